What follows belongs to an exercise in optimizing a design on an open flow for a short achievable clock period and few clock cycles; a production flow would make more cautious choices. RTL that was checked went through simulation tests only; none was proved equivalent to the original. The runs stand in the order in which they began. Some may have run side by side, so a run need not build on the results above it, and the first need not be the original design. Some runs may be left out. An edit can pass the tests and still lose a function that they never use. Function not checked in run 2: the RTL went through the layout flow alone. Power is estimated from default activity; no workload was simulated.

==> flow/design.v <==
`timescale 1ns / 1ps
module processor(
    input clock,
    input rst,
    input [31:0] instruction,
    output [31:0] current_PC, 
    output mem_read,
    output mem_write,
    output [31:0]  address,
    output [31:0] mem_write_data, 
    input [31:0] mem_read_data,
    output reg_write,
    output [4:0] rd,
    output reg [31:0] to_REG_WRITE_DATA
    );
    wire branch;
    wire [1:0] ALU_op;
    wire jump;
    wire jalr_select;
    wire [1:0] writeback_src;
    wire csr_read;
    wire alu_src1_is_pc;
    wire alu_src1_is_zero;
    wire [31:0] from_increment_adder;
    wire [31:0] from_branch_adder;
    wire [31:0] next_PC;
    wire PC_src_control;
    wire ALU_zero;
    wire ALU_src;
    wire [31:0] IMM_value;
    wire [31:0] rs1_value;
    wire [31:0] rs2_value;
    wire [31:0] csr_read_data;
    wire [31:0] PC_increment = 4;
    wire [31:0] from_ALU;
    assign address = from_ALU;
    wire branch_taken = ALU_zero ^ (instruction[12] ^ instruction[14]);
    assign PC_src_control = (branch && branch_taken) || jump;
    CPU_controller CPU_control (.opcode(instruction[6:0]),
                                 .branch(branch),
                                 .mem_read(mem_read),
                                 .ALU_op(ALU_op),
                                 .mem_write(mem_write),
                                 .ALU_src(ALU_src),
                                 .register_write(reg_write),
                                 .writeback_src(writeback_src),
                                 .jump(jump),
                                 .jalr_select(jalr_select),
                                 .csr_read(csr_read),
                                 .alu_src1_is_pc(alu_src1_is_pc),
                                 .alu_src1_is_zero(alu_src1_is_zero)
                                    ); 
    program_counter PC (.next_PC(next_PC), .current_PC(current_PC), .clk(clock), .rst(rst));
    wire [31:0] next_PC_branch_src;
    wire [31:0] branch_adder_inA;
    multiplexor JALR_PC_source_select(.control(jalr_select),
                                      .inA(current_PC),
                                      .inB(rs1_value),
                                      .out(branch_adder_inA));
    adder branch_adder(.inA(branch_adder_inA),
                        .inB(IMM_value),
                        .out(from_branch_adder)
                        );
    assign next_PC_branch_src = from_branch_adder & 32'hFFFFFFFC;
    multiplexor PC_value(.control(PC_src_control),
                         .inA(from_increment_adder), 
                         .inB(next_PC_branch_src),
                         .out(next_PC));
    adder increment_adder(.inA(PC_increment),
                          .inB(current_PC),
                          .out(from_increment_adder)
                          );
    wire [31:0] operand_2;
    multiplexor ALU_operand_2 (.control(ALU_src),
                           .inA(rs2_value), 
                           .inB(IMM_value),
                           .out(operand_2)
                           );
    reg [31:0] alu_op1;
    always @* begin
        if (alu_src1_is_pc) begin
            alu_op1 = current_PC;
        end else if (alu_src1_is_zero) begin
            alu_op1 = 32'b0;
        end else begin
            alu_op1 = rs1_value;
        end
    end
    always @* begin
        case (writeback_src)
            2'b00:  to_REG_WRITE_DATA = from_ALU;            
            2'b01:  to_REG_WRITE_DATA = mem_read_data;       
            2'b10:  to_REG_WRITE_DATA = from_increment_adder;  
            2'b11:  to_REG_WRITE_DATA = csr_read ? csr_read_data : IMM_value;  
            default: to_REG_WRITE_DATA = 32'hdeadbeef;      
        endcase
    end
   wire [4:0] rs1;
   assign rs1 =  instruction[19:15];
   wire [4:0] rs2;
   assign rs2 =  instruction[24:20];
   assign rd =  instruction[11:7];
   wire [6:0] opcode;
   assign opcode = instruction[6:0];
   wire get_counter_wire = 0;
   wire [11:0] csr_addr = instruction[31:20];
   register_file RF (.rs1(rs1),
                     .rs2(rs2),
                     .rd(rd),
                     .rd_value(to_REG_WRITE_DATA),
                     .register_write(reg_write),    
                     .rs1_value(rs1_value),
                     .rs2_value(rs2_value),
                     .clk(clock), 
                     .rst(rst),
                     .get_counter(get_counter_wire),
                     .current_PC(current_PC),
                     .csr_read(csr_read),
                     .csr_addr(csr_addr),
                     .csr_read_data(csr_read_data));
   assign mem_write_data = rs2_value;
    imm_gen IMM (.instruction(instruction), .IMM_value(IMM_value));
    wire [3:0] ALU_opcode;
    ALU ALU_instance (.opcode(ALU_opcode),
                      .operand_1(alu_op1),
                      .operand_2(operand_2),
                      .ALU_result(from_ALU),
                       .zero(ALU_zero),
                       .rst(rst));    
    wire [2:0] funct3 = instruction[14:12];
    wire [6:0] funct7 = instruction[31:25];
    ALU_controller ALU_control (.funct3(funct3),
                                .funct7(funct7),
                                .ALU_op(ALU_op),
                                .opcode(opcode),
                                .ALU_opcode(ALU_opcode)
                                   );
endmodule
`timescale 1ns / 1ps
module CPU_controller(input [6:0]opcode,
                       output wire branch,
                       output wire mem_read,
                       output wire [1:0] ALU_op,
                       output wire  mem_write,
                       output wire ALU_src,
                       output wire  register_write,
                       output reg [1:0] writeback_src,
                       output wire jump,
                       output wire jalr_select,
                       output wire csr_read,
                       output wire alu_src1_is_pc,
                       output wire alu_src1_is_zero
    );
assign alu_src1_is_zero = (opcode == 7'b0110111);  
assign alu_src1_is_pc = (opcode == 7'b0010111);  
assign csr_read = (opcode == 7'b1110011);  
assign jalr_select = (opcode == 7'b1100111) ? 1:0;
assign jump = (opcode == 7'b1101111 || opcode == 7'b1100111) ? 1:0;
assign branch = (opcode == 7'b1100011) ? 1:0;
assign mem_read = (opcode == 7'b0000011)? 1:0;
always @* begin
    case (opcode)
        7'b0000011: writeback_src = 2'b01;  
        7'b1101111: writeback_src = 2'b10;  
        7'b1100111: writeback_src = 2'b10;  
        7'b1110011: writeback_src = 2'b11;  
        default:    writeback_src = 2'b00;  
    endcase
end
assign ALU_op = (opcode == 7'b0110011 || opcode == 7'b0010011) ? 2'b10 :
                (opcode == 7'b1100011) ? 2'b01 :
                2'b00;  
assign mem_write = (opcode == 7'b0100011)? 1:0;
assign ALU_src = (opcode == 7'b0110011 || opcode == 7'b1100011) ? 0 : 1;
wire is_r_type = (opcode == 7'b0110011);
wire is_i_type = (opcode == 7'b0010011) || (opcode == 7'b0000011) || (opcode == 7'b1100111);
wire is_u_type = (opcode == 7'b0110111) || (opcode == 7'b0010111);
wire is_j_type = (opcode == 7'b1101111);
wire is_csr_type = (opcode == 7'b1110011);
assign register_write = is_r_type || is_i_type || is_u_type || is_j_type || is_csr_type;
endmodule
`timescale 1ns / 1ps
module ALU_controller(
    input wire [2:0] funct3,
    input wire [6:0] funct7,
    input wire [1:0] ALU_op,
    input wire [6:0] opcode,   
    output reg [3:0] ALU_opcode
    );
    parameter ALU_ADD = 4'b0001;
    parameter ALU_SUB = 4'b0010;
    parameter ALU_AND = 4'b0011;
    parameter ALU_OR  = 4'b0100;
    parameter ALU_SLL = 4'b0101;
    parameter ALU_SRL = 4'b0110;
    parameter ALU_XOR = 4'b0111;
    parameter ALU_SLT = 4'b0000;
    parameter ALU_SRA = 4'b1010;  
    parameter ALU_SLTU= 4'b1011;  
    parameter R_TYPE = 7'b0110011;
    parameter I_TYPE = 7'b0010011;
    always @* begin
        case (ALU_op)
            2'b10: begin
                case (funct3)
                    3'b000:  
                        if (opcode == R_TYPE && funct7 == 7'b0100000) 
                            ALU_opcode = ALU_SUB;
                        else 
                            ALU_opcode = ALU_ADD;
                    3'b001:  
                        ALU_opcode = ALU_SLL;
                    3'b010:  
                        ALU_opcode = ALU_SLT;
                    3'b011:  
                        ALU_opcode = ALU_SLTU;  
                    3'b100:  
                        ALU_opcode = ALU_XOR;
                    3'b101:  
                        if (funct7[5] == 1'b1) 
                            ALU_opcode = ALU_SRA;  
                        else 
                            ALU_opcode = ALU_SRL;  
                    3'b110:  
                        ALU_opcode = ALU_OR;
                    3'b111:  
                        ALU_opcode = ALU_AND;
                    default: ALU_opcode = 4'b0000;  
                endcase
            end
            2'b01: begin
                case (funct3[2:1])
                    2'b10:   ALU_opcode = ALU_SLT;
                    2'b11:   ALU_opcode = ALU_SLTU;
                    default: ALU_opcode = ALU_SUB;
                endcase
            end
            2'b00: begin
                ALU_opcode = ALU_ADD;
            end
            default: ALU_opcode = 4'b0000;  
        endcase
    end
endmodule
`timescale 1ns / 1ps
module ALU(
    input wire [3:0] opcode,
    input wire [31:0] operand_1,
    input wire [31:0] operand_2,
    output reg [31:0] ALU_result,
    output wire zero,
    input rst
    );
    parameter ADD=4'b0001, SUB=4'b0010, AND=4'b0011, OR=4'b0100, SLL=4'b0101, SRL=4'b0110, XOR=4'b0111, SLT=4'b0000, SRA=4'b1010, SLTU=4'b1011;
    wire [4:0] shift_amount = operand_2[4:0];
    always @* begin
        if (rst) begin
            ALU_result = 32'b0;
        end else begin
            case (opcode)
                ADD:  ALU_result = operand_1 + operand_2;
                SUB:  ALU_result = operand_1 - operand_2;
                AND:  ALU_result = operand_1 & operand_2;
                OR:   ALU_result = operand_1 | operand_2;
                SLL:  ALU_result = operand_1 << shift_amount;
                SRL:  ALU_result = operand_1 >> shift_amount;
                XOR:  ALU_result = operand_1 ^ operand_2;
                SRA:  ALU_result = $signed(operand_1) >>> shift_amount;
                SLT:  ALU_result = ($signed(operand_1) < $signed(operand_2)) ? 1 : 0;
                SLTU: ALU_result = (operand_1 < operand_2) ? 1 : 0;
                default: ALU_result = 32'b0;
            endcase
        end
    end
    assign zero = (ALU_result==0)? 1:0;                     
endmodule
`timescale 1ns / 1ps
module imm_gen(
    input wire [31:0] instruction, 
    output reg [31:0] IMM_value
    );
    wire [6:0] opcode;
    assign opcode = instruction[6:0];
    wire [31:0] stype_imm;
    wire [31:0] itype_imm;
    wire [31:0] btype_imm;
    wire [31:0] utype_imm;
    assign itype_imm = {{20{instruction[31]}},instruction[31:20]};
    assign stype_imm = {{20{instruction[31]}},instruction[31:25],instruction[11:7]};
    assign btype_imm = {{20{instruction[31]}}, instruction[7], instruction[30:25], instruction[11:8], 1'b0};
    assign utype_imm = {instruction[31:12], 12'h0};
    wire [20:0] j_imm_val = {instruction[31], instruction[19:12], instruction[20], instruction[30:21], 1'b0};
    parameter J=7'b1101111;
    parameter I_LOAD=7'b0000011;
    parameter I_ARITH=7'b0010011;
    parameter I_ARITH_SHIFT=7'b0010011; 
    parameter S=7'b0100011;
    parameter B=7'b1100011;
    parameter JALR=7'b1100111;
    parameter LUI=7'b0110111;
    parameter AUIPC=7'b0010111;
    always @* begin
        case (opcode)
            J:       IMM_value = {{11{j_imm_val[20]}}, j_imm_val};
            B:       IMM_value = btype_imm;
            S:       IMM_value = stype_imm;
            LUI:     IMM_value = utype_imm;
            AUIPC:   IMM_value = utype_imm;
            I_ARITH: begin
                if (instruction[14:12] == 3'b001 || instruction[14:12] == 3'b101) begin  
                    IMM_value = {{27{1'b0}}, instruction[24:20]};  
                end else begin
                    IMM_value = itype_imm;  
                end
            end
            I_LOAD:  IMM_value = itype_imm;  
            JALR:    IMM_value = itype_imm;  
            default: IMM_value = 32'b0;
        endcase
    end
endmodule
`timescale 1ns / 1ps
module program_counter(
    input [31:0] next_PC,
    output [31:0] current_PC,
    input clk,
    input rst
   );
    reg [31:0] inst_address;
    assign current_PC = inst_address;
    always @(posedge clk or posedge rst)
       if (rst) begin 
            inst_address <= 32'h80000000; 
       end
       else begin
            inst_address <= next_PC;
       end;
endmodule
`timescale 1ns / 1ps
module register_file(
    input wire [4:0] rs1,
    input wire [4:0] rs2,
    input wire [4:0] rd,
    input wire [31:0] rd_value,
    input register_write,    
    output [31:0] rs1_value,
    output [31:0] rs2_value,
    input  wire clk,
    input wire rst,
    input get_counter,
    input [31:0] current_PC,
    input csr_read,
    input [11:0] csr_addr,
    output reg [31:0] csr_read_data
    );
    reg [31:0] registers [31:0];
    integer i;
    parameter CSR_MHARTID = 12'hF14;
    wire [31:0] mhartid = 32'h0;  
    always @* begin
        if (csr_read && (csr_addr == CSR_MHARTID)) begin
            csr_read_data = mhartid;
        end else begin
            csr_read_data = 32'h0;  
        end
    end
    assign rs1_value = registers[rs1];
    assign rs2_value = registers[rs2];
    always @(posedge clk or posedge rst) 
        if (rst) begin
            for (i=0; i<32; i=i+1) begin
                registers[i] <= 0;
            end
        end
        else if (register_write && (rd != 0)) begin
            if (get_counter) begin 
                registers[rd] <= current_PC+1;
            end
            else begin  
                registers[rd] <= rd_value;
            end 
        end
endmodule
`timescale 1ns / 1ps
module adder(
    input [31:0] inA,
    input [31:0] inB,
    output wire [31:0] out
    );
    assign out = inA + inB;
endmodule
`timescale 1ns / 1ps
module multiplexor(
    input control,
    input [31:0] inA,
    input [31:0] inB,
    output wire [31:0] out
    );
   assign out = (control) ? inB: inA;
endmodule
==> flow/run.sh <==
#!/bin/bash
# synth_recipe.tcl (not shown) runs the flow's synth.tcl, then flattens the netlist and writes it again
# the make line also repeats each setting of config.mk as NAME=value (left out here)
make -C /OpenROAD-flow-scripts/flow DESIGN_CONFIG=/design/flow/config.mk WORK_HOME=/design/flow/orfs CLKGATE_MAP_FILE= SYNTH_SCRIPT=/design/flow/synth_recipe.tcl finish
==> flow/config.mk <==
export PLATFORM = sky130hd
export DESIGN_NAME = processor
export DESIGN_NICKNAME = processor
export VERILOG_FILES = /design/flow/design.v
export SDC_FILE = /design/flow/constraint.sdc
export NUM_CORES = 8
export LEC_CHECK = 0
export CAP_MARGIN = 20
export CORE_MARGIN = 2
export CORE_UTILIZATION = 30
export SETUP_SLACK_MARGIN = 5
export SLEW_MARGIN = 20
export TNS_END_PERCENT = 5
==> flow/constraint.sdc <==
create_clock -name core_clock -period 11.5 [get_ports {clock}]
set_input_delay 2.3000 -clock core_clock [delete_from_list [all_inputs] [get_ports {clock}]]
set_output_delay 2.3000 -clock core_clock [all_outputs]
set_load 0.01 [all_outputs]
==> run summary, run 1 <==
* Status: no timing/DRC/antenna violations
* Post-Route WL at 475800 µm
* DR vias at 78482
* HP Class: flop to flop
* Number of antenna-violating nets in the routed design at 0
* Slowest CP cell: nor2_1
* Register area share after synthesis at 39.76%
* Drt pass-1 iters at 9
* Layout Nets at just over 9000
* Synth warnings at 8
* Lkg Pwr at 40.55 nW
* H-tree depth at 3
* CP startpoint: instruction[15]
* Setup TNS Final at 0 ns
* Clk_skew at 0.08402 ns
* Top FF cell, synth: dfrtp_1
* Initial Util at 30.19%
* Top cells by area, synth: dfrtp_1, nand2_1, o21ai_0
* Most common cell in the netlist: nand2_1
* Mapped Area at about 66000 µm²
* Post-layout util at 40.51%
* Dpl cells at 11606
* Post-synth EDFFs at 0
* Crit path capture type: output port
* DP HPWL at 340400 µm
* FILL cells at 22027
* Post-DP Area at approximately 80000 µm²
* Crit-path max cell delay at 0.62 ns
* Seq. cell area at 26380 µm²
* CTS sink count at 1054
* CP max FO at 5
* Initial antenna violation count at 51
* All-Layer GR Usage at about two fifths
* Synth area leader: dfrtp_1
* CP Launch Type: input port
* DP Worst Slack at -1.095 ns
* Clk latency of the worst-skew pair at about 0.85 ns
* Die footprint at ~220000 µm²
* First-pass GRT wire length at 636400 µm
* Crit Path Class: input port to output port
* Total congestion overflow at 0
* Root Driver: clkbuf_16
* Synthesis-to-layout area growth at 34.17%
* Worst r2r path cells at 33
* Fin crit share at 95.69%
* Yosys top cell area share at 39.72%
* Non-filler instance count after layout at 12059
* Worst-margin pin slew at 1.235 ns
* Power Density at around 120 nW/µm²
* Top-level I/O count at 202
* Die width at around 470 µm
* Num CTS Buffers at 120
* Rows at 172
* Area of the multi-input gates at approximately 40000 µm²
* Cell variety after synth at around 120
* CTS Hold Bufs at 0
* Most frequent cells after synthesis: nand2_1, o21ai_0, dfrtp_1
* DR vias/cell at 6.508
* Max cap viols at 0
* Post-Syn Area per Cell at between 8 and 9 µm²
* Peak supply drop at 0.1421 mV
* Period minus WS final at approximately 11 ns
* Number of global-route vias before repair at 73179
* Gpl congestion at ~1.1
* Arr. time, crit path at between 8 and 9 ns
* Worst Slack Setup Final at 0.4960 ns
* Detailed Route Iter0 Violations at 12317
* RSZ-0062 raised after global routing: true
* Core area at 219700 µm²
* Yosys reg bits at 1054
* CTS tree: yes
* Rel. slew slack at between 15 and 20%
* Clock slew at the register clock pins of the worst setup and hold paths at 0.06 ns
* Total power at 10.32 mW
* Setup violators final at 0
* DR WL/cell at 39.46 µm
* Max-slew violations at 0
* Setup crit end: to_REG_WRITE_DATA[31]
* Hold WS at slightly below 0.4 ns
* Fin area at a little under 90000 µm²
* R2R Path Start: RF.registers[8][2]$_DFFE_PP0P_
* Post-Synthesis Cells at 8063
* Die height at 474.3 µm
* Async S/R FF share, synth at 100.0%
* Largest net degree at the start of global routing at 172
* Fraction of layout cells with a size suffix above 1 at 24.52%
* Port Buf Inserts at 199
* Worst r2r dst: PC.inst_address[2]$_DFF_PP0_
* Worst R2R Setup Slack at 3.33 ns
* Fmax at 0.09088 GHz
* CP Data Required Time at approximately 9.2 ns
* Drt drc at 0
* CTS Buffer Depth at 3
* Final Hold Fails at 0
* CP most frequent cell: buf_4
## layout make-up
type,count,area share (%)
multi-input combinational,6099,44.56
sequential,1054,29.63
timing repair buffer,1529,15.96
tap,2958,4.158
clock buffer,155,3.746
clock inverter,72,1.179
inverter,140,0.6171
antenna,52,0.1462
## flip-flops by register name (all words and copies together), names as in the netlist
signal and cells:
PC.inst_address 30, RF.registers 1024
## what timing repair did
item / in CTS / in global routing
setup buffers: 90 / 74
gates cloned: 6 / 4
resized for setup: 535 / 349
setup endpoints to repair: 1121 / 1262
pin swaps: 157 / 99
## kinds of logic (layout without fill, tap and decap cells)
group | count (synthesis) | count (layout) | share of synthesized area (%)
simple gates | 3027 | 3029 | 21.44
compound gates | 2605 | 2605 | 25.60
flops | 1054 | 1054 | 39.76
buf+inv | 913 | 1896 | 5.628
mux | 268 | 268 | 4.232
fa+ha+maj | 132 | 132 | 2.512
xor+xnor | 63 | 63 | 0.8317
other cells | 1 | 54 | 0.005652
## worst max-delay path, delay by kind of cell
| kind | cells | cell delay, ns |
|---|---|---|
| adders and majority gates | 1 | 0.23 |
| AOI/OAI and AO/OA | 13 | 2.38 |
| muxes | 1 | 0.15 |
| buffers and inverters | 11 | 2.00 |
| and+or+nand+nor | 6 | 1.61 |
## worst min path at each step
stage | startpoint | end | slack (ns) | cells past startpoint
after CTS | RF.registers[0][26]$_DFFE_PP0P_ | RF.registers[0][26]$_DFFE_PP0P_ | 0.40 | 0
after detailed placement | RF.registers[0][18]$_DFFE_PP0P_ | RF.registers[0][18]$_DFFE_PP0P_ | 0.39 | 0
final | RF.registers[0][29]$_DFFE_PP0P_ | RF.registers[0][29]$_DFFE_PP0P_ | 0.40 | 0
after global routing | RF.registers[0][26]$_DFFE_PP0P_ | RF.registers[0][26]$_DFFE_PP0P_ | 0.41 | 0
after global placement | RF.registers[0][26]$_DFFE_PP0P_ | RF.registers[0][26]$_DFFE_PP0P_ | 0.38 | 0
after floorplan | RF.registers[0][10]$_DFFE_PP0P_ | RF.registers[0][10]$_DFFE_PP0P_ | 0.44 | 1
## layout by cell type (no fill, tap or decap), types with 56 or more instances in the layout
cell	netlist	layout
a22oi_1	534	525
and3_1	289	273
clkbuf_16	0	121
nand3_1	285	282
a22o_1	57	56
ha_1	130	112
buf_4	26	1068
buf_6	12	131
nor2_1	350	278
dfrtp_1	1053	1053
nand4_1	107	107
clkdlybuf4s50_1	0	147
o21ai_0	1099	1049
mux2i_1	204	196
inv_1	135	117
a21oi_1	205	168
nor3_1	105	87
nand2_1	1491	1449
buf_12	0	123
## power by group
group | internal (mW) | total (mW) | switching, mW
Sequential | 3.80 | 4.00 | 0.202
Clock | 2.51 | 4.35 | 1.84
Combinational | 0.714 | 1.97 | 1.25
Total | 7.02 | 10.3 | 3.30
## layer usage
layer,GRT usage (%),wire length [µm],vias to the layer above
met5,0.9301,658,-
met4,35.22,51300,26
met3,15.91,61110,2303
met2,58.01,192000,6707
met1,48.30,170800,38235
li1,-,-,31211
Testbench counts, summed over its fixed seeds: cycles 26,159.
==> inputs of run 2 (changes only) <==
--- a/flow/design.v
+++ b/flow/design.v
@@ -3,138 +3,289 @@
     input clock,
     input rst,
     input [31:0] instruction,
-    output [31:0] current_PC, 
+    output [31:0] current_PC,
     output mem_read,
     output mem_write,
     output [31:0]  address,
-    output [31:0] mem_write_data, 
+    output [31:0] mem_write_data,
     input [31:0] mem_read_data,
     output reg_write,
     output [4:0] rd,
     output reg [31:0] to_REG_WRITE_DATA
     );
-    wire branch;
-    wire [1:0] ALU_op;
-    wire jump;
-    wire jalr_select;
-    wire [1:0] writeback_src;
-    wire csr_read;
-    wire alu_src1_is_pc;
-    wire alu_src1_is_zero;
-    wire [31:0] from_increment_adder;
-    wire [31:0] from_branch_adder;
-    wire [31:0] next_PC;
-    wire PC_src_control;
-    wire ALU_zero;
-    wire ALU_src;
-    wire [31:0] IMM_value;
-    wire [31:0] rs1_value;
-    wire [31:0] rs2_value;
-    wire [31:0] csr_read_data;
-    wire [31:0] PC_increment = 4;
-    wire [31:0] from_ALU;
-    assign address = from_ALU;
-    wire branch_taken = ALU_zero ^ (instruction[12] ^ instruction[14]);
-    assign PC_src_control = (branch && branch_taken) || jump;
-    CPU_controller CPU_control (.opcode(instruction[6:0]),
-                                 .branch(branch),
-                                 .mem_read(mem_read),
-                                 .ALU_op(ALU_op),
-                                 .mem_write(mem_write),
-                                 .ALU_src(ALU_src),
-                                 .register_write(reg_write),
-                                 .writeback_src(writeback_src),
-                                 .jump(jump),
-                                 .jalr_select(jalr_select),
-                                 .csr_read(csr_read),
-                                 .alu_src1_is_pc(alu_src1_is_pc),
-                                 .alu_src1_is_zero(alu_src1_is_zero)
-                                    ); 
-    program_counter PC (.next_PC(next_PC), .current_PC(current_PC), .clk(clock), .rst(rst));
-    wire [31:0] next_PC_branch_src;
-    wire [31:0] branch_adder_inA;
-    multiplexor JALR_PC_source_select(.control(jalr_select),
-                                      .inA(current_PC),
-                                      .inB(rs1_value),
-                                      .out(branch_adder_inA));
-    adder branch_adder(.inA(branch_adder_inA),
-                        .inB(IMM_value),
-                        .out(from_branch_adder)
-                        );
-    assign next_PC_branch_src = from_branch_adder & 32'hFFFFFFFC;
-    multiplexor PC_value(.control(PC_src_control),
-                         .inA(from_increment_adder), 
-                         .inB(next_PC_branch_src),
-                         .out(next_PC));
-    adder increment_adder(.inA(PC_increment),
-                          .inB(current_PC),
-                          .out(from_increment_adder)
-                          );
-    wire [31:0] operand_2;
-    multiplexor ALU_operand_2 (.control(ALU_src),
-                           .inA(rs2_value), 
-                           .inB(IMM_value),
-                           .out(operand_2)
-                           );
-    reg [31:0] alu_op1;
+    localparam NB = 16;                
+    reg  [31:2] pc_f;
+    reg         v_d;
+    reg  [31:0] ir_d;
+    reg  [31:2] pc_d;
+    reg  [31:2] pcp4_d;
+    reg         pt_d;                  
+    reg  [31:2] ptgt_d;                
+    reg         v_e;
+    reg  [31:2] pc_e;
+    reg  [31:2] pcp4_e;
+    reg  [31:0] a_e, b_e, sd_e;
+    reg  [31:0] imm_e;
+    reg         fa_e, fb_e, fs_e;      
+    reg  [4:0]  rd_e;
+    reg         wr_e, ld_e, st_e, br_e, jal_e, jalr_e;
+    reg  [2:0]  f3_e;
+    reg  [10:0] sel_e;                 
+    reg  [31:0] pv_e;                  
+    reg  [31:2] tgt_e;                 
+    reg         pt_e;                  
+    reg         bp_e;                  
+    reg  [31:2] ptgt_e;
+    reg         v_m;
+    reg  [31:0] res_m, sd_m;
+    reg  [4:0]  rd_m;
+    reg         wr_m, ld_m, st_m;
+    reg         v_w;
+    reg  [31:0] res_w;
+    reg  [4:0]  rd_w;
+    reg         wr_w;
+    reg  [31:0] rf [1:31];
+    reg  [NB-1:0] bv;
+    reg  [NB-1:0] bt;
+    reg  [31:2] btag [0:NB-1];
+    reg  [31:2] btgt [0:NB-1];
+    reg  [3:0]  bptr;
+    integer i;
+    assign current_PC = {pc_f, 2'b00};
+    wire [31:2] pcp4_f = pc_f + 30'd1;
+    reg [NB-1:0] hv;
+    reg [31:2]   hit_tgt;
+    reg          hit_t;
     always @* begin
-        if (alu_src1_is_pc) begin
-            alu_op1 = current_PC;
-        end else if (alu_src1_is_zero) begin
-            alu_op1 = 32'b0;
-        end else begin
-            alu_op1 = rs1_value;
+        hit_tgt = 30'd0;
+        hit_t = 1'b0;
+        for (i = 0; i < NB; i = i + 1) begin
+            hv[i] = bv[i] && (btag[i] == pc_f);
+            if (hv[i]) begin
+                hit_tgt = hit_tgt | btgt[i];
+                hit_t = hit_t | bt[i];
+            end
         end
     end
+    wire [6:0] op_d  = ir_d[6:0];
+    wire [4:0] rd_d  = ir_d[11:7];
+    wire [2:0] f3_d  = ir_d[14:12];
+    wire [4:0] rs1_d = ir_d[19:15];
+    wire [4:0] rs2_d = ir_d[24:20];
+    wire is_lui   = (op_d == 7'b0110111);
+    wire is_auipc = (op_d == 7'b0010111);
+    wire is_jal   = (op_d == 7'b1101111);
+    wire is_jalr  = (op_d == 7'b1100111);
+    wire is_br    = (op_d == 7'b1100011);
+    wire is_ld    = (op_d == 7'b0000011);
+    wire is_st    = (op_d == 7'b0100011);
+    wire is_opi   = (op_d == 7'b0010011);
+    wire is_op    = (op_d == 7'b0110011);
+    wire is_sys   = (op_d == 7'b1110011);
+    wire use1 = is_jalr | is_br | is_ld | is_st | is_opi | is_op;
+    wire use2 = is_br | is_st | is_op;
+    wire wr_d = (is_lui | is_auipc | is_jal | is_jalr | is_ld | is_opi | is_op | is_sys) && (rd_d != 5'd0);
+    wire [31:0] immI = {{20{ir_d[31]}}, ir_d[31:20]};
+    wire [31:0] immS = {{20{ir_d[31]}}, ir_d[31:25], ir_d[11:7]};
+    wire [31:0] immB = {{20{ir_d[31]}}, ir_d[7], ir_d[30:25], ir_d[11:8], 1'b0};
+    wire [31:0] immU = {ir_d[31:12], 12'h000};
+    wire [31:0] immJ = {{12{ir_d[31]}}, ir_d[19:12], ir_d[20], ir_d[30:21], 1'b0};
+    wire [31:0] tgtJ = {pc_d, 2'b00} + immJ;
+    wire [31:0] tgtB = {pc_d, 2'b00} + immB;
+    wire [31:2] tgt_d = is_jal ? tgtJ[31:2] : tgtB[31:2];
+    wire [31:0] auipc_v = {pc_d, 2'b00} + immU;
+    wire hz1 = use1 && (rs1_d == rd_e) && (rs1_d != 5'd0);
+    wire hz2 = use2 && (rs2_d == rd_e) && (rs2_d != 5'd0);
+    wire stall = v_d && v_e && ld_e && wr_e && (hz1 || hz2);
+    wire m_a = v_m && wr_m && (rd_m == rs1_d);
+    wire m_b = v_m && wr_m && (rd_m == rs2_d);
+    wire w_a = v_w && wr_w && (rd_w == rs1_d);
+    wire w_b = v_w && wr_w && (rd_w == rs2_d);
+    wire [31:0] mval = ld_m ? mem_read_data : res_m;
+    wire [31:0] rf1 = (rs1_d == 5'd0) ? 32'd0 : rf[rs1_d];
+    wire [31:0] rf2 = (rs2_d == 5'd0) ? 32'd0 : rf[rs2_d];
+    wire [31:0] rs1v = m_a ? mval : w_a ? res_w : rf1;
+    wire [31:0] rs2v = m_b ? mval : w_b ? res_w : rf2;
+    wire e_a = v_e && wr_e && (rd_e == rs1_d);
+    wire e_b = v_e && wr_e && (rd_e == rs2_d);
+    wire br_back = is_br && ir_d[31];
+    wire id_taken = is_jal || (br_back && !bhit_d);
+    wire bad_pred = pt_d && !(is_jal || is_br || is_jalr);
+    wire redirect_id = v_d && !stall && ((id_taken && !pt_d) || bad_pred);
+    wire [31:2] rtgt_id = bad_pred ? pcp4_d : tgt_d;
+    reg bhit_d;                        
+    wire f7b = ir_d[30];
+    wire alu = is_op || is_opi;
+    wire s_add  = (alu && f3_d == 3'b000 && !(is_op && f7b)) || is_ld || is_st;
+    wire s_sub  = alu && f3_d == 3'b000 && is_op && f7b;
+    wire s_sll  = alu && f3_d == 3'b001;
+    wire s_slt  = alu && f3_d == 3'b010;
+    wire s_sltu = alu && f3_d == 3'b011;
+    wire s_xor  = alu && f3_d == 3'b100;
+    wire s_srl  = alu && f3_d == 3'b101 && !f7b;
+    wire s_sra  = alu && f3_d == 3'b101 && f7b;
+    wire s_or   = alu && f3_d == 3'b110;
+    wire s_and  = alu && f3_d == 3'b111;
+    wire s_pv   = is_lui || is_auipc || is_jal || is_jalr || is_sys;
+    wire [31:0] pv_d = is_lui ? immU : is_auipc ? auipc_v :
+                       (is_jal || is_jalr) ? {pcp4_d, 2'b00} : 32'd0;
+    wire b_is_rs2 = is_op || is_br;
+    wire [31:0] imm_d = is_st ? immS : immI;
+    wire [31:0] A  = fa_e ? res_m : a_e;
+    wire [31:0] B  = fb_e ? res_m : b_e;
+    wire [31:0] SD = fs_e ? res_m : sd_e;
+    wire [31:0] sum  = A + B;
+    wire [31:0] diff = A - B;
+    wire        lt   = $signed(A) < $signed(B);
+    wire        ltu  = A < B;
+    wire        eq   = (A == B);
+    wire [31:0] sll_v = A << B[4:0];
+    wire [31:0] srl_v = A >> B[4:0];
+    wire [31:0] sra_v = $signed(A) >>> B[4:0];
+    wire [31:0] res_e =
+          ({32{sel_e[0]}}  & sum)
+        | ({32{sel_e[1]}}  & diff)
+        | ({32{sel_e[2]}}  & sll_v)
+        | ({32{sel_e[3]}}  & {31'd0, lt})
+        | ({32{sel_e[4]}}  & {31'd0, ltu})
+        | ({32{sel_e[5]}}  & (A ^ B))
+        | ({32{sel_e[6]}}  & srl_v)
+        | ({32{sel_e[7]}}  & sra_v)
+        | ({32{sel_e[8]}}  & (A | B))
+        | ({32{sel_e[9]}}  & (A & B))
+        | ({32{sel_e[10]}} & pv_e);
+    reg cond;
     always @* begin
-        case (writeback_src)
-            2'b00:  to_REG_WRITE_DATA = from_ALU;            
-            2'b01:  to_REG_WRITE_DATA = mem_read_data;       
-            2'b10:  to_REG_WRITE_DATA = from_increment_adder;  
-            2'b11:  to_REG_WRITE_DATA = csr_read ? csr_read_data : IMM_value;  
-            default: to_REG_WRITE_DATA = 32'hdeadbeef;      
+        case (f3_e)
+            3'b000: cond = eq;
+            3'b001: cond = !eq;
+            3'b100: cond = lt;
+            3'b101: cond = !lt;
+            3'b110: cond = ltu;
+            3'b111: cond = !ltu;
+            default: cond = 1'b0;
         endcase
     end
-   wire [4:0] rs1;
-   assign rs1 =  instruction[19:15];
-   wire [4:0] rs2;
-   assign rs2 =  instruction[24:20];
-   assign rd =  instruction[11:7];
-   wire [6:0] opcode;
-   assign opcode = instruction[6:0];
-   wire get_counter_wire = 0;
-   wire [11:0] csr_addr = instruction[31:20];
-   register_file RF (.rs1(rs1),
-                     .rs2(rs2),
-                     .rd(rd),
-                     .rd_value(to_REG_WRITE_DATA),
-                     .register_write(reg_write),    
-                     .rs1_value(rs1_value),
-                     .rs2_value(rs2_value),
-                     .clk(clock), 
-                     .rst(rst),
-                     .get_counter(get_counter_wire),
-                     .current_PC(current_PC),
-                     .csr_read(csr_read),
-                     .csr_addr(csr_addr),
-                     .csr_read_data(csr_read_data));
-   assign mem_write_data = rs2_value;
-    imm_gen IMM (.instruction(instruction), .IMM_value(IMM_value));
-    wire [3:0] ALU_opcode;
-    ALU ALU_instance (.opcode(ALU_opcode),
-                      .operand_1(alu_op1),
-                      .operand_2(operand_2),
-                      .ALU_result(from_ALU),
-                       .zero(ALU_zero),
-                       .rst(rst));    
-    wire [2:0] funct3 = instruction[14:12];
-    wire [6:0] funct7 = instruction[31:25];
-    ALU_controller ALU_control (.funct3(funct3),
-                                .funct7(funct7),
-                                .ALU_op(ALU_op),
-                                .opcode(opcode),
-                                .ALU_opcode(ALU_opcode)
-                                   );
+    wire [31:2] jt = sum[31:2];
+    wire [31:2] rq = A[31:2] ^ B[31:2] ^ ptgt_e;       
+    wire        c2 = (A[1] & B[1]) | ((A[1] | B[1]) & (A[0] & B[0]));
+    wire [31:3] cg = (A[30:2] & B[30:2]) | ((A[30:2] | B[30:2]) & rq[30:2]);
+    wire        jalr_ok = (rq[2] == c2) && (rq[31:3] == cg[31:3]);
+    wire tgt_bad = (ptgt_e != tgt_e);
+    wire taken_e = jal_e || jalr_e || (br_e && cond);
+    wire mis_br  = br_e && ((cond != pt_e) || (cond && bp_e && tgt_bad));
+    wire mis_jal = jal_e && bp_e && tgt_bad;
+    wire mis_jalr = jalr_e && !(pt_e && jalr_ok);
+    wire redirect_ex = v_e && (mis_br || mis_jal || mis_jalr);
+    wire [31:2] rtgt_ex = jalr_e ? jt : (br_e && !cond) ? pcp4_e : tgt_e;
+    wire [31:2] atgt_e = jalr_e ? jt : tgt_e;         
+    assign address = res_m;
+    assign mem_read = v_m && ld_m;
+    assign mem_write = v_m && st_m;
+    assign mem_write_data = sd_m;
+    assign reg_write = v_w && wr_w;
+    assign rd = rd_w;
+    always @* to_REG_WRITE_DATA = res_w;
+    reg [NB-1:0] um;
+    always @* begin
+        for (i = 0; i < NB; i = i + 1)
+            um[i] = bv[i] && (btag[i] == pc_e);
+    end
+    wire ctl_e = v_e && (br_e || jal_e || jalr_e);
+    wire upd_hit = |um;
+    wire alloc = ctl_e && !upd_hit && taken_e;
+    always @(posedge clock or posedge rst) begin
+        if (rst) begin
+            bv <= {NB{1'b0}};
+            bptr <= 4'd0;
+        end else begin
+            if (alloc) begin
+                bv[bptr] <= 1'b1;
+                bptr <= bptr + 4'd1;
+            end
+        end
+    end
+    always @(posedge clock) begin
+        for (i = 0; i < NB; i = i + 1) begin
+            if (ctl_e && um[i]) begin
+                bt[i] <= taken_e;
+                if (taken_e) btgt[i] <= atgt_e;
+            end else if (alloc && bptr == i) begin
+                bt[i] <= 1'b1;
+                btgt[i] <= atgt_e;
+                btag[i] <= pc_e;
+            end
+        end
+    end
+    always @(posedge clock or posedge rst) begin
+        if (rst) begin
+            pc_f <= 30'h20000000;
+            v_d <= 1'b0;
+            v_e <= 1'b0;
+            v_m <= 1'b0;
+            v_w <= 1'b0;
+        end else begin
+            if (redirect_ex)       pc_f <= rtgt_ex;
+            else if (stall)        pc_f <= pc_f;
+            else if (redirect_id)  pc_f <= rtgt_id;
+            else if (hit_t)        pc_f <= hit_tgt;
+            else                   pc_f <= pcp4_f;
+            if (redirect_ex || redirect_id) v_d <= 1'b0;
+            else if (!stall)                v_d <= 1'b1;
+            v_e <= v_d && !stall && !redirect_ex;
+            v_m <= v_e;
+            v_w <= v_m;
+        end
+    end
+    always @(posedge clock) begin
+        if (!stall) begin
+            ir_d   <= instruction;
+            pc_d   <= pc_f;
+            pcp4_d <= pcp4_f;
+            pt_d   <= hit_t;
+            ptgt_d <= hit_tgt;
+            bhit_d <= |hv;
+        end
+        pc_e   <= pc_d;
+        pcp4_e <= pcp4_d;
+        a_e    <= rs1v;
+        b_e    <= b_is_rs2 ? rs2v : imm_d;
+        sd_e   <= rs2v;
+        imm_e  <= imm_d;
+        fa_e   <= e_a && use1;
+        fb_e   <= e_b && b_is_rs2;
+        fs_e   <= e_b && is_st;
+        rd_e   <= rd_d;
+        wr_e   <= wr_d;
+        ld_e   <= is_ld;
+        st_e   <= is_st;
+        br_e   <= is_br;
+        jal_e  <= is_jal;
+        jalr_e <= is_jalr;
+        f3_e   <= f3_d;
+        sel_e  <= {s_pv, s_and, s_or, s_sra, s_srl, s_xor, s_sltu, s_slt, s_sll, s_sub, s_add};
+        pv_e   <= pv_d;
+        tgt_e  <= tgt_d;
+        pt_e   <= pt_d || (id_taken && !bad_pred);
+        bp_e   <= pt_d;
+        ptgt_e <= pt_d ? ptgt_d : tgt_d;
+        res_m  <= res_e;
+        sd_m   <= SD;
+        rd_m   <= rd_e;
+        wr_m   <= wr_e;
+        ld_m   <= ld_e;
+        st_m   <= st_e;
+        res_w  <= ld_m ? mem_read_data : res_m;
+        rd_w   <= rd_m;
+        wr_w   <= wr_m;
+    end
+    always @(posedge clock or posedge rst) begin
+        if (rst) begin
+            for (i = 1; i < 32; i = i + 1) rf[i] <= 32'd0;
+        end else if (v_w && wr_w) begin
+            rf[rd_w] <= res_w;
+        end
+    end
 endmodule
 `timescale 1ns / 1ps
 module CPU_controller(input [6:0]opcode,
==> run 2 against run 1 <==
Net effect:
- clock skew down 0.015 ns
- combinational power rose to 3.6 times the previous value
- fmax grew 67%
- sequential cell count increased by 1478
- non-clock buffer count decreased by 963
- critical endpoint is now btgt[4][26]$_DFFE_PP_
- largest power group is now registers
==> run summary, run 2 <==
* Status: no timing/DRC/antenna violations
* Commonest non-fill, non-tap cell in the layout: mux2_2
* H-tree depth at 5
* Combinational share of power at between 20% and 30%
* Synth warnings at 4
* Largest net degree at the start of global routing at 141
* Most common cell in the netlist: mux2_2
* Fraction of layout cells with a size suffix above 1 at between 20% and 30%
* Switching share of power at 34.57%
* CP Launch Type: flop
* Fmax at 0.1521 GHz
* Num CTS Buffers at 280
* Drt pass-1 iters at 10
* DR vias at 100483
* Number of antenna-violating nets in the routed design at 0
* Drt drc at 0
* Period minus WS final at between 6 and 7 ns
* Register area share after synthesis at 53.55%
* Die height at 649.5 µm
* RSZ-0062 raised after global routing: true
* Top cells by area, synth: edfxtp_1, dfrtp_1, mux2_2
* Arr. time, crit path at 7.13 ns
* Setup TNS Final at 0 ns
* Clk latency of the worst-skew pair at 0.95 ns
* Max-slew violations at 0
* Largest Register: rf
* Top-level I/O count at 202
* DR WL/cell at 35.81 µm
* CTS Hold Bufs at 0
* CTS tree: yes
* Post-Route WL at 585300 µm
* Root Driver: clkbuf_16
* Post-Syn Area per Cell at approximately 12 µm²
* R2R Path Start: fb_e$_DFF_P_
* Rows at 237
* Final Hold Fails at 0
* Non-filler instance count after layout at 16345
* Async S/R FF share, synth at 41.31%
* CTS Buffer Depth at 4
* Worst r2r path cells at 19
* Most frequent cells after synthesis: mux2_2, edfxtp_1, dfrtp_1
* Post-Synthesis Cells at 10516
* CP max FO at 52
* Die footprint at around 420000 µm²
* Clock slew at the register clock pins of the worst setup and hold paths at 0.06 ns
* Initial Util at between 30% and 40%
* Layout Nets at 10815
* Internal power at about 18 mW
* HP Class: flop to flop
* Worst r2r dst: btgt[4][26]$_DFFE_PP_
* Max FFs per register at 992
* Hold depth at 0
* Clock power share at 33.7%
* DP Worst Slack at 4.316 ns
* Rel. slew slack at 12.05%
* Lkg Pwr at 55.65 nW
* Setup violators final at 0
* Peak supply drop at 0.1725 mV
* Worst R2R Setup Slack at 4.93 ns
* Core area at 415700 µm²
* Top FF cell, synth: edfxtp_1
* CP Data Required Time at 12.05 ns
* Detailed Route Iter0 Violations at 17953
* All-Layer GR Usage at 26.65%
* Hold_sp: wr_m$_DFF_P_
* Post-synth EDFFs at between 1000 and 1500
* Die width at 649.5 µm
* Total congestion overflow at 0
* Largest regs: rf x992, btag x480, btgt x480
* DR vias/cell at 6.148
* Gpl congestion at ~1.0
* Seq pwr share at roughly two fifths
* Synthesis-to-layout area growth at 15.35%
* Hold path endpoint: wr_w$_DFF_P_
* DP HPWL at 361100 µm
* Port Buf Inserts at 199
* Most frequent cells in the layout: mux2_2, edfxtp_1, dfrtp_1, xnor2_1, a22oi_1
* Yosys reg bits at 2532
* Worst Slack Setup Final at 4.926 ns
* Initial antenna violation count at 63
* First-pass GRT wire length at approximately 800000 µm
* Cell variety after synth at around 100
* Max cap viols at 0
* CTS sink count at 2532
* Clk_skew at between 0.06 and 0.07 ns
* Synth area leader: edfxtp_1
* Worst-margin pin slew at 1.313 ns
* Crit Path Class: flop to flop
* Yosys top cell area share at 26.43%
* Mapped Area at 125000 µm²
* Fin crit share at a little under three fifths
* Power Density at 190.9 nW/µm²
* Number of global-route vias before repair at 95002
* NetSw at 9.516 mW
* Dpl cells at 15772
* Crit path capture type: flop
## run 2: what timing repair did
action | 4_1_cts | 5_1_grt
endpoints found under the setup margin | 796 | 875
setup buffers | 3 | 0
pin swaps | 2 | 0
gates resized for setup | 10 | 6
cloned | 2 | 0
## run 2: metrics by stage
step | cell area, µm² | total power [mW] | utilization, % | hold slack, ns
6_report | 144200 | 27.53 | 34.68 | 0.3369
5_1_grt | 144100 | 28.16 | 34.66 | 0.3529
4_1_cts | 143900 | 27.32 | 34.62 | 0.3462
3_5_place_dp | 134700 | 18.15 | 32.39 | 0.3369
3_3_place_gp | 134600 | 18.14 | 32.38 | 0.3374
2_1_floorplan | 125000 | 14.94 | - | 0.3096
## run 2: power by group through the flow
stage,clock network [mW],registers (mW),logic (mW)
after detailed placement,0,11.4,6.78
after CTS,9.30,11.2,6.82
final,9.27,11.2,7.01
after floorplan,0,11.0,3.90
after global placement,0,11.4,6.77
after global routing,9.66,11.3,7.25
## run 2: worst max path at each step
stage,startpoint,end,slack [ns],cells after the start
6_report,fb_e$_DFF_P_,btgt[4][26]$_DFFE_PP_,4.93,19
5_1_grt,fb_e$_DFF_P_,btgt[5][17]$_DFFE_PP_,4.79,19
4_1_cts,fa_e$_DFF_P_,btgt[2][20]$_DFFE_PP_,4.94,14
3_5_place_dp,fb_e$_DFF_P_,btag[0][26]$_DFFE_PP_,4.32,17
3_3_place_gp,fb_e$_DFF_P_,btag[0][6]$_DFFE_PP_,4.23,17
2_1_floorplan,rst,bptr[0]$_DFFE_PP0P_,-5.22,1
## run 2: cell type report
cell class,instances,area [µm²]
inverters,206,792.0
repair inverters,1,7.507
diodes,59,147.6
clock inverters,107,1022
repair buffers,566,4870
well taps,5497,6878
flip-flops and latches,2532,67030
fillers,40985,271600
clock buffers,400,8182
multi-input cells,6977,55250
## run 2: worst max-delay path, stage by stage (launching register included)
cell      delay, ns
dfxtp_2        0.45
buf_6          0.47
mux2i_4        0.30
buf_4          0.26
clkinv_1       0.09
buf_4          0.32
fa_1           0.54
o21bai_1       0.15
a21oi_1        0.16
o211ai_1       0.48
a31oi_1        0.19
buf_4          0.22
o211a_1        0.35
o211ai_2       0.35
a211oi_4       0.12
buf_12         0.17
nor2_4         0.35
nand3_1        0.44
a21boi_4       0.24
buf_4          0.46
## run 2: layer usage
metal,vias up,global-route usage (%),part of all wire (%)
met1,50584,34.52,38
met4,14,16.98,8.0
met5,-,0.03396,0.023
met2,7994,38.36,41
met3,2117,8.317,13
li1,39774,-,-
## run 2: cell families (layout without fill, tap and decap cells)
family                     Yosys count  in the layout  synth area share (%)
and+or+nand+nor                   2047           2048                 8.176
AOI/OAI and AO/OA                 2288           2288                 13.42
muxes                             1297           1297                 11.53
xor gates and xnor gates          1157           1157                 8.107
buffers and inverters             1009           1280                 3.168
DFF                               2532           2532                 53.55
other                                1             61              0.003000
adders and majority gates          185            185                 2.050
==> inputs of run 3 (changes only) <==
==> flow/design.v (replaced) <==
`timescale 1ns / 1ps
module processor(
    input clock,
    input rst,
    input [31:0] instruction,
    output [31:0] current_PC,
    output mem_read,
    output mem_write,
    output [31:0]  address,
    output [31:0] mem_write_data,
    input [31:0] mem_read_data,
    output reg_write,
    output [4:0] rd,
    output reg [31:0] to_REG_WRITE_DATA
    );
    localparam NB = 16;                
    localparam TB = 14;                
    integer i;
    reg  [30:2] pc_o;                  
    reg         pc_o31;                
    reg  [31:2] pc_i;                  
    reg  [TB+1:2] pc_b;                
    reg         v_e;
    reg  [31:2] pc_e;
    reg  [31:2] pcp4_e;
    reg  [31:0] a_e, b_e, sd_e;
    reg  [31:0] imm_e;
    reg         fa_e, fb_e, fs_e;      
    reg         fl_e;                  
    reg  [4:0]  rd_e;
    reg         wr_e, ld_e, st_e, br_e, jal_e, jalr_e;
    reg  [4:0]  rs1_e;
    reg         ret_e;                 
    reg  [5:0]  bty_e;                 
    reg  [12:0] sel_e;                 
    reg         pt_e;                  
    reg  [31:2] ptgt_e;                
    reg         v_m;
    reg  [31:0] addr_o;                
    reg  [31:0] res_n;                 
    reg  [31:0] sd_m;                  
    reg         mrd_o, mwr_o;          
    reg  [4:0]  rd_m;
    reg         wr_m, ld_m;
    reg  [31:0] wd_o;                  
    reg  [4:0]  rd_o;                  
    reg         rw_o;                  
    reg  [31:0] rf [1:31];
    reg  [31:1] rfv;
    reg  [NB-1:0] bv;
    reg  [NB-1:0] bt;
    reg  [TB+1:2] btag [0:NB-1];
    reg  [31:2] btgt [0:NB-1];
    reg  [NB-1:0] bret;                
    reg  [3:0]  bptr;
    reg         lr_v;
    reg  [4:0]  lr_idx;
    reg  [31:2] lr_val;
    reg         u_v, u_t, u_ret;
    reg  [31:2] u_pc, u_tgt;
    wire [31:2] pc_f  = {~pc_i[31], pc_i[30:2]};
    wire [31:0] res_m = ~res_n;
    assign current_PC = {pc_o31, pc_o, 2'b00};
    reg [NB*TB-1:0] btag_flat;
    reg [NB*30-1:0] btgt_flat;
    always @* begin
        for (i = 0; i < NB; i = i + 1) begin
            btag_flat[i*TB +: TB] = btag[i];
            btgt_flat[i*30 +: 30] = btgt[i];
        end
    end
    wire        hit_t;
    wire [31:2] hit_tgt, fd_next, pcp4_f;
    btb_lookup #(.NB(NB), .TB(TB)) btb_i (.pc_tag(~pc_b), .pc(pc_f), .pcp4(pcp4_f), .stall(stall),
                                  .valid(bv), .taken(bt), .tags(btag_flat), .targets(btgt_flat),
                                  .ret(bret), .lr_valid(lr_v), .lr_value(lr_val),
                                  .hit_taken(hit_t), .hit_target(hit_tgt), .fd_next(fd_next));
    wire [4:0] rd_d  = instruction[11:7];
    wire [4:0] rs1_d = instruction[19:15];
    wire [4:0] rs2_d = instruction[24:20];
    wire is_ld, is_st, is_br, is_jal, is_jalr, use1, use2, op2_rs2, wr_d;
    wire [12:0] sel_d;
    wire [5:0]  bty_d;
    wire [31:0] imm_d;
    CPU_controller dec_i (.instruction(instruction), .is_ld(is_ld), .is_st(is_st), .is_br(is_br),
                          .is_jal(is_jal), .is_jalr(is_jalr), .use1(use1), .use2(use2),
                          .op2_rs2(op2_rs2), .wr(wr_d), .sel(sel_d), .btype(bty_d), .imm(imm_d));
    wire ld_ex = v_e && ld_e && wr_e;
    wire st_fwd = is_st && rs2_d == rd_e && rs1_d != rd_e;
    wire stall = ld_ex && ((use1 && rs1_d == rd_e) || (use2 && rs2_d == rd_e)) && !st_fwd;
    wire [31:0] mval = ld_m ? mem_read_data : res_m;
    wire we_m = v_m && wr_m;
    reg  [991:0] rf_flat;
    always @* begin
        for (i = 1; i < 32; i = i + 1)
            rf_flat[(i-1)*32 +: 32] = rf[i];
    end
    wire [31:0] rs1v, rs2v, bval;
    register_file rd_i (.instruction(instruction), .regs(rf_flat), .valid(rfv),
                        .m_write(v_m && wr_m), .m_rd(rd_m), .m_value(mval),
                        .rs1_value(rs1v), .rs2_value(rs2v), .op2_value(bval));
    wire e_a = v_e && wr_e && (rd_e == rs1_d);
    wire e_b = v_e && wr_e && (rd_e == rs2_d);
    wire [31:0] prel;
    adder prel_i (.inA({pc_e, 2'b00}), .inB(imm_e), .out(prel));
    wire [31:0] A, B, SDr, SD;
    operands ops_i (.fa(fa_e), .fb(fb_e), .fs(fs_e), .bypass(res_m), .a(a_e), .b(b_e), .sd(sd_e),
                    .A(A), .B(B), .SD(SDr));
    assign SD = fl_e ? mem_read_data : SDr;
    wire [31:0] sum, diff, rest;
    wire        borrow;
    adder      add_i (.inA(A), .inB(B), .out(sum));
    subtractor sub_i (.inA(A), .inB(B), .out(diff), .borrow(borrow));
    ALU alu_i (.A(A), .B(B), .sel({sel_e[10], sel_e[8:2]}), .imm(imm_e),
               .link({pcp4_e, 2'b00}), .result(rest));
    wire eq_AB, lt, ltu;
    compare cmp_AB (.x(A), .y(B), .eq(eq_AB), .lt(lt), .ltu(ltu));
    wire [31:0] res_e = ({32{sel_e[0]}} & sum) | ({32{sel_e[1]}} & diff) | ({32{sel_e[9]}} & prel)
                      | {31'd0, (sel_e[11] & lt) | (sel_e[12] & ltu)} | rest;
    wire [2:0] eq3, lt3, ltu3;
    compare cmp_aa (.x(a_e),   .y(b_e),   .eq(eq3[0]), .lt(lt3[0]), .ltu(ltu3[0]));
    compare cmp_ra (.x(res_m), .y(b_e),   .eq(eq3[1]), .lt(lt3[1]), .ltu(ltu3[1]));
    compare cmp_ar (.x(a_e),   .y(res_m), .eq(eq3[2]), .lt(lt3[2]), .ltu(ltu3[2]));
    wire cond;
    ALU_controller br_i (.fa(fa_e), .fb(fb_e), .eq(eq3), .lt(lt3), .ltu(ltu3),
                         .btype(bty_e), .cond(cond));
    wire [31:0] jt_a, jt_r;
    adder jta_i (.inA(a_e),   .inB(b_e), .out(jt_a));
    adder jtr_i (.inA(res_m), .inB(b_e), .out(jt_r));
    wire [31:2] jt = fa_e ? jt_r[31:2] : jt_a[31:2];
    wire jok_a, jok_r, ptgt_ok;
    imm_gen jca_i (.x(a_e),   .y(b_e), .k(ptgt_e), .equal(jok_a));
    imm_gen jcr_i (.x(res_m), .y(b_e), .k(ptgt_e), .equal(jok_r));
    imm_gen ptc_i (.x({pc_e, 2'b00}), .y(imm_e), .k(ptgt_e), .equal(ptgt_ok));
    wire jok = fa_e ? jok_r : jok_a;
    wire taken_e = jal_e || jalr_e || (br_e && cond);
    wire [31:2] atgt_e = jalr_e ? jt : prel[31:2];    
    wire [31:2] rt1, rt0, npc1, npc0, npc;
    wire        red1, red0, redirect_ex;
    incrementer inc_i (.pc(pc_f), .pcp4(pcp4_f));
    redirect red_i (.rst(rst), .v(v_e), .br(br_e), .jal(jal_e), .jalr(jalr_e), .pt(pt_e), .tgt_ok(ptgt_ok),
                    .jalr_ok(jok), .prel(prel[31:2]), .pcp4_e(pcp4_e), .jt(jt),
                    .target_if_taken(rt1), .target_if_not(rt0),
                    .redirect_if_taken(red1), .redirect_if_not(red0));
    multiplexor #(.W(30)) m_n1   (.control(red1), .inA(fd_next), .inB(rt1), .out(npc1));
    multiplexor #(.W(30)) m_n0   (.control(red0), .inA(fd_next), .inB(rt0), .out(npc0));
    multiplexor #(.W(30)) m_npc  (.control(cond), .inA(npc0), .inB(npc1), .out(npc));
    multiplexor #(.W(1))  m_red  (.control(cond), .inA(red0), .inB(red1), .out(redirect_ex));
    assign address = addr_o;
    assign mem_read = mrd_o;
    assign mem_write = mwr_o;
    assign mem_write_data = sd_m;
    assign reg_write = rw_o;
    assign rd = rd_o;
    always @* to_REG_WRITE_DATA = wd_o;
    reg [NB-1:0] um;
    always @* begin
        for (i = 0; i < NB; i = i + 1)
            um[i] = bv[i] && (btag[i] == u_pc[TB+1:2]);
    end
    wire upd_hit = |um;
    wire alloc = u_v && !upd_hit && u_t;
    wire ret_ex = v_e && ret_e;
    always @(posedge clock or posedge rst) begin
        if (rst) lr_v <= 1'b0;
        else if (ret_ex) lr_v <= 1'b1;
    end
    always @(posedge clock) begin
        if (ret_ex) begin
            lr_idx <= rs1_e;
            lr_val <= jt;
        end else if (we_m && rd_m == lr_idx) begin
            lr_val <= mval[31:2];
        end
    end
    always @(posedge clock or posedge rst) begin
        if (rst) begin
            bv <= {NB{1'b0}};
            bptr <= 4'd0;
            u_v <= 1'b0;
        end else begin
            u_v <= v_e && (br_e || jal_e || jalr_e);
            if (alloc) begin
                bv[bptr] <= 1'b1;
                bptr <= bptr + 4'd1;
            end
        end
    end
    always @(posedge clock) begin
        u_t   <= taken_e;
        u_ret <= ret_e;
        u_pc  <= pc_e;
        u_tgt <= atgt_e;
        for (i = 0; i < NB; i = i + 1) begin
            if (u_v && um[i]) begin
                bt[i] <= u_t;
                bret[i] <= u_ret;
                if (u_t) btgt[i] <= u_tgt;
            end else if (alloc && bptr == i) begin
                bt[i] <= 1'b1;
                bret[i] <= u_ret;
                btgt[i] <= u_tgt;
                btag[i] <= u_pc[TB+1:2];
            end
        end
    end
    always @(posedge clock or posedge rst) begin
        if (rst) begin
            pc_i <= 30'd0;
            v_e <= 1'b0;
            v_m <= 1'b0;
        end else begin
            pc_i <= {~npc[31], npc[30:2]};
            v_e <= !stall && !redirect_ex;
            v_m <= v_e;
        end
    end
    always @(posedge clock) begin
        pc_o <= npc[30:2];
        pc_o31 <= npc[31];
        pc_b <= ~npc[TB+1:2];
        mrd_o <= v_e && ld_e;
        mwr_o <= v_e && st_e;
        rw_o  <= v_m && wr_m;
    end
    always @(posedge clock) begin
        pc_e   <= pc_f;
        pcp4_e <= pcp4_f;
        a_e    <= rs1v;
        b_e    <= bval;
        sd_e   <= rs2v;
        imm_e  <= imm_d;
        fa_e   <= e_a && use1;
        fb_e   <= e_b && op2_rs2;
        fs_e   <= e_b && is_st && !ld_e;
        fl_e   <= ld_ex && st_fwd;
        rd_e   <= rd_d;
        wr_e   <= wr_d;
        ld_e   <= is_ld;
        st_e   <= is_st;
        br_e   <= is_br;
        jal_e  <= is_jal;
        jalr_e <= is_jalr;
        bty_e  <= bty_d;
        rs1_e  <= rs1_d;
        ret_e  <= is_jalr && rd_d == 5'd0 && instruction[31:20] == 12'd0;
        sel_e  <= sel_d;
        pt_e   <= hit_t;
        ptgt_e <= hit_tgt;
        addr_o <= res_e;
        res_n  <= ~res_e;
        sd_m   <= SD;
        rd_m   <= rd_e;
        wr_m   <= wr_e;
        ld_m   <= ld_e;
        wd_o   <= mval;
        rd_o   <= rd_m;
    end
    always @(posedge clock) begin
        if (we_m) rf[rd_m] <= mval;
    end
    always @(posedge clock or posedge rst) begin
        if (rst) rfv <= 31'd0;
        else if (we_m) rfv[rd_m] <= 1'b1;
    end
endmodule
`timescale 1ns / 1ps
module CPU_controller(
    input  [31:0] instruction,
    output        is_ld,
    output        is_st,
    output        is_br,
    output        is_jal,
    output        is_jalr,
    output        use1,            
    output        use2,            
    output        op2_rs2,         
    output        wr,              
    output [12:0] sel,             
    output [5:0]  btype,           
    output [31:0] imm              
    );
    wire [31:0] ir = instruction;
    wire [6:0] op = ir[6:0];
    wire [2:0] f3 = ir[14:12];
    wire f7b = ir[30];
    wire is_lui   = (op == 7'b0110111);
    wire is_auipc = (op == 7'b0010111);
    assign is_jal  = (op == 7'b1101111);
    assign is_jalr = (op == 7'b1100111);
    assign is_br   = (op == 7'b1100011);
    assign is_ld   = (op == 7'b0000011);
    assign is_st   = (op == 7'b0100011);
    wire is_opi   = (op == 7'b0010011);
    wire is_op    = (op == 7'b0110011);
    wire is_sys   = (op == 7'b1110011);
    assign use1 = is_jalr | is_br | is_ld | is_st | is_opi | is_op;
    assign use2 = is_br | is_st | is_op;
    assign op2_rs2 = is_br | is_op;
    assign wr = (is_lui | is_auipc | is_jal | is_jalr | is_ld | is_opi | is_op | is_sys) && (ir[11:7] != 5'd0);
    wire alu = is_op || is_opi;
    assign sel = {alu && f3 == 3'b011,                         
                  alu && f3 == 3'b010,                         
                  is_jal || is_jalr,                           
                  is_auipc,                                    
                  is_lui,                                      
                  alu && f3 == 3'b111,                         
                  alu && f3 == 3'b110,                         
                  alu && f3 == 3'b101 && f7b,                  
                  alu && f3 == 3'b101 && !f7b,                 
                  alu && f3 == 3'b100,                         
                  alu && f3 == 3'b001,                         
                  alu && f3 == 3'b000 && is_op && f7b,         
                  (alu && f3 == 3'b000 && !(is_op && f7b)) || is_ld || is_st};   
    assign btype = {f3 == 3'b111, f3 == 3'b110, f3 == 3'b101,
                    f3 == 3'b100, f3 == 3'b001, f3 == 3'b000};
    wire [31:0] immI = {{20{ir[31]}}, ir[31:20]};
    wire [31:0] immS = {{20{ir[31]}}, ir[31:25], ir[11:7]};
    wire [31:0] immB = {{20{ir[31]}}, ir[7], ir[30:25], ir[11:8], 1'b0};
    wire [31:0] immU = {ir[31:12], 12'h000};
    wire [31:0] immJ = {{12{ir[31]}}, ir[19:12], ir[20], ir[30:21], 1'b0};
    assign imm = is_jal ? immJ : is_br ? immB : (is_lui || is_auipc) ? immU :
                 is_st ? immS : immI;
endmodule
`timescale 1ns / 1ps
module ALU_controller(
    input         fa,
    input         fb,
    input  [2:0]  eq,              
    input  [2:0]  lt,
    input  [2:0]  ltu,
    input  [5:0]  btype,           
    output        cond
    );
    function cond_of(input [5:0] t, input e, input l, input u);
        cond_of = (t[0] & e) | (t[1] & !e) | (t[2] & l) | (t[3] & !l) | (t[4] & u) | (t[5] & !u);
    endfunction
    wire c_aa = cond_of(btype, eq[0], lt[0], ltu[0]);
    wire c_ra = cond_of(btype, eq[1], lt[1], ltu[1]);
    wire c_ar = cond_of(btype, eq[2], lt[2], ltu[2]);
    wire c_rr = cond_of(btype, 1'b1, 1'b0, 1'b0);
    assign cond = fa ? (fb ? c_rr : c_ra) : (fb ? c_ar : c_aa);
endmodule
module compare(
    input  [31:0] x,
    input  [31:0] y,
    output        eq,
    output        lt,
    output        ltu
    );
    assign eq  = (x == y);
    assign lt  = $signed(x) < $signed(y);
    assign ltu = x < y;
endmodule
`timescale 1ns / 1ps
module ALU(
    input  [31:0] A,
    input  [31:0] B,
    input  [7:0]  sel,             
    input  [31:0] imm,
    input  [31:0] link,
    output [31:0] result
    );
    wire [31:0] sll_v = A << B[4:0];
    wire [31:0] srl_v = A >> B[4:0];
    wire [31:0] sra_v = $signed(A) >>> B[4:0];
    assign result =
          ({32{sel[0]}} & sll_v)
        | ({32{sel[1]}} & (A ^ B))
        | ({32{sel[2]}} & srl_v)
        | ({32{sel[3]}} & sra_v)
        | ({32{sel[4]}} & (A | B))
        | ({32{sel[5]}} & (A & B))
        | ({32{sel[6]}} & imm)
        | ({32{sel[7]}} & link);
endmodule
module operands(
    input         fa,
    input         fb,
    input         fs,
    input  [31:0] bypass,
    input  [31:0] a,
    input  [31:0] b,
    input  [31:0] sd,
    output [31:0] A,
    output [31:0] B,
    output [31:0] SD
    );
    assign A  = fa ? bypass : a;
    assign B  = fb ? bypass : b;
    assign SD = fs ? bypass : sd;
endmodule
`timescale 1ns / 1ps
module imm_gen(
    input  [31:0] x,
    input  [31:0] y,
    input  [31:2] k,
    output        equal
    );
    wire [31:2] q = x[31:2] ^ y[31:2] ^ k;
    wire [31:3] g = (x[30:2] & y[30:2]) | ((x[30:2] | y[30:2]) & q[30:2]);
    wire        c2 = (x[1] & y[1]) | ((x[1] | y[1]) & (x[0] & y[0]));
    assign equal = (q[2] == c2) && (q[31:3] == g[31:3]);
endmodule
`timescale 1ns / 1ps
module btb_lookup #(parameter NB = 16, parameter TB = 14) (
    input  [TB+1:2]    pc_tag,          
    input  [31:2]      pc,              
    input  [31:2]      pcp4,            
    input              stall,           
    input  [NB-1:0]    valid,
    input  [NB-1:0]    taken,
    input  [NB*TB-1:0] tags,
    input  [NB*30-1:0] targets,
    input  [NB-1:0]    ret,
    input              lr_valid,
    input  [31:2]      lr_value,
    output reg         hit_taken,       
    output reg [31:2]  hit_target,      
    output reg [31:2]  fd_next          
    );
    integer i;
    reg [NB-1:0] ht;                    
    reg [NB-1:0] ht_tgt;                
    reg          ht_lr;                 
    reg [31:2]   tgt;
    always @* begin
        for (i = 0; i < NB; i = i + 1)
            ht[i] = valid[i] && taken[i] && tags[i*TB +: TB] == pc_tag;
        ht_tgt = ht & ~(ret & {NB{lr_valid}});
        ht_lr = |(ht & ret & {NB{lr_valid}});
        hit_taken = |ht;
        tgt = {30{ht_lr}} & lr_value;
        for (i = 0; i < NB; i = i + 1)
            tgt = tgt | ({30{ht_tgt[i]}} & targets[i*30 +: 30]);
        hit_target = tgt;
        fd_next = stall ? pc : (tgt | ({30{!hit_taken}} & pcp4));
    end
endmodule
module redirect(
    input         rst,             
    input         v,               
    input         br,
    input         jal,
    input         jalr,
    input         pt,              
    input         tgt_ok,          
    input         jalr_ok,         
    input  [31:2] prel,
    input  [31:2] pcp4_e,
    input  [31:2] jt,
    output [31:2] target_if_taken,     
    output [31:2] target_if_not,
    output        redirect_if_taken,   
    output        redirect_if_not
    );
    wire ok_t = pt && tgt_ok;
    wire k_bt = v && br && !ok_t;
    wire k_bn = v && br && pt;
    wire k_j  = v && jal && !ok_t;
    wire k_o  = v && pt && !(br || jal || jalr);
    wire k_jr = v && jalr && !(pt && jalr_ok);
    wire t1 = k_bt || k_j, t0 = k_j;
    wire p1 = k_o,         p0 = k_bn || k_o;
    assign redirect_if_taken = t1 || p1 || k_jr || rst;
    assign redirect_if_not   = t0 || p0 || k_jr || rst;
    assign target_if_taken = rst ? 30'h20000000 :
                             ({30{t1}} & prel) | ({30{p1}} & pcp4_e) | ({30{!t1 && !p1}} & jt);
    assign target_if_not   = rst ? 30'h20000000 :
                             ({30{t0}} & prel) | ({30{p0}} & pcp4_e) | ({30{!t0 && !p0}} & jt);
endmodule
module incrementer(
    input  [31:2] pc,
    output [31:2] pcp4
    );
    assign pcp4 = pc + 30'd1;
endmodule
`timescale 1ns / 1ps
module register_file(
    input  [31:0]   instruction,
    input  [991:0]  regs,           
    input  [31:1]   valid,          
    input           m_write,        
    input  [4:0]    m_rd,
    input  [31:0]   m_value,
    output [31:0]   rs1_value,
    output [31:0]   rs2_value,
    output [31:0]   op2_value
    );
    wire [6:0] op  = instruction[6:0];
    wire [4:0] rs1 = instruction[19:15];
    wire [4:0] rs2 = instruction[24:20];
    wire is_st  = (op == 7'b0100011);
    wire use_imm = !(op == 7'b0110011 || op == 7'b1100011);
    wire [31:0] immI = {{20{instruction[31]}}, instruction[31:20]};
    wire [31:0] immS = {{20{instruction[31]}}, instruction[31:25], instruction[11:7]};
    wire [31:0] imm  = is_st ? immS : immI;
    wire m_a = m_write && (m_rd == rs1);
    wire m_b = m_write && (m_rd == rs2);
    wire [31:0] dec1 = 32'd1 << rs1;
    wire [31:0] dec2 = 32'd1 << rs2;
    reg  [31:0] rf1, rf2;
    integer i;
    always @* begin
        rf1 = 32'd0;
        rf2 = 32'd0;
        for (i = 1; i < 32; i = i + 1) begin
            rf1 = rf1 | ({32{dec1[i] & valid[i]}} & regs[(i-1)*32 +: 32]);
            rf2 = rf2 | ({32{dec2[i] & valid[i]}} & regs[(i-1)*32 +: 32]);
        end
    end
    assign rs1_value = ({32{m_a}} & m_value) | ({32{!m_a}} & rf1);
    assign rs2_value = ({32{m_b}} & m_value) | ({32{!m_b}} & rf2);
    assign op2_value = ({32{use_imm}} & imm) | ({32{!use_imm && m_b}} & m_value)
                     | ({32{!use_imm && !m_b}} & rf2);
endmodule
`timescale 1ns / 1ps
module adder(
    input [31:0] inA,
    input [31:0] inB,
    output [31:0] out
    );
    assign out = inA + inB;
endmodule
module subtractor(
    input [31:0] inA,
    input [31:0] inB,
    output [31:0] out,
    output borrow
    );
    wire [32:0] d = {1'b0, inA} - {1'b0, inB};
    assign out = d[31:0];
    assign borrow = d[32];
endmodule
`timescale 1ns / 1ps
module multiplexor #(parameter W = 32) (
    input          control,
    input  [W-1:0] inA,
    input  [W-1:0] inB,
    output [W-1:0] out
    );
    assign out = control ? inB : inA;
endmodule
==> flow/flow/run.sh (new file) <==
#!/bin/bash
# Layout flow: the standard ORFS flow (standard.sh, which runs the
# standard synthesis script), with these settings on make's command line:
#  - DONT_USE_CELLS: the platform's list (dont_use_platform.txt) plus slow
#    many-input cells, full and half adder cells and the size-0 cells
#    (dont_use_slow.txt), so that abc maps the logic with faster cells;
#  - the port buffers are buf_4 cells;
set -euo pipefail
cd "$(dirname "$0")/.."
SETUP_MARGIN=8.5
DONT_USE="$(cat flow/dont_use_platform.txt flow/dont_use_slow.txt | tr '\n' ' ')"
bash standard.sh \
  "DONT_USE_CELLS=$DONT_USE" \
  "BUFFER_PORTS_ARGS=-buffer_cell sky130_fd_sc_hd__buf_4" \
  "SETUP_SLACK_MARGIN=$SETUP_MARGIN" \
  "TNS_END_PERCENT=100" \
  finish > standard.log 2>&1
==> flow/flow/dont_use_platform.txt (new file) <==
sky130_fd_sc_hd__probe_p_8
sky130_fd_sc_hd__probec_p_8
sky130_fd_sc_hd__lpflow_bleeder_1
sky130_fd_sc_hd__lpflow_clkbufkapwr_1
sky130_fd_sc_hd__lpflow_clkbufkapwr_16
sky130_fd_sc_hd__lpflow_clkbufkapwr_2
sky130_fd_sc_hd__lpflow_clkbufkapwr_4
sky130_fd_sc_hd__lpflow_clkbufkapwr_8
sky130_fd_sc_hd__lpflow_clkinvkapwr_1
sky130_fd_sc_hd__lpflow_clkinvkapwr_16
sky130_fd_sc_hd__lpflow_clkinvkapwr_2
sky130_fd_sc_hd__lpflow_clkinvkapwr_4
sky130_fd_sc_hd__lpflow_clkinvkapwr_8
sky130_fd_sc_hd__lpflow_decapkapwr_12
sky130_fd_sc_hd__lpflow_decapkapwr_3
sky130_fd_sc_hd__lpflow_decapkapwr_4
sky130_fd_sc_hd__lpflow_decapkapwr_6
sky130_fd_sc_hd__lpflow_decapkapwr_8
sky130_fd_sc_hd__lpflow_inputiso0n_1
sky130_fd_sc_hd__lpflow_inputiso0p_1
sky130_fd_sc_hd__lpflow_inputiso1n_1
sky130_fd_sc_hd__lpflow_inputiso1p_1
sky130_fd_sc_hd__lpflow_inputisolatch_1
sky130_fd_sc_hd__lpflow_isobufsrc_1
sky130_fd_sc_hd__lpflow_isobufsrc_16
sky130_fd_sc_hd__lpflow_isobufsrc_2
sky130_fd_sc_hd__lpflow_isobufsrc_4
sky130_fd_sc_hd__lpflow_isobufsrc_8
sky130_fd_sc_hd__lpflow_isobufsrckapwr_16
sky130_fd_sc_hd__lpflow_lsbuf_lh_hl_isowell_tap_1
sky130_fd_sc_hd__lpflow_lsbuf_lh_hl_isowell_tap_2
sky130_fd_sc_hd__lpflow_lsbuf_lh_hl_isowell_tap_4
sky130_fd_sc_hd__lpflow_lsbuf_lh_isowell_4
sky130_fd_sc_hd__lpflow_lsbuf_lh_isowell_tap_1
sky130_fd_sc_hd__lpflow_lsbuf_lh_isowell_tap_2
sky130_fd_sc_hd__lpflow_lsbuf_lh_isowell_tap_4
==> flow/flow/dont_use_slow.txt (new file) <==
sky130_fd_sc_hd__a2111o_1
sky130_fd_sc_hd__a2111o_2
sky130_fd_sc_hd__a2111o_4
sky130_fd_sc_hd__a2111oi_0
sky130_fd_sc_hd__a2111oi_1
sky130_fd_sc_hd__a2111oi_2
sky130_fd_sc_hd__a2111oi_4
sky130_fd_sc_hd__a221o_1
sky130_fd_sc_hd__a221o_2
sky130_fd_sc_hd__a221o_4
sky130_fd_sc_hd__a222oi_1
sky130_fd_sc_hd__a311o_1
sky130_fd_sc_hd__a311o_2
sky130_fd_sc_hd__a311o_4
sky130_fd_sc_hd__fa_1
sky130_fd_sc_hd__fa_2
sky130_fd_sc_hd__fa_4
sky130_fd_sc_hd__fah_1
sky130_fd_sc_hd__fahcin_1
sky130_fd_sc_hd__fahcon_1
sky130_fd_sc_hd__maj3_1
sky130_fd_sc_hd__maj3_2
sky130_fd_sc_hd__maj3_4
sky130_fd_sc_hd__mux4_1
sky130_fd_sc_hd__mux4_2
sky130_fd_sc_hd__mux4_4
sky130_fd_sc_hd__nor4_1
sky130_fd_sc_hd__nor4_2
sky130_fd_sc_hd__nor4b_1
sky130_fd_sc_hd__nor4b_2
sky130_fd_sc_hd__nor4b_4
sky130_fd_sc_hd__nor4bb_1
sky130_fd_sc_hd__nor4bb_2
sky130_fd_sc_hd__nor4bb_4
sky130_fd_sc_hd__o311a_1
sky130_fd_sc_hd__o311a_2
sky130_fd_sc_hd__o311a_4
sky130_fd_sc_hd__o32a_1
sky130_fd_sc_hd__o32a_2
sky130_fd_sc_hd__o32a_4
sky130_fd_sc_hd__o41a_1
sky130_fd_sc_hd__o41a_2
sky130_fd_sc_hd__o41a_4
sky130_fd_sc_hd__o41ai_1
sky130_fd_sc_hd__o41ai_2
sky130_fd_sc_hd__o41ai_4
sky130_fd_sc_hd__or3_1
sky130_fd_sc_hd__or3_2
sky130_fd_sc_hd__or3_4
sky130_fd_sc_hd__or3b_1
sky130_fd_sc_hd__or3b_2
sky130_fd_sc_hd__or3b_4
sky130_fd_sc_hd__or4_1
sky130_fd_sc_hd__or4_2
sky130_fd_sc_hd__or4_4
sky130_fd_sc_hd__or4b_1
sky130_fd_sc_hd__or4b_2
sky130_fd_sc_hd__or4b_4
sky130_fd_sc_hd__or4bb_1
sky130_fd_sc_hd__or4bb_2
sky130_fd_sc_hd__or4bb_4
sky130_fd_sc_hd__xnor3_1
sky130_fd_sc_hd__xnor3_2
sky130_fd_sc_hd__xnor3_4
sky130_fd_sc_hd__xor3_1
sky130_fd_sc_hd__xor3_2
sky130_fd_sc_hd__xor3_4
sky130_fd_sc_hd__a21boi_0
sky130_fd_sc_hd__and2_0
sky130_fd_sc_hd__o21ai_0
sky130_fd_sc_hd__o311ai_0
sky130_fd_sc_hd__or2_0
sky130_fd_sc_hd__ha_1
sky130_fd_sc_hd__ha_2
sky130_fd_sc_hd__ha_4
==> flow/standard.sh (new file) <==
#!/bin/bash
# synth_recipe.tcl (not shown) runs the flow's synth.tcl, then flattens the netlist and writes it again
# the make line also repeats each setting of config.mk as NAME=value (left out here)
make -C /OpenROAD-flow-scripts/flow DESIGN_CONFIG=/design/flow/config.mk WORK_HOME=/design/flow/orfs CLKGATE_MAP_FILE= SYNTH_SCRIPT=/design/flow/synth_recipe.tcl "${@:-finish}"
--- a/flow/config.mk
+++ b/flow/config.mk
@@ -7,7 +7,6 @@
 export LEC_CHECK = 0
 export CAP_MARGIN = 20
 export CORE_MARGIN = 2
-export CORE_UTILIZATION = 30
-export SETUP_SLACK_MARGIN = 5
+export CORE_UTILIZATION = 40
 export SLEW_MARGIN = 20
-export TNS_END_PERCENT = 5
+export SYNTH_HIERARCHICAL = 1
removed: flow/run.sh
==> run 3 against run 2 <==
Net effect:
- the flow now stops in global routing (5_1_grt)
- synthesized cell count up 19%
- synthesized area up 5.9%
==> run summary, run 3 <==
* DP HPWL at 469900 µm
* H-tree depth at 5
* CTS Buffer Depth at 4
* Halt Stage: global routing (5_1_grt)
* Synth warnings at 12
* All-Layer GR Usage at 52.32%
* Initial Util at 40.14%
* Root Driver: clkbuf_16
* Dpl cells at 16591
* Post-Syn Area per Cell at around 11 µm²
* Post-Synthesis Cells at 12542
* Die width at a little under 600 µm
* Error msg: [ERROR GRT-0232] Routing congestion too high. Check the congestion heatmap in the GUI.
* Die height at 579.3 µm
* CTS sink count at between 2000 and 2500
* Num CTS Buffers at about 270
* Top-level I/O count at 202
* Mapped Area at 132400 µm²
* Rows at 211
* Status: aborted with a tool error
* Total congestion overflow at 1
* Port Buf Inserts at 199
* CTS Hold Bufs at 0
* Gpl congestion at 1.115
* Largest net degree at the start of global routing at 68
-- run 3: worst max-delay path by stage --
| stage | from | end | depth (start not counted) |
|---|---|---|---|
| after floorplan | instruction[6] | pc_i[11]$_DFF_PP0_ | 11 |
| after global placement | instruction[20] | b_e[10]$_DFF_P_ | 9 |
| after detailed placement | instruction[20] | b_e[10]$_DFF_P_ | 9 |
| after CTS | pc_o[22]$_DFF_P_ | current_PC[22] | 1 |
-- run 3: repair_timing --
item	4_1_cts
setup endpoints to repair	2590
buffers inserted	1139
gates cloned	204
resized for setup	2381
pin swaps	580
-- run 3: metal layers --
| layer | GRT overflow | GRT usage, % |
|---|---|---|
| met1 | 0 | 55.20 |
| met2 | 1 | 64.53 |
| met3 | 0 | 37.97 |
| met4 | 0 | 48.78 |
| met5 | 0 | 22.80 |
-- run 3: power by group through the flow --
stage | sequential (mW) | clock, mW | combinational, mW
CTS | 10.3 | 8.93 | 4.81
detailed placement | 10.6 | 0 | 3.38
global placement | 10.6 | 0 | 3.37
floorplan | 10.1 | 0 | 2.26
-- run 3: per-stage QoR --
| stage | hold WS, ns | instance area (µm²) | setup slack [ns] |
|---|---|---|---|
| 2_1_floorplan | 0.3306 | 135300 | 7.347 |
| 3_3_place_gp | 0.3865 | 139700 | 5.016 |
| 3_5_place_dp | 0.3904 | 139800 | 4.950 |
| 4_1_cts | 0.4045 | 175200 | 7.664 |
Testbench counts for the RTL of run 3, summed over its fixed seeds: cycles 27,822.
==> inputs of run 4 (changes only) <==
--- a/flow/design.v
+++ b/flow/design.v
@@ -113,8 +113,8 @@
     subtractor sub_i (.inA(A), .inB(B), .out(diff), .borrow(borrow));
     ALU alu_i (.A(A), .B(B), .sel({sel_e[10], sel_e[8:2]}), .imm(imm_e),
                .link({pcp4_e, 2'b00}), .result(rest));
-    wire eq_AB, lt, ltu;
-    compare cmp_AB (.x(A), .y(B), .eq(eq_AB), .lt(lt), .ltu(ltu));
+    wire lt  = (A[31] == B[31]) ? diff[31] : A[31];
+    wire ltu = borrow;
     wire [31:0] res_e = ({32{sel_e[0]}} & sum) | ({32{sel_e[1]}} & diff) | ({32{sel_e[9]}} & prel)
                       | {31'd0, (sel_e[11] & lt) | (sel_e[12] & ltu)} | rest;
     wire [2:0] eq3, lt3, ltu3;
@@ -135,17 +135,16 @@
     wire jok = fa_e ? jok_r : jok_a;
     wire taken_e = jal_e || jalr_e || (br_e && cond);
     wire [31:2] atgt_e = jalr_e ? jt : prel[31:2];    
-    wire [31:2] rt1, rt0, npc1, npc0, npc;
+    wire [31:2] rt1, rt0, rtgt, npc;
     wire        red1, red0, redirect_ex;
     incrementer inc_i (.pc(pc_f), .pcp4(pcp4_f));
     redirect red_i (.rst(rst), .v(v_e), .br(br_e), .jal(jal_e), .jalr(jalr_e), .pt(pt_e), .tgt_ok(ptgt_ok),
                     .jalr_ok(jok), .prel(prel[31:2]), .pcp4_e(pcp4_e), .jt(jt),
                     .target_if_taken(rt1), .target_if_not(rt0),
                     .redirect_if_taken(red1), .redirect_if_not(red0));
-    multiplexor #(.W(30)) m_n1   (.control(red1), .inA(fd_next), .inB(rt1), .out(npc1));
-    multiplexor #(.W(30)) m_n0   (.control(red0), .inA(fd_next), .inB(rt0), .out(npc0));
-    multiplexor #(.W(30)) m_npc  (.control(cond), .inA(npc0), .inB(npc1), .out(npc));
+    multiplexor #(.W(30)) m_rt   (.control(cond), .inA(rt0), .inB(rt1), .out(rtgt));
     multiplexor #(.W(1))  m_red  (.control(cond), .inA(red0), .inB(red1), .out(redirect_ex));
+    multiplexor #(.W(30)) m_npc  (.control(redirect_ex), .inA(fd_next), .inB(rtgt), .out(npc));
     assign address = addr_o;
     assign mem_read = mrd_o;
     assign mem_write = mwr_o;
==> run 4 against run 3 <==
Net effect:
- the layout now fails its checks (antenna violations)
- synthesized area fell by 1.6%
- synthesized cell count fell by 2.2%
==> run summary, run 4 <==
* Root Driver: clkbuf_16
* Post-Route WL at about 970000 µm
* CTS Buffer Depth at 4
* Max cap viols at 0
* Synth warnings at 12
* Clock power share at 36.9%
* Post-DP Area at 138300 µm²
* CP Data Required Time at 12.40 ns
* Final Hold Fails at 0
* Clock slew at the register clock pins of the worst setup and hold paths at 0.07 ns
* Internal power at 17.14 mW
* Largest Register: rf
* Crit Path Class: input port to flop
* Setup violators final at 0
* CTS sink count at approximately 2300
* Number of antenna-violating nets in the routed design at 6
* Rows at 209
* Total power at 25.55 mW
* Top-level I/O count at 202
* Fraction of layout cells with a size suffix above 1 at 35.25%
* Drt drc at 0
* Die width at 574.7 µm
* Setup TNS Final at 0 ns
* Seq pwr share at about 40%
* CP max FO at 6
* Post-Synthesis Cells at 12265
* Worst R2R Setup Slack at 7.62 ns
* Die height at 574.7 µm
* Max-slew violations at 0
* Drt pass-1 iters at 17
* DR vias/cell at 7.864
* First-pass GRT wire length at 1244000 µm
* DR vias at ~150k
* Layout Nets at 14060
* Blocking Checks: antenna violations
* Num CTS Buffers at 278
* Largest regs: rf x992, btgt x480, btag x224
* Lkg Pwr at 63.66 nW
* Total congestion overflow at 0
* Initial Util at 40.21%
* Clk latency of the worst-skew pair at 1.02 ns
* CP Launch Type: input port
* Worst-margin pin slew at about 1.4 ns
* Slowest CP cell: nand4_1
* Peak supply drop at 0.1353 mV
* HP Class: flop to flop
* Synthesis-to-layout area growth at 40.36%
* Die footprint at 330300 µm²
* Clk_skew at 0.1246 ns
* Port Buf Inserts at 199
* CTS tree: yes
* Post-Syn Area per Cell at 10.62 µm²
* Crit path capture type: flop
* Core area at between 300000 and 400000 µm²
* Period minus WS final at 3.923 ns
* Number of global-route vias before repair at around 130k
* Largest net degree at the start of global routing at 68
* Commonest non-fill, non-tap cell in the layout: edfxtp_1
* Most frequent cells in the layout: edfxtp_1, buf_4, nand2_1, nand4_1, xnor2_1
* Fin area at 182900 µm²
* RSZ-0062 raised after global routing: true
* All-Layer GR Usage at 56.66%
* Fin crit share at around 34%
* Rel. slew slack at roughly 4.6%
* Combinational share of power at 22.6%
* Crit-path cells: buf_16 -> buf_6 -> and3b_4 -> buf_12 -> buf_16 -> nand4_1 -> o2111a_2 -> nand4_1 -> nor3_4 -> o31ai_1
* H-tree depth at 5
* Arr. time, crit path at 4.83 ns
* Power Density at 139.7 nW/µm²
* Crit-path max cell delay at about 0.58 ns
* Fmax at 0.2549 GHz
* DR WL/cell at 51.66 µm
* Gpl congestion at 1.082
* DP HPWL at about 530000 µm
* Max FFs per register at about 990
* NetSw at 8.411 mW
* CTS Hold Bufs at 0
* Status: complete, but fails checks
* Mapped Area at between 100000 and 150000 µm²
* Switching share of power at 32.92%
* Detailed Route Iter0 Violations at roughly 33000
* Initial antenna violation count at 170
[run 4: cell type report]
| class | instances | area [µm²] |
|---|---|---|
| Antenna cell | 249 | 623.1 |
| Clock buffer | 360 | 7727 |
| Clock inverter | 147 | 1580 |
| Fill cell | 26599 | 141100 |
| Inverter | 218 | 1047 |
| Multi-Input combinational cell | 8833 | 70770 |
| Sequential cell | 2340 | 65470 |
| Tap cell | 4325 | 5411 |
| Timing Repair Buffer | 2318 | 30180 |
| Timing Repair inverter | 5 | 41.29 |
[run 4: final timing paths]
| path | endpoint | from | cells past startpoint |
|---|---|---|---|
| max in group asynchronous | bv[15]$_DFFE_PP0P_ | rst | 4 |
| worst max register to register | pc_i[11]$_DFF_PP0_ | pc_b[10]$_DFF_P_ | 15 |
| worst max-delay path | b_e[9]$_DFF_P_ | instruction[23] | 10 |
| min in group asynchronous | v_e$_DFF_PP0_ | rst | 2 |
| worst min register to register | rd_m[2]$_DFF_P_ | rd_e[2]$_DFF_P_ | 0 |
| worst min-delay path | rd_m[2]$_DFF_P_ | rd_e[2]$_DFF_P_ | 0 |
[run 4: worst max-delay path: cells and delay by family]
kind / cells / cell delay, ns
buffers and inverters: 4 / 0.61
AND/OR/NAND/NOR: 4 / 1.21
AO/OA/AOI/OAI: 2 / 0.64
[run 4: what timing repair did]
item | 4_1_cts | 5_1_grt
buffers inserted | 1149 | 337
gates cloned | 176 | 33
pin swaps | 607 | 411
endpoints found under the setup margin | 2785 | 1335
gates resized for setup | 2643 | 634
[run 4: power groups by stage]
stage	sequential [mW]	clock (mW)	combinational [mW]
floorplan	10.1	0	2.16
global placement	10.6	0	3.52
detailed placement	10.6	0	3.55
CTS	10.3	9.25	5.08
global route	10.3	9.62	5.67
finish	10.4	9.43	5.77
[run 4: per-layer routing]
layer | track usage, % | part of all wire (%)
met1 | 59.83 | 31
met4 | 54.32 | 14
met2 | 73.25 | 37
met3 | 37.16 | 18
met5 | 14.12 | 0.44
[run 4: stage by stage]
step | worst slack, ns | util [%] | std cells | hold WS (ns)
floorplan | 7.621 | - | 12278 | 0.3306
global placement | 5.303 | 42.65 | 16338 | 0.3876
detailed placement | 5.300 | 42.69 | 16342 | 0.3886
CTS | 7.706 | 54.06 | 18174 | 0.3940
global route | 7.642 | 56.31 | 18625 | 0.4049
finish | 7.577 | 56.44 | 18795 | 0.3978
Testbench counts for the RTL of run 4, summed over its fixed seeds: cycles 27,822.
==> inputs of run 5 (changes only) <==
==> flow/run.sh (new file) <==
#!/bin/bash
# synth_recipe.tcl (not shown) runs the flow's synth.tcl, then flattens the netlist and writes it again
# the make line also repeats each setting of config.mk as NAME=value (left out here)
make -C /OpenROAD-flow-scripts/flow DESIGN_CONFIG=/design/flow/config.mk WORK_HOME=/design/flow/orfs CLKGATE_MAP_FILE= SYNTH_SCRIPT=/design/flow/synth_recipe.tcl finish
--- a/flow/config.mk
+++ b/flow/config.mk
@@ -8,5 +8,7 @@
 export CAP_MARGIN = 20
 export CORE_MARGIN = 2
 export CORE_UTILIZATION = 40
+export SETUP_SLACK_MARGIN = 5
 export SLEW_MARGIN = 20
 export SYNTH_HIERARCHICAL = 1
+export TNS_END_PERCENT = 100
removed: flow/flow/run.sh
removed: flow/flow/dont_use_platform.txt
removed: flow/flow/dont_use_slow.txt
removed: flow/standard.sh
==> run 5 against run 4 <==
Net effect:
- the run now finishes clean
- final area shrank 20%
- first-iteration DRC count shrank 26%
- critical path depth is the same
- sequential share of layout area grew 8.7 points
- synthesized area shrank 1.4%
- sequential cell count is the same
- combinational power shrank 37%
- critical endpoint unchanged
- largest power group unchanged
- highest routed layer unchanged
==> run summary, run 5 <==
* HP Class: flop to flop
* All-Layer GR Usage at 48.78%
* CTS tree: yes
* DP HPWL at 531200 µm
* Crit-path max cell delay at ~1.1 ns
* Post-synth EDFFs at 1763
* Hold path endpoint: u_ret$_DFF_P_
* Total congestion overflow at 0
* Most frequent cells after synthesis: edfxtp_1, nand2_1, xnor2_1
* Root Driver: clkbuf_16
* Setup TNS Final at 0 ns
* Status: no timing/DRC/antenna violations
* Critical path's top delay family: simple AND/OR/NAND/NOR gates
* H-tree depth at 5
* Drt drc at 0
* Final Hold Fails at 0
* Drt pass-1 iters at 14
* Max cap viols at 0
* Clk latency of the worst-skew pair at roughly 0.95 ns
* Clock slew at the register clock pins of the worst setup and hold paths at roughly 0.060 ns
* Post-Synthesis Cells at 11682
* Slowest CP cell: and3_1
* Arr. time, crit path at around 7 ns
* Most frequent cells in the layout: edfxtp_1, nand2_1, xnor2_1, nand3_1, nand4_1
* Detailed Route Iter0 Violations at 24862
* Fraction of layout cells with a size suffix above 1 at 13.71%
* Most common cell in the netlist: edfxtp_1
* Die width at 570.6 µm
* DR WL/cell at 49.62 µm
* Initial antenna violation count at 143
* CP Launch Type: input port
* Synth warnings at 12
* Largest regs: rf x992, btgt x480, btag x224
* Top-level I/O count at 202
* Fmax at around 0.16 GHz
* Worst R2R Setup Slack at around 5.9 ns
* Yosys reg bits at 2340
* Compound-cell area share of the yosys netlist at 14.33%
* Crit Path Class: input port to flop
* Async S/R FF share, synth at under 10%
* Buf+Inv Stages, Crit Path at 4
* Hold_sp: ret_e$_DFF_P_
* Period minus WS final at 6.256 ns
* Cell variety after synth at 134
* Post-synthesis adder-cell area fraction at ~4.7%
* RSZ-0062 raised after global routing: false
* Rel. slew slack at under 10%
* Mux share of post-synthesis cell area at 4.667%
* Gpl congestion at 1.163
* DR vias/cell at 7.511
* First-pass GRT wire length at around 1100000 µm
* Register area share after synthesis at between 50% and 60%
* Die height at 570.6 µm
* CTS Buffer Depth at 4
* CTS sink count at 2340
* FILL cells at 29510
* Post-CTS Setup Repair Bufs at 0
* CTS resizes at 0
* Synth area leader: edfxtp_1
* CTS Hold Bufs at 0
* Number of antenna-violating nets in the routed design at 0
* Crit path capture type: flop
* Max FFs per register at 992
* Peak supply drop at ~0.13 mV
* Top cells by area, synth: edfxtp_1, dfxtp_1, xnor2_1
* Rows at 208
* Simple logic cell fraction of the synthesized area at 15.92%
* Worst r2r path cells at 12
* Worst r2r dst: pc_i[2]$_DFF_PP0_
* Hold depth at 0
* Fin crit share at between 50% and 60%
* Largest Register: rf
* Layout Nets at between 10000 and 15000
* R2R Path Start: a_e[27]$_DFF_P_
* Port Buf Inserts at about 200
* Power Density at 156.8 nW/µm²
* Hold WS at 0.3697 ns
* Synthesis-to-layout area growth at 13.68%
* Worst-margin pin slew at 1.376 ns
* Setup violators final at 0
* Mapped Area at 128400 µm²
* Core area at ~320000 µm²
* Post-Syn Area per Cell at 10.99 µm²
* DR vias at ~120k
* Die footprint at roughly 330000 µm²
* CP most frequent cell: buf_4
* CP max FO at 31
* Num CTS Buffers at between 200 and 300
* Yosys top cell area share at 41.23%
* Largest family of logic cells by synthesized area: simple AND/OR/NAND/NOR gates
* Synth Area in XOR/XNOR at slightly above 5%
* Initial Util at between 40% and 50%
* Crit-path cells: buf_2 -> buf_4 -> and2_2 -> buf_4 -> buf_4 -> and3_1 -> a222oi_1 -> nor4bb_1 -> a31oi_1 -> mux2_2
* Top FF cell, synth: edfxtp_1
* Largest net degree at the start of global routing at 66
* Clk_skew at 0.06904 ns
* Commonest non-fill, non-tap cell in the layout: edfxtp_1
* Lkg Pwr at between 40 and 50 nW
* Max-slew violations at 0
* Post-Route WL at 816500 µm
* Number of global-route vias before repair at 112341
* CP Data Required Time at 12.36 ns
==> run 5: layer usage <==
metal / GRT usage, % / vias up / share of wire (%)
met1: 56.37 / 60908 / 34
met2: 67.81 / 13048 / 40
met3: 22.29 / 4318 / 15
met4: 42.22 / 73 / 11
li1: - / 45254 / -
met5: 1.661 / - / 0.14
==> run 5: Yosys stat by module, one instance, submodules excluded, a selection <==
module / times used / cells inside
adder: 4 / 248
register_file: 1 / 3193
subtractor: 1 / 301
redirect: 1 / 314
imm_gen: 3 / 104
ALU: 1 / 736
ALU_controller: 1 / 15
incrementer: 1 / 81
processor: 1 / 3601
CPU_controller: 1 / 104
operands: 1 / 108
compare: 3 / 115
==> run 5: final cells by class <==
| class | count | area (µm²) | area share [%] |
|---|---|---|---|
| Sequential cell | 2340 | 64990 | 44.52 |
| Multi-Input combinational cell | 8052 | 58880 | 40.34 |
| Clock buffer | 375 | 7746 | 5.307 |
| Timing Repair Buffer | 645 | 5415 | 3.710 |
| Tap cell | 4305 | 5386 | 3.690 |
| Inverter | 470 | 1767 | 1.210 |
| Clock inverter | 127 | 1424 | 0.9755 |
| Antenna cell | 141 | 352.8 | 0.2417 |
==> run 5: cell families (layout without fill, tap and decap cells) <==
group	Yosys count	after routing
buffers and inverters	1299	1617
other	1	151
DFF	2340	2340
AOI/OAI and AO/OA	2488	2488
and+or+nand+nor	3954	3954
muxes	417	417
adders and majority gates	429	429
xor gates and xnor gates	754	754
==> run 5: how the worst max path moves through the flow <==
stage | from | slack (ns) | cells past startpoint | endpoint
2_1_floorplan | u_pc[8]$_DFF_P_ | 6.83 | 8 | btgt[8][10]$_DFFE_PP_
3_3_place_gp | instruction[20] | 5.08 | 12 | sd_e[10]$_DFF_P_
3_5_place_dp | instruction[20] | 5.03 | 12 | b_e[9]$_DFF_P_
4_1_cts | instruction[20] | 5.92 | 12 | b_e[9]$_DFF_P_
5_1_grt | instruction[20] | 5.67 | 10 | b_e[9]$_DFF_P_
6_report | instruction[20] | 5.24 | 10 | b_e[9]$_DFF_P_
==> run 5: stage by stage <==
stage / area [µm²] / cells / setup slack, ns / utilization, % / total power [mW]
2_1_floorplan: 128400 / 11691 / 6.827 / - / 11.96
3_3_place_gp: 136100 / 15802 / 5.084 / 42.49 / 13.66
3_5_place_dp: 136200 / 15805 / 5.031 / 42.51 / 13.71
4_1_cts: 145300 / 16307 / 5.918 / 45.37 / 22.59
5_1_grt: 145700 / 16331 / 5.665 / 45.46 / 23.20
6_report: 146000 / 16455 / 5.244 / 45.56 / 22.89
==> run 5: report_power, final <==
part,total [mW],internal [mW],switching [mW]
Sequential,10.1,9.59,0.556
Clock,9.09,5.15,3.94
Combinational,3.66,1.07,2.59
==> inputs of run 6 (changes only) <==
==> flow/config.mk (replaced) <==
export PLATFORM = sky130hd
export DESIGN_NAME = processor
export DESIGN_NICKNAME = processor
export VERILOG_FILES = /design/flow/design.v
export SDC_FILE = /design/flow/constraint.sdc
export NUM_CORES = 8
export LEC_CHECK = 0
export CAP_MARGIN = 40
export CORE_MARGIN = 2
export CORE_UTILIZATION = 30
export SETUP_SLACK_MARGIN = 5
export SLEW_MARGIN = 30
export SYNTH_HIERARCHICAL = 1
export TNS_END_PERCENT = 100
==> run 6 against run 5 <==
Net effect:
- core utilization fell by 11 points
- still clean
- critical endpoint is now b_e[27]$_DFF_P_
- register-to-register slack got worse by 0.05 ns
- synthesized cell count did not move
- sequential cell count did not move
- via count fell by 3.4%
==> run summary, run 6 <==
* Top FF cell, synth: edfxtp_1
* Synthesis-to-layout area growth at 15.83%
* Synth area leader: edfxtp_1
* Arr. time, crit path at about 6.8 ns
* Yosys top cell area share at 41.23%
* Async S/R FF share, synth at under 10%
* Crit-path max cell delay at 0.70 ns
* CP most frequent cell: buf_4
* Fraction of layout cells with a size suffix above 1 at 14.04%
* Total congestion overflow at 0
* Dpl cells at 17227
* Initial antenna violation count at 113
* Largest net degree at the start of global routing at 66
* Layout Nets at ~12000
* CTS tree: yes
* DR vias/cell at 6.685
* Worst r2r path cells at 10
* WL met3 at 109800 µm
* Combinational share of power at 15.6%
* Fmax at approximately 0.17 GHz
* Most common cell in the netlist: edfxtp_1
* Max FFs per register at 992
* Clk_skew at around 0.06 ns
* Core area at 426700 µm²
* Switching share of power at 30.37%
* DR WL/cell at 43.28 µm
* Num CTS Buffers at between 200 and 300
* CTS Buffer Depth at 4
* Rows at 240
* Hold_sp: ld_e$_DFF_P_
* Largest Register: rf
* Fin area at ~150000 µm²
* Mapped Area at 128400 µm²
* Final Hold Fails at 0
* Gpl congestion at 1.119
* Top cells by area, synth: edfxtp_1, dfxtp_1, xnor2_1
* Seq pwr share at approximately 45%
* Commonest non-fill, non-tap cell in the layout: edfxtp_1
* Cell variety after synth at 134
* Total power at 22.59 mW
* Worst r2r dst: addr_o[15]$_DFF_P_
* DP HPWL at between 500000 and 600000 µm
* H-tree depth at 5
* Number of antenna-violating nets in the routed design at 0
* Top sig layer: met5
* DR vias at 119354
* Slowest CP cell: nor4_2
* Port Buf Inserts at 199
* Post-Route WL at 772800 µm
* Detailed Route Iter0 Violations at about 23000
* Max-slew violations at 0
* Synth warnings at 12
* Peak supply drop at 0.1502 mV
* Clock slew at the register clock pins of the worst setup and hold paths at 0.06 ns
* Register area share after synthesis at 50.56%
* Crit Path Class: input port to flop
* Setup TNS Final at 0 ns
* Crit path capture type: flop
* Lkg Pwr at ~48 nW
* CTS sink count at 2340
* Die height at 658.2 µm
* Rel. slew slack at 20.29%
* Worst R2R Setup Slack at around 5.9 ns
* Largest regs: rf x992, btgt x480, btag x224
* Met1 Wirelength at 273900 µm
* Top-level I/O count at roughly 200
* Most frequent cells after synthesis: edfxtp_1, nand2_1, xnor2_1
* CTS resizes at 0
* Hold path endpoint: ld_m$_DFF_P_
* CP Data Required Time at 12.30 ns
* Root Driver: clkbuf_16
* NetSw at 6.861 mW
* All-Layer GR Usage at 34.16%
* Worst-margin pin slew at 1.186 ns
* DP Worst Slack at 5.012 ns
* Number of global-route vias before repair at 108759
* Most frequent cells in the layout: edfxtp_1, nand2_1, xnor2_1, nand3_1, nand4_1
* Non-filler instance count after layout at ~18000
* Drt pass-1 iters at 12
* Fin crit share at 51.85%
* HP Class: flop to flop
* Status: no timing/DRC/antenna violations
* Max cap viols at 0
* Post-layout util at 34.85%
* DR WL met2 at 314800 µm
* Crit-path cells: buf_4 -> buf_4 -> nor2b_4 -> buf_4 -> buf_4 -> nand2_1 -> buf_4 -> o22ai_1 -> or4_1 -> nor4_2 -> buf_4 -> o31ai_1
* Hold depth at 0
* Post-Syn Area per Cell at 10.99 µm²
* Clk latency of the worst-skew pair at 0.97 ns
* R2R Path Start: fb_e$_DFF_P_
* Die width at 658.2 µm
* Post-DP Area at approximately 140000 µm²
* Initial Util at 30.09%
* Period minus WS final at between 5 and 6 ns
* Clock power share at 39.6%
* CTS Hold Bufs at 0
* Setup violators final at 0
* Internal power at 15.73 mW
* CP Launch Type: input port
* Post-CTS Setup Repair Bufs at 0
* Yosys reg bits at between 2000 and 2500
* Power Density at between 150 and 200 nW/µm²
* Hold WS at 0.3995 ns
* Post-synth EDFFs at 1763
* First-pass GRT wire length at 1005000 µm
* Drt drc at 0
* CP max FO at 25
* Die footprint at approximately 430000 µm²
* Worst Slack Setup Final at 5.537 ns
* Post-Synthesis Cells at 11682
* RSZ-0062 raised after global routing: false
==> run 6: cells by family after synthesis <==
kind of cell             count (synthesis)  share of synthesized area, %
buffers and inverters                 1299                         4.658
multiplexers                           417                         4.667
flip-flops                            2340                         50.56
XOR/XNOR                               754                         5.143
other                                    1                      0.002921
adder cells (fa/ha/maj)                429                         4.718
AND/OR/NAND/NOR                       3954                         15.92
AO/OA/AOI/OAI                         2488                         14.33
==> run 6: cell type report <==
type	instances	area, µm²
timing repair buffer	708	6759
clock inverter	130	1373
antenna	102	255.2
tap	5687	7116
inverter	470	1767
clock buffer	366	7601
sequential	2340	64990
multi-input combinational	8052	58850
fill	42281	278000
==> run 6: modules after synthesis (local to each module, per instance), excerpt <==
| module | flops+latches | copies in the design | cell area (µm²) | cells |
|---|---|---|---|---|
| ALU | 0 | 1 | 5968 | 736 |
| incrementer | 0 | 1 | 565.5 | 81 |
| imm_gen | 0 | 3 | 1074 | 104 |
| adder | 0 | 4 | 1739 | 248 |
| operands | 0 | 1 | 1633 | 108 |
| CPU_controller | 0 | 1 | 673.1 | 104 |
| processor | 2340 | 1 | 73390 | 3601 |
| compare | 0 | 3 | 825.8 | 115 |
| register_file | 0 | 1 | 17740 | 3193 |
| ALU_controller | 0 | 1 | 141.4 | 15 |
| subtractor | 0 | 1 | 1979 | 301 |
| redirect | 0 | 1 | 2044 | 314 |
==> run 6: worst max path at each step <==
stage	from	cells after the start	endpoint	slack, ns
after floorplan	u_pc[8]$_DFF_P_	8	btgt[8][10]$_DFFE_PP_	6.83
after global placement	instruction[24]	12	b_e[27]$_DFF_P_	4.78
after detailed placement	instruction[24]	12	b_e[27]$_DFF_P_	5.01
after CTS	instruction[24]	12	b_e[27]$_DFF_P_	5.99
after global routing	instruction[24]	12	b_e[27]$_DFF_P_	5.89
final	instruction[24]	12	b_e[27]$_DFF_P_	5.54
==> run 6: per-layer routing <==
metal  GRT usage [%]  vias to the layer above
met1           40.68                    59148
li1                -                    45306
met3           13.83                     3317
met2           49.12                    11541
met4           25.66                       42
met5           1.031                        -
==> run 6: worst max-delay path: cells and delay by family <==
kind / cells / cell delay, ns
buffers and inverters: 6 / 2.15
and+or+nand+nor: 4 / 2.03
AOI/OAI and AO/OA: 2 / 0.18
==> run 6: power groups by stage <==
| stage | Combinational (mW) | Sequential (mW) | Clock (mW) |
|---|---|---|---|
| final | 3.53 | 10.1 | 8.94 |
| after global routing | 3.58 | 10.1 | 9.27 |
| after CTS | 3.35 | 10.1 | 8.95 |
| after detailed placement | 3.34 | 10.3 | 0 |
| after global placement | 3.31 | 10.3 | 0 |
| after floorplan | 1.93 | 10.0 | 0 |
==> inputs of run 7 (changes only) <==
==> flow/flow/run.sh (new file) <==
#!/bin/bash
# Layout flow: the standard ORFS flow (standard.sh, which runs the
# standard synthesis script), with these settings on make's command line:
#  - DONT_USE_CELLS: the platform's list (dont_use_platform.txt) plus slow
#    many-input cells, full and half adder cells and the size-0 cells
#    (dont_use_slow.txt), so that abc maps the logic with faster cells;
#  - the port buffers are buf_4 cells;
set -euo pipefail
cd "$(dirname "$0")/.."
SETUP_MARGIN=7.5
DONT_USE="$(cat flow/dont_use_platform.txt flow/dont_use_slow.txt | tr '\n' ' ')"
bash standard.sh \
  "DONT_USE_CELLS=$DONT_USE" \
  "BUFFER_PORTS_ARGS=-buffer_cell sky130_fd_sc_hd__buf_4" \
  "SETUP_SLACK_MARGIN=$SETUP_MARGIN" \
  "TNS_END_PERCENT=100" \
  finish > standard.log 2>&1
==> flow/flow/dont_use_platform.txt (new file) <==
sky130_fd_sc_hd__probe_p_8
sky130_fd_sc_hd__probec_p_8
sky130_fd_sc_hd__lpflow_bleeder_1
sky130_fd_sc_hd__lpflow_clkbufkapwr_1
sky130_fd_sc_hd__lpflow_clkbufkapwr_16
sky130_fd_sc_hd__lpflow_clkbufkapwr_2
sky130_fd_sc_hd__lpflow_clkbufkapwr_4
sky130_fd_sc_hd__lpflow_clkbufkapwr_8
sky130_fd_sc_hd__lpflow_clkinvkapwr_1
sky130_fd_sc_hd__lpflow_clkinvkapwr_16
sky130_fd_sc_hd__lpflow_clkinvkapwr_2
sky130_fd_sc_hd__lpflow_clkinvkapwr_4
sky130_fd_sc_hd__lpflow_clkinvkapwr_8
sky130_fd_sc_hd__lpflow_decapkapwr_12
sky130_fd_sc_hd__lpflow_decapkapwr_3
sky130_fd_sc_hd__lpflow_decapkapwr_4
sky130_fd_sc_hd__lpflow_decapkapwr_6
sky130_fd_sc_hd__lpflow_decapkapwr_8
sky130_fd_sc_hd__lpflow_inputiso0n_1
sky130_fd_sc_hd__lpflow_inputiso0p_1
sky130_fd_sc_hd__lpflow_inputiso1n_1
sky130_fd_sc_hd__lpflow_inputiso1p_1
sky130_fd_sc_hd__lpflow_inputisolatch_1
sky130_fd_sc_hd__lpflow_isobufsrc_1
sky130_fd_sc_hd__lpflow_isobufsrc_16
sky130_fd_sc_hd__lpflow_isobufsrc_2
sky130_fd_sc_hd__lpflow_isobufsrc_4
sky130_fd_sc_hd__lpflow_isobufsrc_8
sky130_fd_sc_hd__lpflow_isobufsrckapwr_16
sky130_fd_sc_hd__lpflow_lsbuf_lh_hl_isowell_tap_1
sky130_fd_sc_hd__lpflow_lsbuf_lh_hl_isowell_tap_2
sky130_fd_sc_hd__lpflow_lsbuf_lh_hl_isowell_tap_4
sky130_fd_sc_hd__lpflow_lsbuf_lh_isowell_4
sky130_fd_sc_hd__lpflow_lsbuf_lh_isowell_tap_1
sky130_fd_sc_hd__lpflow_lsbuf_lh_isowell_tap_2
sky130_fd_sc_hd__lpflow_lsbuf_lh_isowell_tap_4
==> flow/flow/dont_use_slow.txt (new file) <==
sky130_fd_sc_hd__a2111o_1
sky130_fd_sc_hd__a2111o_2
sky130_fd_sc_hd__a2111o_4
sky130_fd_sc_hd__a2111oi_0
sky130_fd_sc_hd__a2111oi_1
sky130_fd_sc_hd__a2111oi_2
sky130_fd_sc_hd__a2111oi_4
sky130_fd_sc_hd__a221o_1
sky130_fd_sc_hd__a221o_2
sky130_fd_sc_hd__a221o_4
sky130_fd_sc_hd__a222oi_1
sky130_fd_sc_hd__a311o_1
sky130_fd_sc_hd__a311o_2
sky130_fd_sc_hd__a311o_4
sky130_fd_sc_hd__fa_1
sky130_fd_sc_hd__fa_2
sky130_fd_sc_hd__fa_4
sky130_fd_sc_hd__fah_1
sky130_fd_sc_hd__fahcin_1
sky130_fd_sc_hd__fahcon_1
sky130_fd_sc_hd__maj3_1
sky130_fd_sc_hd__maj3_2
sky130_fd_sc_hd__maj3_4
sky130_fd_sc_hd__mux4_1
sky130_fd_sc_hd__mux4_2
sky130_fd_sc_hd__mux4_4
sky130_fd_sc_hd__nor4_1
sky130_fd_sc_hd__nor4_2
sky130_fd_sc_hd__nor4b_1
sky130_fd_sc_hd__nor4b_2
sky130_fd_sc_hd__nor4b_4
sky130_fd_sc_hd__nor4bb_1
sky130_fd_sc_hd__nor4bb_2
sky130_fd_sc_hd__nor4bb_4
sky130_fd_sc_hd__o311a_1
sky130_fd_sc_hd__o311a_2
sky130_fd_sc_hd__o311a_4
sky130_fd_sc_hd__o32a_1
sky130_fd_sc_hd__o32a_2
sky130_fd_sc_hd__o32a_4
sky130_fd_sc_hd__o41a_1
sky130_fd_sc_hd__o41a_2
sky130_fd_sc_hd__o41a_4
sky130_fd_sc_hd__o41ai_1
sky130_fd_sc_hd__o41ai_2
sky130_fd_sc_hd__o41ai_4
sky130_fd_sc_hd__or3_1
sky130_fd_sc_hd__or3_2
sky130_fd_sc_hd__or3_4
sky130_fd_sc_hd__or3b_1
sky130_fd_sc_hd__or3b_2
sky130_fd_sc_hd__or3b_4
sky130_fd_sc_hd__or4_1
sky130_fd_sc_hd__or4_2
sky130_fd_sc_hd__or4_4
sky130_fd_sc_hd__or4b_1
sky130_fd_sc_hd__or4b_2
sky130_fd_sc_hd__or4b_4
sky130_fd_sc_hd__or4bb_1
sky130_fd_sc_hd__or4bb_2
sky130_fd_sc_hd__or4bb_4
sky130_fd_sc_hd__xnor3_1
sky130_fd_sc_hd__xnor3_2
sky130_fd_sc_hd__xnor3_4
sky130_fd_sc_hd__xor3_1
sky130_fd_sc_hd__xor3_2
sky130_fd_sc_hd__xor3_4
sky130_fd_sc_hd__a21boi_0
sky130_fd_sc_hd__and2_0
sky130_fd_sc_hd__o21ai_0
sky130_fd_sc_hd__o311ai_0
sky130_fd_sc_hd__or2_0
sky130_fd_sc_hd__ha_1
sky130_fd_sc_hd__ha_2
sky130_fd_sc_hd__ha_4
==> flow/standard.sh (new file) <==
#!/bin/bash
# synth_recipe.tcl (not shown) runs the flow's synth.tcl, then flattens the netlist and writes it again
# the make line also repeats each setting of config.mk as NAME=value (left out here)
make -C /OpenROAD-flow-scripts/flow DESIGN_CONFIG=/design/flow/config.mk WORK_HOME=/design/flow/orfs CLKGATE_MAP_FILE= SYNTH_SCRIPT=/design/flow/synth_recipe.tcl "${@:-finish}"
==> flow/config.mk (replaced) <==
export PLATFORM = sky130hd
export DESIGN_NAME = processor
export DESIGN_NICKNAME = processor
export VERILOG_FILES = /design/flow/design.v
export SDC_FILE = /design/flow/constraint.sdc
export NUM_CORES = 8
export LEC_CHECK = 0
export CAP_MARGIN = 30
export CORE_MARGIN = 2
export CORE_UTILIZATION = 35
export SLEW_MARGIN = 20
export SYNTH_HIERARCHICAL = 1
removed: flow/run.sh
==> run 7 against run 6 <==
Net effect:
- final area increased by 2.3%
- synthesized area up 1.5%
- critical path depth shrank 2
- core utilization is 6.1 points higher
- clock power hardly changed
- highest routed layer unchanged
- worst setup slack gained 1.7 ns
- largest power group unchanged
- register-to-register slack improved by 1.5 ns
- fmax is 39% higher
- via count is 7.7% higher
- clock skew up 0.052 ns
- critical endpoint is now a_e[22]$_DFF_P_
- sequential power about the same
==> run summary, run 7 <==
* Die width at 614.1 µm
* Synthesis-to-layout area growth at 16.82%
* First-pass GRT wire length at 1016000 µm
* Num CTS Buffers at around 270
* Area of the multi-input gates at approximately 62000 µm²
* Power Density at 152.9 nW/µm²
* HP Class: flop to flop
* Die footprint at between 300000 and 400000 µm²
* Peak supply drop at 0.1765 mV
* Seq pwr share at 44.2%
* Max FFs per register at 992
* Commonest non-fill, non-tap cell in the layout: edfxtp_1
* DR WL/cell at 43.56 µm
* CTS Buffer Depth at 4
* Seq. cell area at 65100 µm²
* Max cap viols at 0
* Number of global-route vias before repair at roughly 110k
* Total congestion overflow at 0
* Worst-margin pin slew at 1.259 ns
* Initial antenna violation count at 129
* CP Data Required Time at about 12 ns
* Layout Nets at 12628
* Crit-path cells: buf_6 -> nor3b_4 -> buf_6 -> buf_12 -> and2_1 -> buf_6 -> nand3_1 -> o2111ai_1 -> nor3_1 -> a31oi_1
* Rel. slew slack at 16.04%
* NetSw at 7.371 mW
* Critical path's top delay family: buffers and inverters
* Post-Syn Area per Cell at 10.62 µm²
* FILL cells at 35623
* Rows at around 220
* Die height at about 610 µm
* Port Buf Inserts at ~200
* CTS sink count at ~2300
* Gpl congestion at 1.097
* CP Launch Type: input port
* Fin crit share at 37.20%
* Internal power at 15.90 mW
* Lkg Pwr at 50.54 nW
* Switching share of power at between 30% and 40%
* Buf+Inv Stages, Crit Path at 4
* Synth warnings at 12
* Drt drc at 0
* Slowest CP cell: a31oi_1
* Crit Path Class: input port to flop
* DP Worst Slack at 4.929 ns
* Most frequent cells in the layout: edfxtp_1, nand2_1, nand3_1, buf_4, xnor2_1
* Fmax at 0.2337 GHz
* Clk latency of the worst-skew pair at slightly below 1 ns
* Mapped Area at 130300 µm²
* Initial Util at 35.08%
* Drt pass-1 iters at 14
* Largest Register: rf
* Number of antenna-violating nets in the routed design at 0
* All-Layer GR Usage at 39.55%
* Max-slew violations at 0
* Worst Slack Setup Final at 7.222 ns
* Arr. time, crit path at between 5 and 6 ns
* Non-filler instance count after layout at 17903
* Period minus WS final at between 4 and 5 ns
* Status: no timing/DRC/antenna violations
* Fraction of layout cells with a size suffix above 1 at 18.68%
* Clock power share at 38.3%
* CTS tree: yes
* Dpl cells at 17033
* Setup TNS Final at 0 ns
* Clk_skew at about 0.11 ns
* Clock slew at the register clock pins of the worst setup and hold paths at approximately 0.06 ns
* Post-Route WL at 779900 µm
* DP HPWL at approximately 500000 µm
* DR vias/cell at 7.181
* Top-level I/O count at 202
* Root Driver: clkbuf_16
* Post-Synthesis Cells at between 10000 and 15000
* Core area at approximately 370000 µm²
* Crit path capture type: flop
* RSZ-0062 raised after global routing: true
* Detailed Route Iter0 Violations at around 26000
* Combinational share of power at between 10% and 20%
* Crit-path max cell delay at 0.42 ns
* H-tree depth at 5
* Final Hold Fails at 0
* Total power at around 23 mW
* Largest net degree at the start of global routing at 68
* DR vias at 128568
* Largest regs: rf x992, btgt x480, btag x224
* Setup violators final at 0
* CP max FO at 23
* CP most frequent cell: buf_6
==> run 7: power groups by stage <==
stage | combinational, mW | sequential, mW | clock, mW
floorplan | 2.11 | 10.1 | 0
global placement | 3.60 | 10.4 | 0
detailed placement | 3.63 | 10.4 | 0
CTS | 3.75 | 10.3 | 8.90
global route | 4.06 | 10.3 | 9.22
finish | 4.06 | 10.3 | 8.92
==> run 7: per-layer routing <==
layer	share of wire [%]	up-vias	global-route usage (%)	routed length, µm
met1	34	62122	45.49	263400
met2	39	13746	53.72	301900
met3	16	4796	20.78	126200
met5	0.24	-	2.880	1882
li1	-	47830	-	-
met4	11	74	32.40	86510
==> run 7: worst register-to-register path, delay by kind of cell (launching register included) <==
kind	cells	cell delay [ns]
buffers and inverters	2	1.27
flip-flops	1	0.43
AND/OR/NAND/NOR	3	1.96
==> run 7: repair_timing <==
item,CTS,global route
endpoints found under the setup margin,770,427
setup buffers,108,89
cloned,16,7
pin swaps,17,14
hold buffers,0,0
resized for setup,312,200
==> run 7: final cells by class <==
cell class / count / area share (%)
Multi-Input combinational cell: 8811 / 40.76
Clock inverter: 125 / 0.8633
Clock buffer: 365 / 4.967
Timing Repair Buffer: 917 / 5.656
Antenna cell: 153 / 0.2516
Inverter: 218 / 0.6322
Tap cell: 4972 / 4.088
Sequential cell: 2340 / 42.77
Timing Repair inverter: 2 / 0.009866
==> run 7: path summary, 6_finish.rpt <==
path                            startpoint                  end  slack, ns  depth (start not counted)
hold / removal             rd_e[4]$_DFF_P_      rd_m[4]$_DFF_P_       0.40                          0
setup / recovery           instruction[19]      a_e[22]$_DFF_P_       7.22                         10
hold reg to reg            rd_e[4]$_DFF_P_      rd_m[4]$_DFF_P_       0.40                          0
min in group asynchronous              rst        v_e$_DFF_PP0_       1.69                          2
max in group asynchronous              rst   bv[15]$_DFFE_PP0P_       7.94                          4
setup reg to reg             v_m$_DFF_PP0_  rf[27][8]$_DFFE_PP_       7.41                          5
==> run 7: per-stage QoR <==
stage          instance area (µm²)  hold slack, ns  util [%]
6_report                    152200          0.3976     40.98
4_1_cts                     150000          0.3859     40.39
5_1_grt                     151900          0.3933     40.90
3_5_place_dp                138600          0.3775     37.33
3_3_place_gp                138000          0.3855     37.17
2_1_floorplan               130300          0.3306         -
==> inputs of run 8 (changes only) <==
==> flow/run.sh (new file) <==
#!/bin/bash
# synth_recipe.tcl (not shown) runs the flow's synth.tcl, then flattens the netlist and writes it again
# the make line also repeats each setting of config.mk as NAME=value (left out here)
make -C /OpenROAD-flow-scripts/flow DESIGN_CONFIG=/design/flow/config.mk WORK_HOME=/design/flow/orfs CLKGATE_MAP_FILE= SYNTH_SCRIPT=/design/flow/synth_recipe.tcl finish
==> flow/config.mk (replaced) <==
export PLATFORM = sky130hd
export DESIGN_NAME = processor
export DESIGN_NICKNAME = processor
export VERILOG_FILES = /design/flow/design.v
export SDC_FILE = /design/flow/constraint.sdc
export NUM_CORES = 8
export LEC_CHECK = 0
export CAP_MARGIN = 40
export CORE_MARGIN = 2
export CORE_UTILIZATION = 25
export SETUP_SLACK_MARGIN = 5
export SLEW_MARGIN = 30
export SYNTH_HIERARCHICAL = 1
export TNS_END_PERCENT = 100
removed: flow/flow/run.sh
removed: flow/flow/dont_use_platform.txt
removed: flow/flow/dont_use_slow.txt
removed: flow/standard.sh
==> run 8 against run 7 <==
Net effect:
- core utilization decreased by 12 points
- via count fell by 7.6%
- synthesized cell count shrank 4.8%
- combinational power down 13%
- global-route usage down 10 points
- worst setup slack worse by 2.3 ns
- final area decreased by 1.2%
- clock skew shrank 0.0071 ns
- largest cell class unchanged
==> run summary, run 8 <==
* Status: no timing/DRC/antenna violations
* All-Layer GR Usage at 29.40%
* Synthesis-to-layout area growth at 17.07%
* Yosys top cell area share at 41.23%
* H-tree depth at 5
* Synth warnings at 12
* Drt drc at 0
* First-pass GRT wire length at around 1000000 µm
* Largest Register: rf
* Most frequent cells in the layout: edfxtp_1, nand2_1, xnor2_1, nand3_1, nand4_1
* Post-Synthesis Cells at 11682
* Drt pass-1 iters at 10
* DP Worst Slack at around 4.5 ns
* RSZ-0062 raised after global routing: false
* CTS Buffer Depth at 4
* Top-level I/O count at 202
* Gpl congestion at 1.087
* Post-synthesis adder-cell area fraction at 4.718%
* CTS tree: yes
* Max FFs per register at between 900 and 1000
* Clk latency of the worst-skew pair at 1.03 ns
* Initial antenna violation count at about 120
* Worst-margin pin slew at 1.147 ns
* Post-Syn Area per Cell at 10.99 µm²
* CP Data Required Time at 12.38 ns
* Die width at approximately 720 µm
* NetSw at a little under 7 mW
* Post-layout util at around 29%
* Fin crit share at 57.48%
* Commonest non-fill, non-tap cell in the layout: edfxtp_1
* Port Buf Inserts at slightly below 200
* Largest family of logic cells by synthesized area: simple AND/OR/NAND/NOR gates
* Num CTS Buffers at 274
* Die footprint at 519300 µm²
* Synth area leader: edfxtp_1
* Number of global-route vias before repair at ~110k
* Max cap viols at 0
* Peak supply drop at 0.1468 mV
* CTS Hold Bufs at 0
* Rows at 263
* Lkg Pwr at 48.55 nW
* Internal power at 15.90 mW
* Crit Path Class: input port to flop
* Root Driver: clkbuf_16
* Clk_skew at 0.1038 ns
* Mux share of post-synthesis cell area at 4.667%
* Seq pwr share at 44.3%
* CP max FO at 24
* Rel. slew slack at between 20% and 30%
* CP Launch Type: input port
* HP Class: flop to flop
* Setup TNS Final at 0 ns
* DR vias at 118771
* Register area share after synthesis at 50.56%
* Fmax at 0.1513 GHz
* Core area at 512400 µm²
* Compound-cell area share of the yosys netlist at 14.33%
* Most frequent cells after synthesis: edfxtp_1, nand2_1, xnor2_1
* Top cells by area, synth: edfxtp_1, dfxtp_1, xnor2_1
* Post-synth EDFFs at 1763
* Die height at 720.7 µm
* Clock power share at 40.3%
* Detailed Route Iter0 Violations at 22123
* Worst Slack Setup Final at 4.890 ns
* Fraction of layout cells with a size suffix above 1 at 14.13%
* Largest net degree at the start of global routing at 66
* Setup violators final at 0
* Post-Route WL at 801200 µm
* Simple logic cell fraction of the synthesized area at 15.92%
* CTS resizes at 0
* DR WL/cell at 42.33 µm
* Total congestion overflow at 0
* Switching share of power at 30.45%
* Top FF cell, synth: edfxtp_1
* Initial Util at 25.06%
* DP HPWL at 557200 µm
* Period minus WS final at 6.610 ns
* Layout Nets at 12345
* CTS sink count at about 2300
* Clock slew at the register clock pins of the worst setup and hold paths at 0.07 ns
* Arr. time, crit path at 7.49 ns
* Crit path capture type: flop
* Async S/R FF share, synth at 3.632%
* Largest regs: rf x992, btgt x480, btag x224
* Most common cell in the netlist: edfxtp_1
* Post-CTS Setup Repair Bufs at 0
* Final Hold Fails at 0
* Yosys reg bits at 2340
* DR vias/cell at 6.275
* Number of antenna-violating nets in the routed design at 0
* Synth Area in XOR/XNOR at under 10%
* Power Density at 152.1 nW/µm²
* Max-slew violations at 0
* Combinational share of power at about 16%
* Cell variety after synth at 134
* Mapped Area at 128400 µm²
run 8: cell families (layout without fill, tap and decap cells):
family,Yosys count,after routing
DFF,2340,2340
other,1,107
adders and majority gates,429,429
buffers and inverters,1299,1681
AOI/OAI and AO/OA,2488,2488
xor gates and xnor gates,754,754
and+or+nand+nor,3954,3954
muxes,417,417
run 8: per-layer routing:
metal | GRT usage, % | share of wire (%) | wire (µm)
met1 | 36.14 | 37 | 295600
met2 | 41.86 | 41 | 325300
met4 | 20.07 | 8.4 | 67700
met3 | 11.89 | 14 | 111900
met5 | 0.3699 | 0.090 | 722
run 8: area by class of cell:
type                    count  area (µm²)
well taps                6757        8454
fillers                 52622      362000
flip-flops and latches   2340       65000
repair buffers            712        6837
inverters                 470        1767
diodes                     97       242.7
multi-input cells        8052       58840
clock inverters           138        1630
clock buffers             361        7556
run 8: path summary, 6_finish.rpt:
check	startpoint	to	slack [ns]	depth (start not counted)
worst min register to register	rd_e[3]$_DFF_P_	rd_m[3]$_DFF_P_	0.40	0
worst max-delay path	instruction[24]	b_e[4]$_DFF_P_	4.89	12
max in group asynchronous	rst	rfv[20]$_DFFE_PP0P_	8.45	5
min in group asynchronous	rst	pc_i[22]$_DFF_PP0_	1.71	3
worst min-delay path	rd_e[3]$_DFF_P_	rd_m[3]$_DFF_P_	0.40	0
worst max register to register	fb_e$_DFF_P_	addr_o[2]$_DFF_P_	5.80	10
run 8: Yosys stat by module, one instance, submodules excluded, a selection:
module	cell area, µm²	copies in the design	flip-flops and latches	cells
compare	825.8	3	0	115
adder	1739	4	0	248
imm_gen	1074	3	0	104
subtractor	1979	1	0	301
CPU_controller	673.1	1	0	104
processor	73390	1	2340	3601
run 8: worst max-delay path: stages:
cell and delay [ns]:
buf_2 0.48, buf_4 0.50, buf_4 0.45, nor2_4 0.17, buf_4 0.37, nand2_2 0.51
buf_4 0.45, o22ai_1 0.12, or4_1 0.54, nor4b_1 1.00, buf_4 0.33, o22ai_1 0.10
run 8: power groups by stage:
stage	logic [mW]	registers (mW)	clock network [mW]
3_3_place_gp	3.32	10.3	0
6_report	3.53	10.1	9.21
3_5_place_dp	3.35	10.3	0
5_1_grt	3.58	10.1	9.54
4_1_cts	3.36	10.1	9.23
2_1_floorplan	1.93	10.0	0
run 8: through the flow:
| step | instance area [µm²] | total power [mW] | hold slack [ns] | cells |
|---|---|---|---|---|
| floorplan | 128400 | 11.96 | 0.3306 | 11691 |
| global placement | 139000 | 13.61 | 0.3880 | 18224 |
| detailed placement | 140500 | 13.63 | 0.3895 | 18302 |
| CTS | 149700 | 22.70 | 0.4042 | 18801 |
| global route | 150100 | 23.26 | 0.4081 | 18835 |
| finish | 150300 | 22.87 | 0.4013 | 18927 |
==> inputs of run 9 (changes only) <==
--- a/flow/design.v
+++ b/flow/design.v
@@ -113,8 +113,8 @@
     subtractor sub_i (.inA(A), .inB(B), .out(diff), .borrow(borrow));
     ALU alu_i (.A(A), .B(B), .sel({sel_e[10], sel_e[8:2]}), .imm(imm_e),
                .link({pcp4_e, 2'b00}), .result(rest));
-    wire lt  = (A[31] == B[31]) ? diff[31] : A[31];
-    wire ltu = borrow;
+    wire eq_AB, lt, ltu;
+    compare cmp_AB (.x(A), .y(B), .eq(eq_AB), .lt(lt), .ltu(ltu));
     wire [31:0] res_e = ({32{sel_e[0]}} & sum) | ({32{sel_e[1]}} & diff) | ({32{sel_e[9]}} & prel)
                       | {31'd0, (sel_e[11] & lt) | (sel_e[12] & ltu)} | rest;
     wire [2:0] eq3, lt3, ltu3;
@@ -135,16 +135,17 @@
     wire jok = fa_e ? jok_r : jok_a;
     wire taken_e = jal_e || jalr_e || (br_e && cond);
     wire [31:2] atgt_e = jalr_e ? jt : prel[31:2];    
-    wire [31:2] rt1, rt0, rtgt, npc;
+    wire [31:2] rt1, rt0, npc1, npc0, npc;
     wire        red1, red0, redirect_ex;
     incrementer inc_i (.pc(pc_f), .pcp4(pcp4_f));
     redirect red_i (.rst(rst), .v(v_e), .br(br_e), .jal(jal_e), .jalr(jalr_e), .pt(pt_e), .tgt_ok(ptgt_ok),
                     .jalr_ok(jok), .prel(prel[31:2]), .pcp4_e(pcp4_e), .jt(jt),
                     .target_if_taken(rt1), .target_if_not(rt0),
                     .redirect_if_taken(red1), .redirect_if_not(red0));
-    multiplexor #(.W(30)) m_rt   (.control(cond), .inA(rt0), .inB(rt1), .out(rtgt));
+    multiplexor #(.W(30)) m_n1   (.control(red1), .inA(fd_next), .inB(rt1), .out(npc1));
+    multiplexor #(.W(30)) m_n0   (.control(red0), .inA(fd_next), .inB(rt0), .out(npc0));
+    multiplexor #(.W(30)) m_npc  (.control(cond), .inA(npc0), .inB(npc1), .out(npc));
     multiplexor #(.W(1))  m_red  (.control(cond), .inA(red0), .inB(red1), .out(redirect_ex));
-    multiplexor #(.W(30)) m_npc  (.control(redirect_ex), .inA(fd_next), .inB(rtgt), .out(npc));
     assign address = addr_o;
     assign mem_read = mrd_o;
     assign mem_write = mwr_o;
--- a/flow/config.mk
+++ b/flow/config.mk
@@ -7,7 +7,7 @@
 export LEC_CHECK = 0
 export CAP_MARGIN = 40
 export CORE_MARGIN = 2
-export CORE_UTILIZATION = 25
+export CORE_UTILIZATION = 30
 export SETUP_SLACK_MARGIN = 5
 export SLEW_MARGIN = 30
 export SYNTH_HIERARCHICAL = 1
==> run 9 against run 8 <==
Net effect:
- combinational power grew 7.9%
- clock skew grew 0.026 ns
- power grew 1.0%
- synthesized cell count grew 1.0%
- final area is essentially flat
- worst setup slack gained 0.43 ns
- sequential share of layout area is essentially flat
- sequential cell count is the same
- still clean
- cell count shrank 4.9%
==> run summary, run 9 <==
* Status: no timing/DRC/antenna violations
* DP Worst Slack at roughly 4.6 ns
* Root Driver: clkbuf_16
* Most frequent cells in the layout: edfxtp_1, nand2_1, xnor2_1, nand3_1, inv_1
* Fmax at 0.1619 GHz
* Fraction of layout cells with a size suffix above 1 at 14.59%
* Post-Syn Area per Cell at 10.96 µm²
* Setup violators final at 0
* First-pass GRT wire length at 1007000 µm
* Worst r2r path cells at 9
* DR vias at 120987
* DP HPWL at 522300 µm
* Hold_sp: wr_e$_DFF_P_
* Max-slew violations at 0
* Critical path's top delay family: buffers and inverters
* Synth warnings at 12
* Final Hold Fails at 0
* Clk_skew at 0.1302 ns
* FILL cells at 42537
* All-Layer GR Usage at 33.87%
* R2R Path Start: fb_e$_DFF_P_
* Initial antenna violation count at 101
* Max FFs per register at 992
* Worst R2R Setup Slack at 6.16 ns
* Number of global-route vias before repair at 110482
* Lkg Pwr at approximately 50 nW
* Post-Synthesis Cells at 11802
* Die width at 660.8 µm
* Num CTS Buffers at roughly 270
* Port Buf Inserts at 199
* Worst-margin pin slew at between 1 and 1.5 ns
* Crit Path Class: input port to flop
* Arr. time, crit path at 6.98 ns
* Hold depth at 0
* Drt drc at 0
* Crit-path max cell delay at 0.64 ns
* H-tree depth at 5
* CTS Buffer Depth at 4
* Top-level I/O count at between 200 and 250
* DR vias/cell at 6.724
* Post-Route WL at just under 800000 µm
* Fin crit share at 53.71%
* Hold path endpoint: wr_m$_DFF_P_
* Largest Register: rf
* Die height at 660.8 µm
* Crit-path cells: buf_2 -> buf_4 -> and2_2 -> buf_4 -> nand2_1 -> buf_4 -> o22ai_1 -> nor4_1 -> and4_1 -> o31ai_1
* Core area at between 400000 and 500000 µm²
* CP most frequent cell: buf_4
* CTS sink count at ~2300
* Rows at between 200 and 250
* Crit path capture type: flop
* Buf+Inv Stages, Crit Path at 4
* Die footprint at 436600 µm²
* CP max FO at 30
* Mapped Area at roughly 130000 µm²
* Largest net degree at the start of global routing at 66
* Max cap viols at 0
* HP Class: flop to flop
* CP Data Required Time at 12.30 ns
* CTS resizes at 0
* CP Launch Type: input port
* Post-CTS Setup Repair Bufs at 0
* Initial Util at a little under a third
* Drt pass-1 iters at 9
* Clk latency of the worst-skew pair at 1.02 ns
* Peak supply drop at between 0.1 and 0.15 mV
* Setup TNS Final at 0 ns
* Worst r2r dst: addr_o[27]$_DFF_P_
* Synthesis-to-layout area growth at 16.16%
* RSZ-0062 raised after global routing: false
* Detailed Route Iter0 Violations at 23245
* Rel. slew slack at 27.90%
* Period minus WS final at 6.177 ns
* Number of antenna-violating nets in the routed design at 0
* Worst Slack Setup Final at 5.323 ns
* Layout Nets at 12515
* CTS Hold Bufs at 0
* Commonest non-fill, non-tap cell in the layout: edfxtp_1
* Clock slew at the register clock pins of the worst setup and hold paths at about 0.06 ns
* DR WL/cell at between 40 and 50 µm
* Total congestion overflow at 0
* Power Density at approximately 150 nW/µm²
* CTS tree: yes
* Largest regs: rf x992, btgt x480, btag x224
* Gpl congestion at about 1.1
* Slowest CP cell: buf_2
-- run 9: how the worst max path moves through the flow --
stage / startpoint / cells past startpoint / endpoint
finish: instruction[20] / 10 / b_e[16]$_DFF_P_
global route: instruction[20] / 10 / b_e[16]$_DFF_P_
CTS: instruction[20] / 10 / b_e[22]$_DFF_P_
detailed placement: instruction[20] / 10 / b_e[22]$_DFF_P_
global placement: instruction[20] / 10 / b_e[22]$_DFF_P_
floorplan: u_pc[0]$_DFF_P_ / 9 / btgt[4][10]$_DFFE_PP_
-- run 9: per-layer routing --
metal	track usage, %	vias up	wire length [µm]
met1	40.73	59856	272900
met2	47.75	11735	309000
li1	-	45757	-
met5	0.4654	-	632
met3	13.89	3583	111200
met4	26.29	56	75930
-- run 9: stage by stage --
stage	hold slack [ns]	util (%)	power, mW	std cells	instance area (µm²)
after floorplan	0.3306	-	11.99	11811	129400
after CTS	0.3257	34.81	22.88	17894	149800
final	0.3067	34.93	23.10	17992	150300
after detailed placement	0.3709	32.66	13.86	17404	140600
after global placement	0.3745	32.30	13.78	17324	139000
after global routing	0.3280	34.89	23.46	17926	150100
-- run 9: area by class of cell --
cell class	count	area, µm²	area share [%]
Antenna cell	73	182.7	0.1215
Tap cell	5710	7144	4.753
Inverter	503	1891	1.258
Clock inverter	153	1878	1.249
Timing Repair Buffer	738	6884	4.580
Clock buffer	337	7373	4.905
Multi-Input combinational cell	8138	59970	39.90
Sequential cell	2340	64990	43.24
-- run 9: where the power goes --
part,leakage [nW],switching [mW],internal [mW]
combinational,24.4,2.63,1.18
sequential,20.9,0.528,9.59
clock,4.50,3.90,5.27
total,49.8,7.06,16.0
Testbench counts for the RTL of run 9, summed over its fixed seeds: cycles 27,822.

==> separate check: timing with driven ports <==
The results above use ideal ports. As a check the final layouts listed here were re-extracted and re-timed, cells and wires unchanged. Step 1: set_driving_cell puts a clkbuf_16 on clock and a buf_2 on each other input, an assumption about the parent block. Step 2 times the ports against the registers' clock, not the clock port: input delays grow and output delays shrink by t, the midpoint of the rising clock arrivals with the driver on. a / b / c = ideal ports / drivers / drivers and shift; a / b = the first two.
run	shift t [ns]	setup WS [ns]	hold slack, ns	latest minus earliest clock arrival (ns)
run 1	0.908	0.496 / 0.318 / 0.318	0.396 / 0.396 / 0.396	0.084 / 0.084
run 2	1.027	4.926 / 4.926 / 4.926	0.337 / 0.337 / 0.337	0.085 / 0.086
run 4	1.069	7.577 / 7.577 / 6.508	0.398 / 0.398 / 0.398	0.134 / 0.133
run 5	1.040	5.244 / 5.335 / 4.295	0.370 / 0.370 / 0.370	0.070 / 0.069
run 6	1.076	5.537 / 5.639 / 4.563	0.400 / 0.400 / 0.400	0.066 / 0.066
run 7	1.047	7.222 / 7.277 / 6.230	0.398 / 0.398 / 0.398	0.127 / 0.127
run 8	1.087	4.890 / 4.972 / 3.885	0.401 / 0.401 / 0.401	0.106 / 0.106
run 9	1.054	5.323 / 5.395 / 4.341	0.307 / 0.307 / 0.307	0.134 / 0.134
For run 4, which loses most, drivers alone change the setup slack by 0.000 ns; drivers and shift together by -1.069 ns.
